Context: an optimization exercise on an open-source flow, tuned for small area. The choices shown serve that exercise and are no tape-out recipe.
Function was checked by simulation only, so behaviour that the tests miss may differ from the original.
Runs are listed by start time; runs that overlapped did not see each other's results, and the first one shown may already differ from the original design.
Not every run is shown, and edits may drop behaviour that the tests do not exercise.
The flow treats the clock pin as an ideal source. Dropping or thinning the clock tree relies on that and would not hold on a real chip.

## constraint.sdc

```tcl
create_clock -name core_clock -period 10.0 [get_ports {i_clk}]
set_input_delay 2.0000 -clock core_clock [delete_from_list [all_inputs] [get_ports {i_clk}]]
set_output_delay 2.0000 -clock core_clock [all_outputs]
set_load 0.01 [all_outputs]
```

## config.mk

```make
export PLATFORM = sky130hd
export DESIGN_NAME = top_TimeClock
export DESIGN_NICKNAME = top_TimeClock
export VERILOG_FILES = /design/flow/design.v
export SDC_FILE = /design/flow/constraint.sdc
export NUM_CORES = 4
export LEC_CHECK = 0
export CAP_MARGIN = 20
export CORE_MARGIN = 2
export CORE_UTILIZATION = 40
export SLEW_MARGIN = 20
```

## design.v

```verilog
`timescale 1ns / 1ps
module Clock_Divider(
    input i_clk,
    input i_reset,
    output o_clk,
    output o_tick
    );
    reg r_clk;
    reg [31:0] r_counter;
    assign o_clk = r_clk;
    assign o_tick = (r_counter == 50 - 1) && (r_clk == 1'b0);
    always @(posedge i_clk or posedge i_reset) begin
        if(i_reset) begin
            r_clk <= 0;
            r_counter <= 0;
        end
        else begin        
            if(r_counter == 50 -1) begin          
                r_counter <= 0;
                r_clk <= ~r_clk;
            end
            else begin
                r_counter <= r_counter + 1;
            end
        end
    end
endmodule
`timescale 1ns / 1ps
module CounterFND(
    input i_clk,
    input i_reset,
    input i_tick,
    output [2:0] o_counter
    );
    reg [2:0] r_counter;
    assign o_counter = r_counter;
    always @(posedge i_clk or posedge i_reset) begin
        if(i_reset)begin
            r_counter <= 0;
        end
        else if(i_tick) begin
            r_counter <= r_counter + 1;
        end
    end
endmodule
`timescale 1ns / 1ps
module DecoderFNDDigit(
    input [2:0] i_select,
    input i_en,
    output [3:0] o_digitPosition
    );
    reg [3:0] r_digitPosition;
    assign o_digitPosition = r_digitPosition;
    always @(i_select or i_en) begin
        if(i_en) begin
            r_digitPosition <= 4'b1111;
        end
        else begin
        case (i_select)
            3'h0 : r_digitPosition <= 4'b1110;
            3'h1 : r_digitPosition <= 4'b1101;
            3'h2 : r_digitPosition <= 4'b1011;
            3'h3 : r_digitPosition <= 4'b0111;
            3'h4 : r_digitPosition <= 4'b1110;
            3'h5 : r_digitPosition <= 4'b1101;
            3'h6 : r_digitPosition <= 4'b1011;
            3'h7 : r_digitPosition <= 4'b0111;
        endcase
        end
    end
endmodule
`timescale 1ns / 1ps
module TriBuff(
    input [3:0] i_x,
    input i_en,
    output [3:0] o_y
    );
    assign o_y = (i_en == 1'b0) ? i_x : 4'b1111;
endmodule
`timescale 1ns / 1ps
module TimeClockCounter(
    input i_clk,
    input i_reset,
    input i_tick,
    input i_set,
    input [35:0] i_set_time,
    output [6:0] o_hour, o_min, o_sec,
    output [6:0] o_msec
    );
    reg [6:0] r_hour, r_min, r_sec;
    reg [9:0] r_msec;
    assign o_hour = r_hour;
    assign o_min  = r_min;
    assign o_sec  = r_sec;
    assign o_msec = r_msec/10;
    wire [6:0] w_set_hour = i_set_time[35:32]*10 + i_set_time[31:28];
    wire [6:0] w_set_min  = i_set_time[27:24]*10 + i_set_time[23:20];
    wire [6:0] w_set_sec  = i_set_time[19:16]*10 + i_set_time[15:12];
    wire [9:0] w_set_msec = i_set_time[11:8]*100 + i_set_time[7:4]*10 + i_set_time[3:0];
    always @(posedge i_clk or posedge i_reset) begin
        if(i_reset) begin
            r_hour <= 0;
            r_min  <= 0;
            r_sec  <= 0;
            r_msec <= 0;
        end
        else if(i_set) begin
            r_hour <= w_set_hour;
            r_min  <= w_set_min;
            r_sec  <= w_set_sec;
            r_msec <= w_set_msec;
        end
        else if(i_tick) begin
            if(r_msec == 999) begin
                r_msec <= 0;
                if(r_sec == 59) begin
                    r_sec <= 0;
                    if(r_min == 59) begin
                        r_min <= 0;
                        if(r_hour == 23) begin
                            r_hour <= 0;
                        end
                        else begin
                            r_hour <= r_hour + 1;
                        end
                    end
                    else begin
                        r_min <= r_min + 1;
                    end
                end
                else begin
                    r_sec <= r_sec + 1;
                end
            end
            else begin
                r_msec <= r_msec + 1;
            end
        end
    end
endmodule
`timescale 1ns / 1ps
module DigitDivider(
    input [6:0] i_a, i_b,
    output [3:0] o_1a, o_10a, o_1b, o_10b
    );
    assign o_1a  = i_a % 10;
    assign o_10a = i_a / 10 % 10;
    assign o_1b  = i_b % 10;
    assign o_10b = i_b / 10 % 10;
endmodule
`timescale 1ns / 1ps
module Comparator(
    input [6:0] i_msec,
    output [3:0] o_fndDP
    );
    assign o_fndDP = (i_msec <50) ? 11 : 10;
endmodule
`timescale 1ns / 1ps
module Mux_8x1(
    input [3:0] i_a, i_b, i_c, i_d, i_a1, i_b1, i_c1, i_d1,
    input [2:0] i_select,
    output [3:0] o_y
    );
    reg [3:0] r_y;
    assign o_y = r_y;
    always @(*) begin
        case (i_select)
            3'b000 : r_y <= i_a;
            3'b001 : r_y <= i_b;
            3'b010 : r_y <= i_c;
            3'b011 : r_y <= i_d;
            3'b100 : r_y <= i_a1;
            3'b101 : r_y <= i_b1;
            3'b110 : r_y <= i_c1;
            3'b111 : r_y <= i_d1;
        endcase
    end
endmodule
`timescale 1ns / 1ps
module Mux_2x1(
    input [3:0] i_a, i_b,
    input i_select,
    output [3:0] o_clockvalue
    );
    reg [3:0] r_clockvalue;
    assign o_clockvalue = r_clockvalue;
    always @(*) begin
        case (i_select)
            1'b0 : r_clockvalue <= i_a;
            1'b1 : r_clockvalue <= i_b;
        endcase
    end
endmodule
`timescale 1ns / 1ps
module BCDtoFND_Decoder(
    input [3:0] i_clockvalue,
    input i_en,
    output [7:0] o_fndfont
    );
    reg [7:0] r_fndfont;
    assign o_fndfont = r_fndfont;
    always @(i_en or i_clockvalue) begin
        if(i_en) begin
            r_fndfont <= 8'hff;
        end
        else begin
        case (i_clockvalue)
            default : r_fndfont <= 8'hff; 
            4'h0 : r_fndfont <= 8'hc0;
            4'h1 : r_fndfont <= 8'hf9;
            4'h2 : r_fndfont <= 8'ha4;
            4'h3 : r_fndfont <= 8'hb0;
            4'h4 : r_fndfont <= 8'h99;
            4'h5 : r_fndfont <= 8'h92;
            4'h6 : r_fndfont <= 8'h82;
            4'h7 : r_fndfont <= 8'hf8;
            4'h8 : r_fndfont <= 8'h80;
            4'h9 : r_fndfont <= 8'h90;
            4'ha : r_fndfont <= 8'h7f;        
        endcase
        end
    end
endmodule
`timescale 1ns / 1ps
module top_TimeClock(
    input i_clk,
    input i_reset,
    input i_mode_SW,
    input i_en,
    input i_enTriBuff,
    input i_set,
    input [35:0] i_set_time,
    output [3:0] o_digitPosition,
    output [7:0] o_fndfont
    );
    wire w_clk_1hz;
    wire w_tick;
    wire [3:0] w_digitPosition;
    wire [2:0] w_counter;
    wire [6:0] w_hour, w_min, w_sec, w_msec;
    wire [3:0] w_hour10, w_hour1, w_min10, w_min1;
    wire [3:0] w_sec10, w_sec1, w_msec10, w_msec1;
    wire [3:0] w_y0, w_y1;
    wire [3:0] w_clockvalue;
    Clock_Divider clk_div(
        .i_clk(i_clk),
        .i_reset(i_reset),
        .o_clk(w_clk_1hz),
        .o_tick(w_tick)
    );
    CounterFND cntFND(
        .i_clk(i_clk),
        .i_reset(i_reset),
        .i_tick(w_tick),
        .o_counter(w_counter)
    );
    DecoderFNDDigit Decoder2x4(
        .i_select(w_counter),
        .i_en(i_en),
        .o_digitPosition(w_digitPosition)
    );
    TriBuff TriBuff(
        .i_x(w_digitPosition),
        .i_en(i_enTriBuff),
        .o_y(o_digitPosition)
    );
    TimeClockCounter timeclkcnt(
        .i_clk(i_clk),
        .i_reset(i_reset),
        .i_tick(w_tick),
        .i_set(i_set),
        .i_set_time(i_set_time),
        .o_hour(w_hour),
        .o_min(w_min),
        .o_sec(w_sec),
        .o_msec(w_msec)
    );
    DigitDivider digit_div_hourmin(
        .i_a(w_min),
        .i_b(w_hour),
        .o_1a(w_min1),
        .o_10a(w_min10),
        .o_1b(w_hour1),
        .o_10b(w_hour10)
    );
    wire [3:0] w_fndDP;
    Comparator cmp(
        .i_msec(w_msec),
        .o_fndDP(w_fndDP)
    );
    Mux_8x1 mux_8x1_dut0(
        .i_a(w_min1),
        .i_b(w_min10),
        .i_c(w_hour1),
        .i_d(w_hour10),
        .i_select(w_counter),
        .i_a1(4'd11),
        .i_b1(4'd11),
        .i_c1(w_fndDP),
        .i_d1(4'd11),
        .o_y(w_y0)
    );
    DigitDivider digit_div_secmsec(
        .i_a(w_msec),
        .i_b(w_sec),
        .o_1a(w_msec1),
        .o_10a(w_msec10),
        .o_1b(w_sec1),
        .o_10b(w_sec10)
    );
    Mux_8x1 mux_8x1_dut1(
        .i_a(w_msec1),
        .i_b(w_msec10),
        .i_c(w_sec1),
        .i_d(w_sec10),
        .i_select(w_counter),
        .i_a1(4'd11),
        .i_b1(4'd11),
        .i_c1(w_fndDP),
        .i_d1(4'd11),
        .o_y(w_y1)
    );
    Mux_2x1 mux_2x1_0(
        .i_a(w_y1),
        .i_b(w_y0),
        .i_select(i_mode_SW),
        .o_clockvalue(w_clockvalue)
    );
    BCDtoFND_Decoder BCDtoFND(
        .i_clockvalue(w_clockvalue),
        .i_en(i_en),
        .o_fndfont(o_fndfont)
    );
endmodule
```

## run.sh

```bash
#!/bin/bash
# synth_recipe.tcl (not shown) runs the flow's synth.tcl, then flattens the netlist and writes it again
# the make line also repeats each setting of config.mk as NAME=value (left out here)
make -C /OpenROAD-flow-scripts/flow DESIGN_CONFIG=/design/flow/config.mk WORK_HOME=/design/flow/orfs CLKGATE_MAP_FILE= SYNTH_SCRIPT=/design/flow/synth_recipe.tcl finish
```

==> notes.md, run 1 <==
status=no timing/DRC/antenna violations; Initial Util=40.8%; htree depth=3; post-detailed-routing wire length=21900 um; Post-synth EDFFs=0; Post-CTS Hold Fix Bufs=0; WP data arrival=7.32 ns; Max FO, Critical Path=23; die area=22600 um^2; r2r setup slk=6.94 ns; met1 GRT Util=29.2%; largest cells by area after synthesis=dfrtp_1 (20%), ha_1 (10%), xnor2_1 (6.3%); synthesized flop and latch total=67; Hold Fails Final Rpt=0; worst-margin pin slew=0.858 ns; share of cells above drive strength 1=6.06%; wire per inst=15.6 um; post-CTS repair timing setup buffer count=0; DRC=0; number of global-route vias before repair=7456; library cells used by synthesis=107; Starting DRT DRC Count=784; Row Count=53; min Tclk post-route=9.32 ns; Slew Limit Fails=0; fillers=2058; final critical-path share of the clock period=93.2%; GRT Total Usage=19.7%; Setup TNS Final=0 ns; Slew headroom=42.8%; RSZ-0062 raised after global routing=no; clock sink total=67; most common cell after layout, fill and taps aside=nand2_1; first-pass GRT wire length=36900 um; Synth Instances=1097; met2 usage=30.4%; nets=1241; CORE AREA=21000 um^2; Root Driver=clkbuf_16; register area=1680 um^2; CTS clock-pin slew for the worst setup and hold paths=0.06 ns; post-DR vias/cell=5.83; register area share after synthesis=19.5%; Synth async-reset ratio=100%; RePlAce Congestion=0.917; die width=150 um; YS warnings=7; Layout area overhead=11.1%; Buffers on Ports=53; Worst Setup Start Kind=register; FMAX=107 MHz; post-route antenna net violation count=0; I/O pin cnt=54; CTS-repair resized insts=0; skew final=0.00621 ns; number of diodes=0; CP endpoint kind=primary output; area of the multi-input gates=6440 um^2; routing usage on met3=2.33%; final setup violating endpoints=0; initial antenna violation count=0; total CTS buffers=9; post-DP HPWL=16700 um; Hold Crit Class=reg2reg; max cap viols=0; Syn Area/Cell=7.82 um^2; Most Crowded Layer GR=met2; worst skew pair latency=0.33 ns; TritonCTS clock tree=built; Cell Area, Synth=8580 um^2; share of the synthesized area in the top cell type=19.5%; Initial DRT Pass Iterations=7; grt ovf=0; Synth area leader=dfrtp_1; DIE HEIGHT=150 um; Post-synth top flop=dfrtp_1; Net Count, Synth=1219; via count=8157; CP required=8.00 ns; crit path kind=reg2out; largest net degree at the start of global routing=68; Max clock buf depth=2; most frequent cells in the layout=nand2_1 (98), nor2_1 (91), o21ai_0 (84)
-- metrics by stage --
step	utilization [%]	std cells	hold slack (ns)	setup WS [ns]	cell area, um^2
floorplan	-	1097	0.443	2.29	8580
global placement	44.1	1383	0.456	1.28	9270
detailed placement	44.1	1383	0.460	1.15	9270
CTS	45.4	1398	0.471	0.773	9530
global route	45.4	1398	0.477	0.127	9530
finish	45.4	1398	0.469	0.682	9530
-- synthesized netlist by cell type (all sizes together) (7+ instances only) --
master	number
nor4	13
fa	11
a211oi	11
a21oi	70
o311ai	7
nand4	11
o221ai	7
o211ai	14
xnor2	62
nand2	98
nand3	43
and3	19
o22ai	7
nand2b	13
o21ai	91
dfrtp	67
nor2b	23
xor2	8
nor3b	9
inv	58
buf	17
clkbuf	32
ha	69
mux2i	16
a31oi	17
a221o	9
a22oi	10
or3	7
nor2	93
nor3	37
a21o	19
and4	7
-- per-layer routing --
layer / vias to the layer above / routed length (um)
met5: - / 0
met1: 3810 / 10800
met3: 23 / 949
met2: 199 / 9740
met4: 0 / 324
li1: 4125 / -
-- worst paths after layout --
| path | depth (start not counted) | to | start |
|---|---|---|---|
| max in group asynchronous | 3 | cntFND.r_counter[1]$_DFFE_PP0P_ | i_reset |
| setup / recovery | 25 | o_fndfont[2] | timeclkcnt.r_msec[7]$_DFFE_PP0P_ |
| setup reg to reg | 7 | timeclkcnt.r_hour[5]$_DFFE_PP0P_ | timeclkcnt.r_msec[4]$_DFFE_PP0P_ |
| hold reg to reg | 1 | clk_div.r_clk$_DFFE_PP0N_ | clk_div.r_clk$_DFFE_PP0N_ |
| min in group asynchronous | 3 | clk_div.r_counter[26]$_DFF_PP0_ | i_reset |
| hold / removal | 1 | clk_div.r_clk$_DFFE_PP0N_ | clk_div.r_clk$_DFFE_PP0N_ |
-- state kept, by name (all words and copies together), names as in the netlist --
register           flops
timeclkcnt.r_min       7
timeclkcnt.r_msec     10
timeclkcnt.r_sec       7
clk_div.r_clk          1
cntFND.r_counter       3
timeclkcnt.r_hour      7
clk_div.r_counter     32
-- cells by family (layout without fill, tap and decap cells) --
family          after synthesis  after routing  share of synthesized area, %
mux                          21             21                          2.67
simple gates                401            401                          24.1
xor+xnor                     70             70                          7.15
fa+ha+maj                    82             82                          12.9
compound gates              347            347                          28.3
flops                        67             67                          19.5
buf+inv                     109            135                          5.37
-- critical path, stage by stage (launching register included) --
cell,delay [ns]
dfrtp_1,0.59
nor2_2,0.23
inv_2,0.09
ha_1,0.33
nand2b_1,0.24
a21o_1,0.24
a22oi_1,0.29
nand3_1,0.28
o31a_1,0.38
ha_1,0.31
nor2b_1,0.18
nand3_1,0.11
a31oi_1,0.26
nor2_1,0.12
nor3b_1,0.53
nor2_1,0.17
ha_1,0.26
nand4_1,0.09
o311a_1,0.20
o21a_1,0.13
a31oi_2,0.06
or4b_1,0.52
and3_1,0.32
or3_1,0.40
a21o_1,0.18
clkdlybuf4s50_1,0.47
-- area by class of cell --
type / count / area share [%]
multi-input cells: 921 / 67.6
flip-flops and latches: 67 / 17.6
repair buffers: 60 / 6.06
well taps: 275 / 3.61
clock buffers: 10 / 2.51
inverters: 60 / 2.36
clock inverters: 5 / 0.315
Power of run 1 is not shown: the default activity estimate is doubtful for this run.
==> run 2: changes to the inputs <==
==> design.v (replaced) <==
`timescale 1ns / 1ps
module Clock_Divider(
    input i_clk,
    input i_reset,
    output o_tick
    );
    reg [6:0] r_sr;
    assign o_tick = r_sr[6] & r_sr[5] & ~r_sr[4] & ~r_sr[2] & r_sr[1] & r_sr[0];
    always @(posedge i_clk or posedge i_reset) begin
        if(i_reset) begin
            r_sr <= 7'b0001100;
        end
        else begin
            r_sr <= {r_sr[5:0], r_sr[6] ^ r_sr[0] ^ o_tick};
        end
    end
endmodule
`timescale 1ns / 1ps
module TimeClockCounter(
    input i_clk,
    input i_reset,
    input i_tick,
    input i_set,
    input [35:0] i_set_time,
    output [3:0] o_ms100, o_ms10,
    output [3:0] o_sec1, o_min1, o_hour1,
    output [2:0] o_sec10, o_min10,
    output [1:0] o_hour10
    );
    reg [3:0] r_ms1, r_ms10, r_ms100, r_sec1, r_min1, r_hour1;
    reg [2:0] r_sec10, r_min10;
    reg [1:0] r_hour10;
    assign o_ms100  = r_ms100;
    assign o_ms10   = r_ms10;
    assign o_sec1   = r_sec1;
    assign o_sec10  = r_sec10;
    assign o_min1   = r_min1;
    assign o_min10  = r_min10;
    assign o_hour1  = r_hour1;
    assign o_hour10 = r_hour10;
    wire t_ms1   = i_tick & r_ms1[0];
    wire c_ms1   = t_ms1 & r_ms1[3];
    wire t_ms10  = c_ms1 & r_ms10[0];
    wire c_ms10  = t_ms10 & r_ms10[3];
    wire t_ms100 = c_ms10 & r_ms100[0];
    wire c_ms100 = t_ms100 & r_ms100[3];
    wire t_sec1  = c_ms100 & r_sec1[0];
    wire c_sec1  = t_sec1 & r_sec1[3];
    wire t_sec10 = c_sec1 & r_sec10[0];
    wire c_sec10 = t_sec10 & r_sec10[2];
    wire t_min1  = c_sec10 & r_min1[0];
    wire c_min1  = t_min1 & r_min1[3];
    wire t_min10 = c_min1 & r_min10[0];
    wire c_min10 = t_min10 & r_min10[2];
    wire t_hour1 = c_min10 & r_hour1[0];
    wire c_hour1 = t_hour1 & r_hour1[3];
    wire w_wrap  = t_hour1 & r_hour10[1] & r_hour1[1];    
    function [3:0] tog10(input c, input t, input [3:0] q);
        tog10 = {t & (q[3] | (q[2] & q[1])), t & q[1], t & ~q[3], c};
    endfunction
    function [2:0] tog6(input c, input t, input [2:0] q);
        tog6 = {t & (q[2] | q[1]), t & ~q[2], c};
    endfunction
    wire [3:0] w_ms1   = r_ms1   ^ tog10(i_tick,  t_ms1,   r_ms1);
    wire [3:0] w_ms10  = r_ms10  ^ tog10(c_ms1,   t_ms10,  r_ms10);
    wire [3:0] w_ms100 = r_ms100 ^ tog10(c_ms10,  t_ms100, r_ms100);
    wire [3:0] w_sec1  = r_sec1  ^ tog10(c_ms100, t_sec1,  r_sec1);
    wire [2:0] w_sec10 = r_sec10 ^ tog6 (c_sec1,  t_sec10, r_sec10);
    wire [3:0] w_min1  = r_min1  ^ tog10(c_sec10, t_min1,  r_min1);
    wire [2:0] w_min10 = r_min10 ^ tog6 (c_min1,  t_min10, r_min10);
    wire [3:0] w_hour1 = r_hour1 ^ {t_hour1 & (r_hour1[3] | (r_hour1[2] & r_hour1[1])),
                                    t_hour1 & r_hour1[1] & ~r_hour10[1],
                                    t_hour1 & ~r_hour1[3],
                                    c_min10};
    wire [1:0] w_hour10 = r_hour10 ^ {(c_hour1 & r_hour10[0]) | w_wrap, c_hour1};
    always @(posedge i_clk or posedge i_reset) begin
        if(i_reset) begin
            r_ms1    <= 0;
            r_ms10   <= 0;
            r_ms100  <= 0;
            r_sec1   <= 0;
            r_sec10  <= 0;
            r_min1   <= 0;
            r_min10  <= 0;
            r_hour1  <= 0;
            r_hour10 <= 0;
        end
        else if(i_set) begin
            r_ms1    <= i_set_time[3:0];
            r_ms10   <= i_set_time[7:4];
            r_ms100  <= i_set_time[11:8];
            r_sec1   <= i_set_time[15:12];
            r_sec10  <= i_set_time[18:16];
            r_min1   <= i_set_time[23:20];
            r_min10  <= i_set_time[26:24];
            r_hour1  <= i_set_time[31:28];
            r_hour10 <= i_set_time[33:32];
        end
        else begin
            r_ms1    <= w_ms1;
            r_ms10   <= w_ms10;
            r_ms100  <= w_ms100;
            r_sec1   <= w_sec1;
            r_sec10  <= w_sec10;
            r_min1   <= w_min1;
            r_min10  <= w_min10;
            r_hour1  <= w_hour1;
            r_hour10 <= w_hour10;
        end
    end
endmodule
`timescale 1ns / 1ps
module top_TimeClock(
    input i_clk,
    input i_reset,
    input i_mode_SW,
    input i_en,
    input i_enTriBuff,
    input i_set,
    input [35:0] i_set_time,
    output [3:0] o_digitPosition,
    output [7:0] o_fndfont
    );
    wire w_tick;
    wire [3:0] w_ms100, w_ms10, w_sec1, w_min1, w_hour1;
    wire [2:0] w_sec10, w_min10;
    wire [1:0] w_hour10;
    Clock_Divider clk_div(
        .i_clk(i_clk),
        .i_reset(i_reset),
        .o_tick(w_tick)
    );
    TimeClockCounter timeclkcnt(
        .i_clk(i_clk),
        .i_reset(i_reset),
        .i_tick(w_tick),
        .i_set(i_set),
        .i_set_time(i_set_time),
        .o_ms100(w_ms100),
        .o_ms10(w_ms10),
        .o_sec1(w_sec1),
        .o_sec10(w_sec10),
        .o_min1(w_min1),
        .o_min10(w_min10),
        .o_hour1(w_hour1),
        .o_hour10(w_hour10)
    );
    reg [2:0] r_scan;
    always @(posedge i_clk or posedge i_reset) begin
        if(i_reset) begin
            r_scan <= 0;
        end
        else if(w_tick) begin
            r_scan <= r_scan + 1;
        end
    end
    assign o_digitPosition = (i_en | i_enTriBuff) ? 4'b1111 :
                             ~(4'b0001 << r_scan[1:0]);
    reg [3:0] r_value;
    always @(*) begin
        case ({i_mode_SW, r_scan[1:0]})
            3'b000 : r_value = w_ms10;
            3'b001 : r_value = w_ms100;
            3'b010 : r_value = w_sec1;
            3'b011 : r_value = {1'b0, w_sec10};
            3'b100 : r_value = w_min1;
            3'b101 : r_value = {1'b0, w_min10};
            3'b110 : r_value = w_hour1;
            3'b111 : r_value = {2'b00, w_hour10};
        endcase
    end
    reg [6:0] r_seg;
    always @(*) begin
        case (r_value)
            4'h0 : r_seg = 7'h40;
            4'h1 : r_seg = 7'h79;
            4'h2 : r_seg = 7'h24;
            4'h3 : r_seg = 7'h30;
            4'h4 : r_seg = 7'h19;
            4'h5 : r_seg = 7'h12;
            4'h6 : r_seg = 7'h02;
            4'h7 : r_seg = 7'h78;
            4'h8 : r_seg = 7'h00;
            default : r_seg = 7'h10;
        endcase
    end
    wire w_dp = (r_scan == 3'd6) & (w_ms100[3] | (w_ms100[2] & (w_ms100[1] | w_ms100[0])));
    assign o_fndfont = {~w_dp | i_en, (r_scan[2] | i_en) ? 7'h7f : r_seg};
endmodule
==> run 2 against run 1 <==
Against the previous run: routed wire length is 77% lower; setup slack better by 2.4 ns; cell count decreased by 73%; highest routed layer unchanged; synthesized cell count is 77% lower; critical path depth down 16; still clean on timing, DRC and antenna; largest cell class unchanged; fmax increased by 35%.
==> notes.md, run 2 <==
grt ovf=0; Post-synth EDFFs=0; via count=1850; Initial Util=42.0%; Top reg by flops=clk_div.r_sr; Synth async-reset ratio=100%; I/O pin cnt=54; share of the synthesized area in the top cell type=39.8%; Syn Area/Cell=10.1 um^2; FMAX=145 MHz; top cells by count, synth=dfrtp_1 (40), nand2_1 (37), o21ai_0 (27); total CTS buffers=5; YS warnings=3; count leader, synth=dfrtp_1; largest net degree at the start of global routing=56; max cap viols=0; Setup TNS Final=0 ns; DIE HEIGHT=83.3 um; Cell Area, Synth=2510 um^2; Synth Instances=249; Initial DRT Pass Iterations=4; status=no timing/DRC/antenna violations; fillers=540; Post-synth top flop=dfrtp_1; TritonCTS clock tree=built; Slew Limit Fails=0; worst-margin pin slew=0.964 ns; Net Count, Synth=310; Slew headroom=35.6%; RSZ-0062 raised after global routing=no; min Tclk post-route=6.91 ns; RePlAce Congestion=0.769; crit path kind=in2out; final critical-path share of the clock period=69.1%; first-pass GRT wire length=8510 um; Row Count=28; post-route antenna net violation count=0; Buffers on Ports=49; Max clock buf depth=2; die width=83.3 um; largest cells by area after synthesis=dfrtp_1 (40%), ha_1 (9.5%), mux2_2 (7.6%); max reg flops=7; most frequent cells in the layout=clkdlybuf4s50_1 (48), dfrtp_1 (40), nand2_1 (37); Post-CTS Hold Fix Bufs=0; Hold Crit Class=reg2reg; post-DP HPWL=3810 um; DRC=0; post-CTS repair timing setup buffer count=0; Root Driver=clkbuf_8; CP endpoint kind=primary output; die area=6940 um^2; Max FO, Critical Path=14; Worst Setup Start Kind=primary input; CTS clock-pin slew for the worst setup and hold paths=0.08 ns; number of global-route vias before repair=1781; CORE AREA=5990 um^2; Hold Fails Final Rpt=0; Starting DRT DRC Count=57; share of cells above drive strength 1=11.4%; most common cell after layout, fill and taps aside=clkdlybuf4s50_1; post-DR vias/cell=4.96; htree depth=2; nets=358; CP required=8.00 ns; Synth area leader=dfrtp_1; wire per inst=13.7 um; clock sink total=42; CTS-repair resized insts=0; synthesized flop and latch total=42; Layout area overhead=26.0%; initial antenna violation count=0; final setup violating endpoints=0; worst skew pair latency=0.29 ns; GRT Total Usage=15.2%; library cells used by synthesis=44; number of diodes=0; WP data arrival=4.91 ns; skew final=0.00546 ns; register area share after synthesis=41.9%; post-detailed-routing wire length=5100 um
==> run 2: final cells by class <==
class	count	area, um^2	area share (%)
multi-input combinational	191	1390	43.9
sequential	42	1050	33.2
timing repair buffer	50	493	15.6
tap	75	93.8	2.96
clock buffer	6	72.6	2.29
clock inverter	2	37.5	1.18
inverter	7	26.3	0.829
==> run 2: worst paths after layout <==
check,from,end,slack (ns),depth (start not counted)
worst max-delay path,i_mode_SW,o_fndfont[4],3.09,9
worst min-delay path,clk_div.r_sr[2]$_DFF_PP1_,clk_div.r_sr[3]$_DFF_PP1_,0.36,0
worst max register to register,clk_div.r_sr[2]$_DFF_PP1_,timeclkcnt.r_hour10[1]$_DFF_PP0_,4.99,22
worst min register to register,clk_div.r_sr[2]$_DFF_PP1_,clk_div.r_sr[3]$_DFF_PP1_,0.36,0
max in group asynchronous,i_reset,clk_div.r_sr[3]$_DFF_PP1_,7.49,3
min in group asynchronous,i_reset,timeclkcnt.r_hour1[3]$_DFF_PP0_,2.14,3
==> run 2: cell families (layout without fill, tap and decap cells) <==
family	after synthesis	in the layout	synth area share, %
AND/OR/NAND/NOR	76	76	14.9
AO/OA/AOI/OAI	53	53	13.6
flip-flops	42	42	41.9
multiplexers	26	26	11.5
adder cells (fa/ha/maj)	19	19	9.45
XOR/XNOR	17	17	5.92
buffers and inverters	16	65	2.74
==> run 2: routing by layer <==
metal	share of wire (%)	track usage [%]	vias up
met4	1.1	4.02	0
met5	0	0	-
met1	50	21.2	855
li1	-	-	953
met2	45	24.1	37
met3	4.2	2.98	5
==> run 2: per-stage QoR <==
stage | setup slack [ns] | area (um^2) | hold slack (ns) | instances | util, %
after floorplan | 4.45 | 2510 | 0.346 | 249 | -
after global placement | 3.08 | 3060 | 0.358 | 365 | 51.1
after detailed placement | 3.08 | 3060 | 0.354 | 365 | 51.1
after CTS | 3.08 | 3170 | 0.366 | 373 | 52.9
after global routing | 2.92 | 3170 | 0.372 | 373 | 52.9
final | 3.09 | 3170 | 0.365 | 373 | 52.9
==> run 2: worst max-delay path: stages <==
cell,delay (ns)
clkdlybuf4s50_1,0.84
mux2_1,0.38
a22o_1,0.23
o22ai_1,0.31
inv_1,0.14
ha_1,0.21
nor3b_1,0.13
o21ai_1,0.13
clkdlybuf4s50_1,0.54
Power of run 2 is not shown: the default activity estimate is doubtful for this run.
==> run 3: changes to the inputs <==
==> design.v (replaced) <==
`timescale 1ns / 1ps
module g_inv(input a, output y); assign y = ~a; endmodule
module g_nand2(input a, b, output y); assign y = ~(a & b); endmodule
module g_nand3(input a, b, c, output y); assign y = ~(a & b & c); endmodule
module g_nor2(input a, b, output y); assign y = ~(a | b); endmodule
module g_nor3(input a, b, c, output y); assign y = ~(a | b | c); endmodule
module g_or2(input a, b, output y); assign y = a | b; endmodule
module g_and2(input a, b, output y); assign y = a & b; endmodule
module g_and3(input a, b, c, output y); assign y = a & b & c; endmodule
module g_a21o(input a1, a2, b, output y); assign y = (a1 & a2) | b; endmodule
module g_a21oi(input a1, a2, b, output y); assign y = ~((a1 & a2) | b); endmodule
module g_o21ai(input a1, a2, b, output y); assign y = ~((a1 | a2) & b); endmodule
module g_o2111ai(input a1, a2, b, c, d, output y); assign y = ~((a1 | a2) & b & c & d); endmodule
module g_a22oi(input a1, a2, b1, b2, output y); assign y = ~((a1 & a2) | (b1 & b2)); endmodule
module g_a222oi(input a1, a2, b1, b2, c1, c2, output y); assign y = ~((a1 & a2) | (b1 & b2) | (c1 & c2)); endmodule
module g_nand3b(input an, b, c, output y); assign y = ~(~an & b & c); endmodule
`timescale 1ns / 1ps
module BCDtoFND_Decoder(
    input i_mode_SW, input i_en, input i_enTriBuff, input [2:0] r_scan,
    input [3:0] w_ms100, w_ms10, w_sec1, w_min1, w_hour1,
    input [2:0] w_sec10, w_min10,
    input [1:0] w_hour10,
    output [3:0] o_digitPosition,
    output [7:0] o_fndfont);
    wire S2 = r_scan[2], S1 = r_scan[1], S0 = r_scan[0], m = i_mode_SW;
    wire nS1, nS0, nm, noff;
    g_inv u_i1(S1, nS1);
    g_inv u_i0(S0, nS0);
    g_inv u_im(m, nm);
    g_nor2  u_noff(i_en, i_enTriBuff, noff);
    g_nand3 u_p0(noff, nS1, nS0, o_digitPosition[0]);
    g_nand3 u_p1(noff, nS1, S0,  o_digitPosition[1]);
    g_nand3 u_p2(noff, S1,  nS0, o_digitPosition[2]);
    g_nand3 u_p3(noff, S1,  S0,  o_digitPosition[3]);
    wire [7:0] s;
    g_nor3 u_s0(S1,  S0,  m,  s[0]);
    g_nor3 u_s1(S1,  nS0, m,  s[1]);
    g_nor3 u_s2(nS1, S0,  m,  s[2]);
    g_nor3 u_s3(nS1, nS0, m,  s[3]);
    g_nor3 u_s4(S1,  S0,  nm, s[4]);
    g_nor3 u_s5(S1,  nS0, nm, s[5]);
    g_nor3 u_s6(nS1, S0,  nm, s[6]);
    g_nor3 u_s7(nS1, nS0, nm, s[7]);
    wire [3:0] v;
    wire k0a, k0b, k0c, k1a, k1b, k1c, k2a, k2b, k2c, k3a, k3b;
    g_a222oi u_k0a(s[0], w_ms10[0], s[1], w_ms100[0], s[2], w_sec1[0], k0a);
    g_a222oi u_k0b(s[3], w_sec10[0], s[4], w_min1[0], s[5], w_min10[0], k0b);
    g_a22oi  u_k0c(s[6], w_hour1[0], s[7], w_hour10[0], k0c);
    g_nand3  u_v0(k0a, k0b, k0c, v[0]);
    g_a222oi u_k1a(s[0], w_ms10[1], s[1], w_ms100[1], s[2], w_sec1[1], k1a);
    g_a222oi u_k1b(s[3], w_sec10[1], s[4], w_min1[1], s[5], w_min10[1], k1b);
    g_a22oi  u_k1c(s[6], w_hour1[1], s[7], w_hour10[1], k1c);
    g_nand3  u_v1(k1a, k1b, k1c, v[1]);
    g_a222oi u_k2a(s[0], w_ms10[2], s[1], w_ms100[2], s[2], w_sec1[2], k2a);
    g_a222oi u_k2b(s[3], w_sec10[2], s[4], w_min1[2], s[5], w_min10[2], k2b);
    g_nand2  u_k2c(s[6], w_hour1[2], k2c);
    g_nand3  u_v2(k2a, k2b, k2c, v[2]);
    g_a222oi u_k3a(s[0], w_ms10[3], s[1], w_ms100[3], s[2], w_sec1[3], k3a);
    g_a22oi  u_k3b(s[4], w_min1[3], s[6], w_hour1[3], k3b);
    g_nand2  u_v3(k3a, k3b, v[3]);
    wire nx, x;
    g_nor2 u_nx(i_en, S2, nx);
    g_inv  u_x(nx, x);
    wire n14, n15, n16, n17, n18, n20, n23, n25, n27, n28;
    g_inv     u_n14(v[3], n14);
    g_o21ai   u_n15(v[1], v[0], v[2], n15);
    g_inv     u_n16(v[2], n16);
    g_nand2   u_n17(n16, v[1], n17);
    g_o2111ai u_n18(v[2], v[0], n14, n15, n17, n18);
    g_nand2   u_o0(n18, nx, o_fndfont[0]);
    g_and2    u_n20(v[1], v[0], n20);
    g_o21ai   u_o1(n15, n20, nx, o_fndfont[1]);
    g_o21ai   u_o2(v[0], n17, nx, o_fndfont[2]);
    g_a21oi   u_n23(n20, v[2], x, n23);
    g_nand2   u_o3(n23, n18, o_fndfont[3]);
    g_nor2    u_n25(x, v[0], n25);
    g_o21ai   u_o4(v[1], n16, n25, o_fndfont[4]);
    g_nor2    u_n27(v[1], v[0], n27);
    g_nand2   u_n28(n14, n16, n28);
    g_o21ai   u_o5(n27, n28, n23, o_fndfont[5]);
    g_o21ai   u_o6(v[1], n28, n23, o_fndfont[6]);
    wire q6, b10, ge;
    g_and3  u_q6(S2, S1, nS0, q6);
    g_or2   u_b10(w_ms100[1], w_ms100[0], b10);
    g_a21o  u_ge(w_ms100[2], b10, w_ms100[3], ge);
    g_nand3b u_dp(i_en, q6, ge, o_fndfont[7]);
endmodule
`timescale 1ns / 1ps
module top_TimeClock(
    input i_clk,
    input i_reset,
    input i_mode_SW,
    input i_en,
    input i_enTriBuff,
    input i_set,
    input [35:0] i_set_time,
    output [3:0] o_digitPosition,
    output [7:0] o_fndfont
    );
    reg [6:0] r_presc;
    wire w_tick = r_presc[6] & r_presc[5] & ~r_presc[4] & ~r_presc[2] & r_presc[1] & r_presc[0];
    always @(posedge i_clk or posedge i_reset) begin
        if(i_reset) begin
            r_presc <= 7'b0001100;
        end
        else begin
            r_presc <= {r_presc[5:0], r_presc[6] ^ r_presc[0] ^ w_tick};
        end
    end
    reg [2:0] r_scan;
    always @(posedge i_clk or posedge i_reset) begin
        if(i_reset) begin
            r_scan <= 0;
        end
        else if(w_tick) begin
            r_scan <= r_scan + 1;
        end
    end
    reg [3:0] r_ms1, r_ms10, r_ms100, r_sec1, r_min1, r_hour1;
    reg [2:0] r_sec10, r_min10;
    reg [1:0] r_hour10;
    wire t_ms1   = w_tick & r_ms1[0];
    wire c_ms1   = t_ms1 & r_ms1[3];
    wire t_ms10  = c_ms1 & r_ms10[0];
    wire c_ms10  = t_ms10 & r_ms10[3];
    wire t_ms100 = c_ms10 & r_ms100[0];
    wire c_ms100 = t_ms100 & r_ms100[3];
    wire t_sec1  = c_ms100 & r_sec1[0];
    wire c_sec1  = t_sec1 & r_sec1[3];
    wire t_sec10 = c_sec1 & r_sec10[0];
    wire c_sec10 = t_sec10 & r_sec10[2];
    wire t_min1  = c_sec10 & r_min1[0];
    wire c_min1  = t_min1 & r_min1[3];
    wire t_min10 = c_min1 & r_min10[0];
    wire c_min10 = t_min10 & r_min10[2];
    wire t_hour1 = c_min10 & r_hour1[0];
    wire c_hour1 = t_hour1 & r_hour1[3];
    wire w_wrap  = t_hour1 & r_hour10[1] & r_hour1[1];    
    function [3:0] tog10(input c, input t, input [3:0] q);
        tog10 = {t & (q[3] | (q[2] & q[1])), t & q[1], t & ~q[3], c};
    endfunction
    function [2:0] tog6(input c, input t, input [2:0] q);
        tog6 = {t & (q[2] | q[1]), t & ~q[2], c};
    endfunction
    wire [3:0] w_ms1   = r_ms1   ^ tog10(w_tick,  t_ms1,   r_ms1);
    wire [3:0] w_ms10  = r_ms10  ^ tog10(c_ms1,   t_ms10,  r_ms10);
    wire [3:0] w_ms100 = r_ms100 ^ tog10(c_ms10,  t_ms100, r_ms100);
    wire [3:0] w_sec1  = r_sec1  ^ tog10(c_ms100, t_sec1,  r_sec1);
    wire [2:0] w_sec10 = r_sec10 ^ tog6 (c_sec1,  t_sec10, r_sec10);
    wire [3:0] w_min1  = r_min1  ^ tog10(c_sec10, t_min1,  r_min1);
    wire [2:0] w_min10 = r_min10 ^ tog6 (c_min1,  t_min10, r_min10);
    wire [3:0] w_hour1 = r_hour1 ^ {t_hour1 & (r_hour1[3] | (r_hour1[2] & r_hour1[1])),
                                    t_hour1 & r_hour1[1] & ~r_hour10[1],
                                    t_hour1 & ~r_hour1[3],
                                    c_min10};
    wire [1:0] w_hour10 = r_hour10 ^ {(c_hour1 & r_hour10[0]) | w_wrap, c_hour1};
    always @(posedge i_clk or posedge i_reset) begin
        if(i_reset) begin
            r_ms1    <= 0;
            r_ms10   <= 0;
            r_ms100  <= 0;
            r_sec1   <= 0;
            r_sec10  <= 0;
            r_min1   <= 0;
            r_min10  <= 0;
            r_hour1  <= 0;
            r_hour10 <= 0;
        end
        else if(i_set) begin
            r_ms1    <= i_set_time[3:0];
            r_ms10   <= i_set_time[7:4];
            r_ms100  <= i_set_time[11:8];
            r_sec1   <= i_set_time[15:12];
            r_sec10  <= i_set_time[18:16];
            r_min1   <= i_set_time[23:20];
            r_min10  <= i_set_time[26:24];
            r_hour1  <= i_set_time[31:28];
            r_hour10 <= i_set_time[33:32];
        end
        else begin
            r_ms1    <= w_ms1;
            r_ms10   <= w_ms10;
            r_ms100  <= w_ms100;
            r_sec1   <= w_sec1;
            r_sec10  <= w_sec10;
            r_min1   <= w_min1;
            r_min10  <= w_min10;
            r_hour1  <= w_hour1;
            r_hour10 <= w_hour10;
        end
    end
    BCDtoFND_Decoder display(
        .i_mode_SW(i_mode_SW),
        .i_en(i_en),
        .i_enTriBuff(i_enTriBuff),
        .r_scan(r_scan),
        .w_ms100(r_ms100),
        .w_ms10(r_ms10),
        .w_sec1(r_sec1),
        .w_min1(r_min1),
        .w_hour1(r_hour1),
        .w_sec10(r_sec10),
        .w_min10(r_min10),
        .w_hour10(r_hour10),
        .o_digitPosition(o_digitPosition),
        .o_fndfont(o_fndfont)
    );
endmodule
==> flow/run.sh (new file) <==
#!/bin/bash
# The standard layout with: cells downsized to their smallest drive
# strength after synthesis, single-size port buffers (buf_1), clkbuf_4 clock
# buffers and no CTS dummy loads. make's output goes to standard.log, each
# ORFS step's own log to orfs/logs/.
F=$(pwd)/flow
bash standard.sh \
  POST_SYNTH_TCL=$F/downsize.tcl \
  BUFFER_PORTS_ARGS="-buffer_cell sky130_fd_sc_hd__buf_1" \
  CTS_ARGS="-sink_clustering_enable -repair_clock_nets -dont_use_dummy_load -buf_list {sky130_fd_sc_hd__clkbuf_4 sky130_fd_sc_hd__clkbuf_8}" \
  finish > standard.log 2>&1
==> flow/downsize.tcl (new file) <==
set block [ord::get_db_block]
set db [ord::get_db]
set dont_use [split $::env(DONT_USE_CELLS)]
set n 0
foreach inst [$block getInsts] {
  set m [$inst getMaster]
  set name [$m getName]
  if {![regexp {^(sky130_fd_sc_hd__[a-z0-9]+)_([0-9]+)$} $name -> base strength]} { continue }
  set best $m
  set best_area [expr {[$m getWidth] * [$m getHeight]}]
  foreach lib [$db getLibs] {
    foreach c [$lib getMasters] {
      set cn [$c getName]
      if {![regexp "^${base}_(\[0-9\]+)\$" $cn]} { continue }
      if {[lsearch -exact $dont_use $cn] >= 0} { continue }
      set a [expr {[$c getWidth] * [$c getHeight]}]
      if {$a < $best_area} {
        set best $c
        set best_area $a
      }
    }
  }
  if {$best ne $m} {
    $inst swapMaster $best
    incr n
  }
}
puts "downsize: swapped $n instances"
==> standard.sh (new file) <==
#!/bin/bash
# synth_recipe.tcl (not shown) runs the flow's synth.tcl, then flattens the netlist and writes it again
# the make line also repeats each setting of config.mk as NAME=value (left out here)
make -C /OpenROAD-flow-scripts/flow DESIGN_CONFIG=/design/flow/config.mk WORK_HOME=/design/flow/orfs CLKGATE_MAP_FILE= SYNTH_SCRIPT=/design/flow/synth_recipe.tcl "${@:-finish}"
--- a/config.mk
+++ b/config.mk
@@ -8,4 +8,5 @@
 export CAP_MARGIN = 20
-export CORE_MARGIN = 2
-export CORE_UTILIZATION = 40
+export CORE_AREA = 2.3 2.72 57.5 59.84
+export DIE_AREA = 0 0 59.8 62.56
 export SLEW_MARGIN = 20
+export SYNTH_HIERARCHICAL = 1
removed: run.sh
==> run 3 against run 2 <==
Against the previous run: critical path depth shrank 1; global-route usage grew 11 points; count of clock-buffer cells in the layout shrank 1; routed wire length shrank 15%; first-iteration DRC count grew to 3.1 times the previous value; fmax grew 23%; cell count shrank 15%; area after synthesis shrank 9.5%; via count shrank 0.11%; utilization grew 27 points; synthesized cell count shrank 6.0%; largest cell class unchanged.
==> notes.md, run 3 <==
CTS-repair resized insts=0; Worst Setup Start Kind=primary input; RePlAce Congestion=0.812; htree depth=2; initial antenna violation count=0; Starting DRT DRC Count=174; worst-margin pin slew=0.945 ns; grt ovf=0; Buffers on Ports=49; Layout area overhead=11.0%; Post-CTS Hold Fix Bufs=0; fillers=209; CP required=8.00 ns; Syn Area/Cell=9.73 um^2; worst skew pair latency=0.33 ns; skew final=0.0107 ns; Setup TNS Final=0 ns; max cap viols=0; most frequent cells in the layout=buf_1 (48), dfrtp_1 (40), nand2_1 (34); wire per inst=13.6 um; most common cell after layout, fill and taps aside=buf_1; Slew Limit Fails=0; post-detailed-routing wire length=4320 um; RSZ-0062 raised after global routing=no; first-pass GRT wire length=7420 um; DIE HEIGHT=62.6 um; I/O pin cnt=54; TritonCTS clock tree=built; CP endpoint kind=primary output; post-DR vias/cell=5.83; die width=59.8 um; final critical-path share of the clock period=56.3%; crit path kind=in2out; share of cells above drive strength 1=6.71%; Max FO, Critical Path=6; Synth Instances=234; post-DP HPWL=3260 um; WP data arrival=3.63 ns; Net Count, Synth=287; YS warnings=7; Cell Area, Synth=2280 um^2; min Tclk post-route=5.63 ns; nets=338; Row Count=21; Hold Fails Final Rpt=0; register area=1050 um^2; number of global-route vias before repair=1792; area of the multi-input gates=1170 um^2; post-route antenna net violation count=0; number of diodes=0; Initial DRT Pass Iterations=5; Root Driver=clkbuf_4; CORE AREA=3150 um^2; final setup violating endpoints=0; largest net degree at the start of global routing=56; FMAX=178 MHz; status=no timing/DRC/antenna violations; Hold Crit Class=reg2reg; Top reg by flops=r_presc; Initial Util=72.2%; max reg flops=7; post-CTS repair timing setup buffer count=0; GRT Total Usage=25.8%; Max clock buf depth=2; CTS clock-pin slew for the worst setup and hold paths=0.11 ns; clock sink total=42; total CTS buffers=5; via count=1848; Slew headroom=37.0%; die area=3740 um^2; DRC=0
==> run 3: worst paths after layout <==
kind | startpoint | end | slack [ns] | cells after the start
worst max-delay path | i_mode_SW | o_fndfont[5] | 4.37 | 8
worst min-delay path | r_presc[2]$_DFF_PP1_ | r_presc[3]$_DFF_PP1_ | 0.38 | 0
worst max register to register | r_presc[2]$_DFF_PP1_ | r_hour10[0]$_DFF_PP0_ | 5.49 | 20
worst min register to register | r_presc[2]$_DFF_PP1_ | r_presc[3]$_DFF_PP1_ | 0.38 | 0
max in group asynchronous | i_reset | r_ms10[0]$_DFF_PP0_ | 7.88 | 3
min in group asynchronous | i_reset | r_presc[5]$_DFF_PP0_ | 1.75 | 3
==> run 3: stage by stage <==
stage          util (%)  cell area [um^2]  cells  hold WS, ns  setup slack [ns]
2_1_floorplan         -              2280    234        0.347              4.84
3_3_place_gp       79.0              2490    312        0.356              4.42
3_5_place_dp       79.0              2490    312        0.360              4.40
4_1_cts            80.2              2530    317        0.378              4.39
5_1_grt            80.2              2530    317        0.384              4.16
6_report           80.2              2530    317        0.377              4.37
==> run 3: final cells by class <==
| type | count | area share, % |
|---|---|---|
| sequential | 42 | 41.7 |
| tap | 34 | 1.68 |
| inverter | 9 | 1.34 |
| multi-input combinational | 177 | 46.2 |
| timing repair buffer | 50 | 7.62 |
| clock buffer | 5 | 1.49 |
==> run 3: worst max-delay path, cell delays in order <==
cell      delay, ns
buf_1          0.17
nor3_1         0.12
a222oi_1       0.43
nand3_1        0.25
and2_1         0.22
a21oi_1        0.21
o21ai_1        0.10
buf_1          0.13
==> run 3: metal layers <==
metal / routed length [um] / GRT usage (%) / vias to the layer above
met3: 202 / 4.76 / 6
met2: 2160 / 42.9 / 51
met5: 0 / 0 / -
met4: 39 / 8.06 / 0
li1: - / - / 921
met1: 1920 / 33.4 / 870
Power of run 3 is not shown: the default activity estimate is doubtful for this run.
==> run 4: changes to the inputs <==
--- a/flow/run.sh
+++ b/flow/run.sh
@@ -9,3 +9,3 @@
   BUFFER_PORTS_ARGS="-buffer_cell sky130_fd_sc_hd__buf_1" \
-  CTS_ARGS="-sink_clustering_enable -repair_clock_nets -dont_use_dummy_load -buf_list {sky130_fd_sc_hd__clkbuf_4 sky130_fd_sc_hd__clkbuf_8}" \
+  CTS_ARGS="-sink_clustering_enable -repair_clock_nets -dont_use_dummy_load -buf_list sky130_fd_sc_hd__clkbuf_4 -sink_clustering_max_diameter 20" \
   finish > standard.log 2>&1
==> run 4 against run 3 <==
Against the previous run: cell count stayed put; area after synthesis stayed put; global-route usage stayed put; non-clock buffer count stayed put; sequential share of layout area stayed put; fmax stayed put; critical path depth stayed put; first-iteration DRC count stayed put; cell area stayed put; synthesized cell count stayed put; critical endpoint unchanged.
==> notes.md, run 4 <==
Layout area overhead=11.0%; DRC=0; final critical-path share of the clock period=56.3%; CTS-repair resized insts=0; wire per inst=13.6 um; post-DR vias/cell=5.83; min Tclk post-route=5.63 ns; GRT Total Usage=25.8%; area of the multi-input gates=1170 um^2; Setup TNS Final=0 ns; most frequent cells in the layout=buf_1 (48), dfrtp_1 (40), nand2_1 (34); clock sink total=42; via count=1848; skew final=0.0107 ns; RePlAce Congestion=0.812; post-detailed-routing wire length=4320 um; YS warnings=7; die area=3740 um^2; total CTS buffers=5; CORE AREA=3150 um^2; Starting DRT DRC Count=174; status=no timing/DRC/antenna violations; Root Driver=clkbuf_4; Worst Hold Launch=r_presc[2]$_DFF_PP1_; CP endpoint kind=primary output; Syn Area/Cell=9.73 um^2; TritonCTS clock tree=built; final setup violating endpoints=0; CP required=8.00 ns; first-pass GRT wire length=7420 um; Hold Crit Class=reg2reg; worst skew pair latency=0.33 ns; CP startpoint=i_mode_SW; max reg flops=7; number of diodes=0; most common cell after layout, fill and taps aside=buf_1; Final Cell Area=2530 um^2; initial antenna violation count=0; Initial DRT Pass Iterations=5; Synth Instances=234; max cap viols=0; crit path kind=in2out; CTS clock-pin slew for the worst setup and hold paths=0.11 ns; RSZ-0062 raised after global routing=no; DIE HEIGHT=62.6 um; worst-margin pin slew=0.945 ns; Hold Fails Final Rpt=0; largest net degree at the start of global routing=56; Max FO, Critical Path=6; Worst Setup Start Kind=primary input; die width=59.8 um; I/O pin cnt=54; WP data arrival=3.63 ns; fillers=209; Buffers on Ports=49; Top reg by flops=r_presc; DP Area=2490 um^2; post-CTS repair timing setup buffer count=0; reg-to-reg startpoint=r_presc[2]$_DFF_PP1_; Row Count=21; FMAX=178 MHz; number of global-route vias before repair=1792; r2r setup slk=5.49 ns; grt ovf=0; Max clock buf depth=2; Cell Area, Synth=2280 um^2; Post-CTS Hold Fix Bufs=0; nets=338; post-route antenna net violation count=0; Net Count, Synth=287; htree depth=2; Slew headroom=37.0%; Initial Util=72.2%; share of cells above drive strength 1=6.71%; register area=1050 um^2; post-DP HPWL=3260 um; Slew Limit Fails=0
run 4: metal layers:
| layer | vias up | GRT usage (%) | wire [um] |
|---|---|---|---|
| li1 | 921 | - | - |
| met1 | 870 | 33.4 | 1920 |
| met2 | 51 | 42.9 | 2160 |
| met3 | 6 | 4.76 | 202 |
| met4 | 0 | 8.06 | 39 |
| met5 | - | 0 | 0 |
run 4: area by class of cell:
type | instances | area share (%)
inverters | 9 | 1.34
well taps | 34 | 1.68
flip-flops and latches | 42 | 41.7
multi-input cells | 177 | 46.2
clock buffers | 5 | 1.49
repair buffers | 50 | 7.62
run 4: per-stage QoR:
step	hold slack [ns]	utilization (%)	worst slack, ns	std cells
2_1_floorplan	0.347	-	4.84	234
3_3_place_gp	0.356	79.0	4.42	312
3_5_place_dp	0.360	79.0	4.40	312
4_1_cts	0.378	80.2	4.39	317
5_1_grt	0.384	80.2	4.16	317
6_report	0.377	80.2	4.37	317
run 4: path summary, 6_finish.rpt:
path / end / depth (start not counted)
max reg2reg: r_hour10[0]$_DFF_PP0_ / 20
max in group asynchronous: r_ms10[0]$_DFF_PP0_ / 3
max: o_fndfont[5] / 8
min in group asynchronous: r_presc[5]$_DFF_PP0_ / 3
min reg2reg: r_presc[3]$_DFF_PP1_ / 0
min: r_presc[3]$_DFF_PP1_ / 0
run 4: critical path, cell delays in order:
cell and delay (ns):
buf_1 0.17, nor3_1 0.12, a222oi_1 0.43, nand3_1 0.25
and2_1 0.22, a21oi_1 0.21, o21ai_1 0.10, buf_1 0.13
Power of run 4 is not shown: the default activity estimate is doubtful for this run.
==> run 5: changes to the inputs <==
--- a/design.v
+++ b/design.v
@@ -1 +1,197 @@
+`timescale 1ns / 1ps
+module gc_a21oi_1(input A1, input A2, input B1, output Y); assign Y = (~A1&~B1) | (~A2&~B1); endmodule
+module gc_a31oi_1(input A1, input A2, input A3, input B1, output Y); assign Y = (~A1&~B1) | (~A2&~B1) | (~A3&~B1); endmodule
+module gc_a32o_1(input A1, input A2, input A3, input B1, input B2, output X); assign X = (A1&A2&A3) | (B1&B2); endmodule
+module gc_and2_1(input A, input B, output X); assign X = (A&B); endmodule
+module gc_and3_1(input A, input B, input C, output X); assign X = (A&B&C); endmodule
+module gc_inv_1(input A, output Y); assign Y = (~A); endmodule
+module gc_nand2_1(input A, input B, output Y); assign Y = (~A) | (~B); endmodule
+module gc_nand3_1(input A, input B, input C, output Y); assign Y = (~A) | (~B) | (~C); endmodule
+module gc_nor2_1(input A, input B, output Y); assign Y = (~A&~B); endmodule
+module gc_nor2b_1(input A, input B_N, output Y); assign Y = (~A&B_N); endmodule
+module gc_nor3_1(input A, input B, input C, output Y); assign Y = (~A&~B&~C); endmodule
+module gc_o21a_1(input A1, input A2, input B1, output X); assign X = (A1&B1) | (A2&B1); endmodule
+module gc_o21ai_1(input A1, input A2, input B1, output Y); assign Y = (~A1&~A2) | (~B1); endmodule
+module gc_o22a_1(input A1, input A2, input B1, input B2, output X); assign X = (A1&B1) | (A2&B1) | (A1&B2) | (A2&B2); endmodule
+module gc_o31ai_1(input A1, input A2, input A3, input B1, output Y); assign Y = (~A1&~A2&~A3) | (~B1); endmodule
+module gc_o32a_1(input A1, input A2, input A3, input B1, input B2, output X); assign X = (A1&B1) | (A1&B2) | (A2&B1) | (A3&B1) | (A2&B2) | (A3&B2); endmodule
+module gc_o32ai_1(input A1, input A2, input A3, input B1, input B2, output Y); assign Y = (~A1&~A2&~A3) | (~B1&~B2); endmodule
+module gc_or2_1(input A, input B, output X); assign X = (A) | (B); endmodule
+`timescale 1ns / 1ps
+module TimeClockCounter(
+    input [6:0] r_presc,
+    input [2:0] r_scan,
+    input [3:0] r_ms1, r_ms10, r_ms100, r_sec1, r_min1, r_hour1,
+    input [2:0] r_sec10, r_min10,
+    input [1:0] r_hour10,
+    input i_set,
+    input [35:0] i_set_time,
+    output [6:0] n_presc,
+    output [2:0] n_scan,
+    output [3:0] n_ms1, n_ms10, n_ms100, n_sec1, n_min1, n_hour1,
+    output [2:0] n_sec10, n_min10,
+    output [1:0] n_hour10
+    );
+    wire new_n122, new_n123, new_n124, new_n125, new_n126, new_n127, new_n128, new_n129, new_n130, new_n131, new_n132, new_n133, new_n134, new_n135, new_n136, new_n138, new_n139, new_n141, new_n142, new_n144, new_n146, new_n147, new_n149, new_n150, new_n151, new_n152, new_n154, new_n155, new_n156, new_n158, new_n159, new_n160, new_n162, new_n163, new_n165, new_n166, new_n167, new_n168, new_n170, new_n171, new_n172, new_n174, new_n175, new_n176, new_n178, new_n179, new_n181, new_n182, new_n183, new_n184, new_n186, new_n187, new_n188, new_n190, new_n191, new_n192, new_n194, new_n195, new_n197, new_n198, new_n199, new_n200, new_n202, new_n203, new_n204, new_n206, new_n207, new_n208, new_n210, new_n211, new_n212, new_n213, new_n214, new_n216, new_n217, new_n218, new_n219, new_n221, new_n222, new_n223, new_n225, new_n226, new_n227, new_n229, new_n230, new_n231, new_n232, new_n233, new_n235, new_n236, new_n237, new_n238, new_n240, new_n241, new_n242, new_n243, new_n244, new_n245, new_n247, new_n248, new_n250, new_n251, new_n253, new_n254, new_n255, new_n256, new_n258, new_n260, new_n261, new_n263, new_n264, new_n265, new_n266, new_n268, new_n270, new_n271, new_n273, new_n274;
+    gc_inv_1 u0(.A(r_ms1[1]), .Y(new_n122));
+    gc_inv_1 u1(.A(r_ms10[1]), .Y(new_n123));
+    gc_inv_1 u2(.A(r_ms100[1]), .Y(new_n124));
+    gc_inv_1 u3(.A(r_sec1[1]), .Y(new_n125));
+    gc_inv_1 u4(.A(r_min1[1]), .Y(new_n126));
+    gc_inv_1 u5(.A(r_hour1[1]), .Y(new_n127));
+    gc_inv_1 u6(.A(r_sec10[2]), .Y(new_n128));
+    gc_inv_1 u7(.A(r_min10[2]), .Y(new_n129));
+    gc_inv_1 u8(.A(i_set), .Y(new_n130));
+    gc_inv_1 u9(.A(i_set_time[31]), .Y(new_n131));
+    gc_and2_1 u10(.A(r_presc[0]), .B(r_presc[6]), .X(new_n132));
+    gc_nand3_1 u11(.A(r_presc[1]), .B(r_presc[5]), .C(new_n132), .Y(new_n133));
+    gc_nor3_1 u12(.A(r_presc[2]), .B(r_presc[4]), .C(new_n133), .Y(new_n134));
+    gc_inv_1 u13(.A(new_n134), .Y(new_n135));
+    gc_nor2_1 u14(.A(r_presc[0]), .B(r_presc[6]), .Y(new_n136));
+    gc_o21ai_1 u15(.A1(new_n132), .A2(new_n136), .B1(new_n135), .Y(n_presc[0]));
+    gc_nor2b_1 u16(.A(new_n135), .B_N(r_scan[0]), .Y(new_n138));
+    gc_nor2_1 u17(.A(r_scan[0]), .B(new_n134), .Y(new_n139));
+    gc_nor2_1 u18(.A(new_n138), .B(new_n139), .Y(n_scan[0]));
+    gc_and3_1 u19(.A(r_scan[0]), .B(new_n134), .C(r_scan[1]), .X(new_n141));
+    gc_nor2_1 u20(.A(r_scan[1]), .B(new_n138), .Y(new_n142));
+    gc_nor2_1 u21(.A(new_n141), .B(new_n142), .Y(n_scan[1]));
+    gc_nor2_1 u22(.A(r_scan[2]), .B(new_n141), .Y(new_n144));
+    gc_a21oi_1 u23(.A1(r_scan[2]), .A2(new_n141), .B1(new_n144), .Y(n_scan[2]));
+    gc_nand2_1 u24(.A(r_ms1[0]), .B(new_n134), .Y(new_n146));
+    gc_o21a_1 u25(.A1(r_ms1[0]), .A2(new_n134), .B1(new_n146), .X(new_n147));
+    gc_o22a_1 u26(.A1(i_set), .A2(new_n147), .B1(new_n130), .B2(i_set_time[0]), .X(n_ms1[0]));
+    gc_nand2_1 u27(.A(i_set), .B(i_set_time[1]), .Y(new_n149));
+    gc_nor2_1 u28(.A(r_ms1[3]), .B(new_n146), .Y(new_n150));
+    gc_nor2_1 u29(.A(new_n122), .B(new_n150), .Y(new_n151));
+    gc_a21oi_1 u30(.A1(new_n122), .A2(new_n150), .B1(new_n151), .Y(new_n152));
+    gc_o21ai_1 u31(.A1(i_set), .A2(new_n152), .B1(new_n149), .Y(n_ms1[1]));
+    gc_nor2_1 u32(.A(new_n122), .B(new_n146), .Y(new_n154));
+    gc_nor2_1 u33(.A(r_ms1[2]), .B(new_n154), .Y(new_n155));
+    gc_a21oi_1 u34(.A1(r_ms1[2]), .A2(new_n154), .B1(new_n155), .Y(new_n156));
+    gc_o22a_1 u35(.A1(i_set), .A2(new_n156), .B1(new_n130), .B2(i_set_time[2]), .X(n_ms1[2]));
+    gc_a21oi_1 u36(.A1(r_ms1[2]), .A2(new_n154), .B1(r_ms1[3]), .Y(new_n158));
+    gc_and3_1 u37(.A(r_ms1[0]), .B(new_n134), .C(r_ms1[3]), .X(new_n159));
+    gc_nand2_1 u38(.A(i_set), .B(i_set_time[3]), .Y(new_n160));
+    gc_o31ai_1 u39(.A1(i_set), .A2(new_n159), .A3(new_n158), .B1(new_n160), .Y(n_ms1[3]));
+    gc_nand2_1 u40(.A(r_ms10[0]), .B(new_n159), .Y(new_n162));
+    gc_o21a_1 u41(.A1(r_ms10[0]), .A2(new_n159), .B1(new_n162), .X(new_n163));
+    gc_o22a_1 u42(.A1(i_set), .A2(new_n163), .B1(new_n130), .B2(i_set_time[4]), .X(n_ms10[0]));
+    gc_nand2_1 u43(.A(i_set), .B(i_set_time[5]), .Y(new_n165));
+    gc_nor2_1 u44(.A(r_ms10[3]), .B(new_n162), .Y(new_n166));
+    gc_nor2_1 u45(.A(new_n123), .B(new_n166), .Y(new_n167));
+    gc_a21oi_1 u46(.A1(new_n123), .A2(new_n166), .B1(new_n167), .Y(new_n168));
+    gc_o21ai_1 u47(.A1(i_set), .A2(new_n168), .B1(new_n165), .Y(n_ms10[1]));
+    gc_nor2_1 u48(.A(new_n123), .B(new_n162), .Y(new_n170));
+    gc_nor2_1 u49(.A(r_ms10[2]), .B(new_n170), .Y(new_n171));
+    gc_a21oi_1 u50(.A1(r_ms10[2]), .A2(new_n170), .B1(new_n171), .Y(new_n172));
+    gc_o22a_1 u51(.A1(i_set), .A2(new_n172), .B1(new_n130), .B2(i_set_time[6]), .X(n_ms10[2]));
+    gc_nand2_1 u52(.A(i_set), .B(i_set_time[7]), .Y(new_n174));
+    gc_a21oi_1 u53(.A1(r_ms10[2]), .A2(new_n170), .B1(r_ms10[3]), .Y(new_n175));
+    gc_nor2b_1 u54(.A(new_n162), .B_N(r_ms10[3]), .Y(new_n176));
+    gc_o31ai_1 u55(.A1(i_set), .A2(new_n176), .A3(new_n175), .B1(new_n174), .Y(n_ms10[3]));
+    gc_nand2_1 u56(.A(r_ms100[0]), .B(new_n176), .Y(new_n178));
+    gc_o21a_1 u57(.A1(r_ms100[0]), .A2(new_n176), .B1(new_n178), .X(new_n179));
+    gc_o22a_1 u58(.A1(i_set), .A2(new_n179), .B1(new_n130), .B2(i_set_time[8]), .X(n_ms100[0]));
+    gc_nand2_1 u59(.A(i_set), .B(i_set_time[9]), .Y(new_n181));
+    gc_nor2_1 u60(.A(r_ms100[3]), .B(new_n178), .Y(new_n182));
+    gc_nor2_1 u61(.A(new_n124), .B(new_n182), .Y(new_n183));
+    gc_a21oi_1 u62(.A1(new_n124), .A2(new_n182), .B1(new_n183), .Y(new_n184));
+    gc_o21ai_1 u63(.A1(i_set), .A2(new_n184), .B1(new_n181), .Y(n_ms100[1]));
+    gc_nor2_1 u64(.A(new_n124), .B(new_n178), .Y(new_n186));
+    gc_nor2_1 u65(.A(r_ms100[2]), .B(new_n186), .Y(new_n187));
+    gc_a21oi_1 u66(.A1(r_ms100[2]), .A2(new_n186), .B1(new_n187), .Y(new_n188));
+    gc_o22a_1 u67(.A1(i_set), .A2(new_n188), .B1(new_n130), .B2(i_set_time[10]), .X(n_ms100[2]));
+    gc_nand2_1 u68(.A(i_set), .B(i_set_time[11]), .Y(new_n190));
+    gc_a21oi_1 u69(.A1(r_ms100[2]), .A2(new_n186), .B1(r_ms100[3]), .Y(new_n191));
+    gc_nor2b_1 u70(.A(new_n178), .B_N(r_ms100[3]), .Y(new_n192));
+    gc_o31ai_1 u71(.A1(i_set), .A2(new_n192), .A3(new_n191), .B1(new_n190), .Y(n_ms100[3]));
+    gc_nand2_1 u72(.A(r_sec1[0]), .B(new_n192), .Y(new_n194));
+    gc_o21a_1 u73(.A1(r_sec1[0]), .A2(new_n192), .B1(new_n194), .X(new_n195));
+    gc_o22a_1 u74(.A1(i_set), .A2(new_n195), .B1(new_n130), .B2(i_set_time[12]), .X(n_sec1[0]));
+    gc_nand2_1 u75(.A(i_set), .B(i_set_time[13]), .Y(new_n197));
+    gc_nor2_1 u76(.A(r_sec1[3]), .B(new_n194), .Y(new_n198));
+    gc_nor2_1 u77(.A(new_n125), .B(new_n198), .Y(new_n199));
+    gc_a21oi_1 u78(.A1(new_n125), .A2(new_n198), .B1(new_n199), .Y(new_n200));
+    gc_o21ai_1 u79(.A1(i_set), .A2(new_n200), .B1(new_n197), .Y(n_sec1[1]));
+    gc_nor2_1 u80(.A(new_n125), .B(new_n194), .Y(new_n202));
+    gc_nor2_1 u81(.A(r_sec1[2]), .B(new_n202), .Y(new_n203));
+    gc_a21oi_1 u82(.A1(r_sec1[2]), .A2(new_n202), .B1(new_n203), .Y(new_n204));
+    gc_o22a_1 u83(.A1(i_set), .A2(new_n204), .B1(new_n130), .B2(i_set_time[14]), .X(n_sec1[2]));
+    gc_nand2_1 u84(.A(i_set), .B(i_set_time[15]), .Y(new_n206));
+    gc_a21oi_1 u85(.A1(r_sec1[2]), .A2(new_n202), .B1(r_sec1[3]), .Y(new_n207));
+    gc_nor2b_1 u86(.A(new_n194), .B_N(r_sec1[3]), .Y(new_n208));
+    gc_o31ai_1 u87(.A1(i_set), .A2(new_n208), .A3(new_n207), .B1(new_n206), .Y(n_sec1[3]));
+    gc_nand2_1 u88(.A(r_sec10[0]), .B(new_n208), .Y(new_n210));
+    gc_inv_1 u89(.A(new_n210), .Y(new_n211));
+    gc_nor2_1 u90(.A(new_n128), .B(new_n210), .Y(new_n212));
+    gc_nand2_1 u91(.A(r_min1[0]), .B(new_n212), .Y(new_n213));
+    gc_o21a_1 u92(.A1(r_min1[0]), .A2(new_n212), .B1(new_n213), .X(new_n214));
+    gc_o22a_1 u93(.A1(i_set), .A2(new_n214), .B1(new_n130), .B2(i_set_time[20]), .X(n_min1[0]));
+    gc_nand2_1 u94(.A(i_set), .B(i_set_time[21]), .Y(new_n216));
+    gc_nor2_1 u95(.A(r_min1[3]), .B(new_n213), .Y(new_n217));
+    gc_nor2_1 u96(.A(new_n126), .B(new_n217), .Y(new_n218));
+    gc_a21oi_1 u97(.A1(new_n126), .A2(new_n217), .B1(new_n218), .Y(new_n219));
+    gc_o21ai_1 u98(.A1(i_set), .A2(new_n219), .B1(new_n216), .Y(n_min1[1]));
+    gc_nor2_1 u99(.A(new_n126), .B(new_n213), .Y(new_n221));
+    gc_nor2_1 u100(.A(r_min1[2]), .B(new_n221), .Y(new_n222));
+    gc_a21oi_1 u101(.A1(r_min1[2]), .A2(new_n221), .B1(new_n222), .Y(new_n223));
+    gc_o22a_1 u102(.A1(i_set), .A2(new_n223), .B1(new_n130), .B2(i_set_time[22]), .X(n_min1[2]));
+    gc_nand2_1 u103(.A(i_set), .B(i_set_time[23]), .Y(new_n225));
+    gc_a21oi_1 u104(.A1(r_min1[2]), .A2(new_n221), .B1(r_min1[3]), .Y(new_n226));
+    gc_nor2b_1 u105(.A(new_n213), .B_N(r_min1[3]), .Y(new_n227));
+    gc_o31ai_1 u106(.A1(i_set), .A2(new_n227), .A3(new_n226), .B1(new_n225), .Y(n_min1[3]));
+    gc_nand2_1 u107(.A(r_min10[0]), .B(new_n227), .Y(new_n229));
+    gc_inv_1 u108(.A(new_n229), .Y(new_n230));
+    gc_nor2_1 u109(.A(new_n129), .B(new_n229), .Y(new_n231));
+    gc_nand2_1 u110(.A(r_hour1[0]), .B(new_n231), .Y(new_n232));
+    gc_o21a_1 u111(.A1(r_hour1[0]), .A2(new_n231), .B1(new_n232), .X(new_n233));
+    gc_o22a_1 u112(.A1(i_set), .A2(new_n233), .B1(new_n130), .B2(i_set_time[28]), .X(n_hour1[0]));
+    gc_nand2_1 u113(.A(i_set), .B(i_set_time[29]), .Y(new_n235));
+    gc_nor2_1 u114(.A(r_hour1[3]), .B(new_n232), .Y(new_n236));
+    gc_nor2_1 u115(.A(new_n127), .B(new_n236), .Y(new_n237));
+    gc_a21oi_1 u116(.A1(new_n127), .A2(new_n236), .B1(new_n237), .Y(new_n238));
+    gc_o21ai_1 u117(.A1(i_set), .A2(new_n238), .B1(new_n235), .Y(n_hour1[1]));
+    gc_nand2_1 u118(.A(i_set), .B(i_set_time[30]), .Y(new_n240));
+    gc_nor2_1 u119(.A(new_n127), .B(new_n232), .Y(new_n241));
+    gc_inv_1 u120(.A(new_n241), .Y(new_n242));
+    gc_nor2_1 u121(.A(r_hour10[1]), .B(new_n242), .Y(new_n243));
+    gc_nand2_1 u122(.A(r_hour1[2]), .B(new_n243), .Y(new_n244));
+    gc_o21ai_1 u123(.A1(r_hour1[2]), .A2(new_n243), .B1(new_n244), .Y(new_n245));
+    gc_o21ai_1 u124(.A1(i_set), .A2(new_n245), .B1(new_n240), .Y(n_hour1[2]));
+    gc_a21oi_1 u125(.A1(r_hour1[2]), .A2(new_n241), .B1(r_hour1[3]), .Y(new_n247));
+    gc_nor2b_1 u126(.A(new_n232), .B_N(r_hour1[3]), .Y(new_n248));
+    gc_o32ai_1 u127(.A1(i_set), .A2(new_n248), .A3(new_n247), .B1(new_n130), .B2(new_n131), .Y(n_hour1[3]));
+    gc_nor2_1 u128(.A(r_sec10[0]), .B(new_n208), .Y(new_n250));
+    gc_nand2_1 u129(.A(i_set), .B(i_set_time[16]), .Y(new_n251));
+    gc_o31ai_1 u130(.A1(new_n211), .A2(new_n250), .A3(i_set), .B1(new_n251), .Y(n_sec10[0]));
+    gc_nand2_1 u131(.A(i_set), .B(i_set_time[17]), .Y(new_n253));
+    gc_a21oi_1 u132(.A1(new_n128), .A2(new_n211), .B1(r_sec10[1]), .Y(new_n254));
+    gc_a31oi_1 u133(.A1(new_n128), .A2(new_n211), .A3(r_sec10[1]), .B1(i_set), .Y(new_n255));
+    gc_inv_1 u134(.A(new_n255), .Y(new_n256));
+    gc_o21ai_1 u135(.A1(new_n254), .A2(new_n256), .B1(new_n253), .Y(n_sec10[1]));
+    gc_o21ai_1 u136(.A1(new_n128), .A2(new_n211), .B1(new_n255), .Y(new_n258));
+    gc_o21a_1 u137(.A1(new_n130), .A2(i_set_time[18]), .B1(new_n258), .X(n_sec10[2]));
+    gc_nor2_1 u138(.A(r_min10[0]), .B(new_n227), .Y(new_n260));
+    gc_nand2_1 u139(.A(i_set), .B(i_set_time[24]), .Y(new_n261));
+    gc_o31ai_1 u140(.A1(new_n230), .A2(new_n260), .A3(i_set), .B1(new_n261), .Y(n_min10[0]));
+    gc_nand2_1 u141(.A(i_set), .B(i_set_time[25]), .Y(new_n263));
+    gc_a21oi_1 u142(.A1(new_n129), .A2(new_n230), .B1(r_min10[1]), .Y(new_n264));
+    gc_a31oi_1 u143(.A1(new_n129), .A2(new_n230), .A3(r_min10[1]), .B1(i_set), .Y(new_n265));
+    gc_inv_1 u144(.A(new_n265), .Y(new_n266));
+    gc_o21ai_1 u145(.A1(new_n264), .A2(new_n266), .B1(new_n263), .Y(n_min10[1]));
+    gc_o21ai_1 u146(.A1(new_n129), .A2(new_n230), .B1(new_n265), .Y(new_n268));
+    gc_o21a_1 u147(.A1(new_n130), .A2(i_set_time[26]), .B1(new_n268), .X(n_min10[2]));
+    gc_or2_1 u148(.A(r_hour10[0]), .B(new_n248), .X(new_n270));
+    gc_nand2_1 u149(.A(r_hour10[0]), .B(new_n248), .Y(new_n271));
+    gc_a32o_1 u150(.A1(new_n270), .A2(new_n271), .A3(new_n130), .B1(i_set), .B2(i_set_time[32]), .X(n_hour10[0]));
+    gc_nor2_1 u151(.A(r_hour10[1]), .B(new_n271), .Y(new_n273));
+    gc_and3_1 u152(.A(r_hour10[1]), .B(new_n242), .C(new_n271), .X(new_n274));
+    gc_o32a_1 u153(.A1(i_set), .A2(new_n274), .A3(new_n273), .B1(new_n130), .B2(i_set_time[33]), .X(n_hour10[1]));
+    assign n_presc[1] = r_presc[0];
+    assign n_presc[2] = r_presc[1];
+    assign n_presc[3] = r_presc[2];
+    assign n_presc[4] = r_presc[3];
+    assign n_presc[5] = r_presc[4];
+    assign n_presc[6] = r_presc[5];
+endmodule
 `timescale 1ns / 1ps
@@ -100,20 +296,3 @@
     reg [6:0] r_presc;
-    wire w_tick = r_presc[6] & r_presc[5] & ~r_presc[4] & ~r_presc[2] & r_presc[1] & r_presc[0];
-    always @(posedge i_clk or posedge i_reset) begin
-        if(i_reset) begin
-            r_presc <= 7'b0001100;
-        end
-        else begin
-            r_presc <= {r_presc[5:0], r_presc[6] ^ r_presc[0] ^ w_tick};
-        end
-    end
     reg [2:0] r_scan;
-    always @(posedge i_clk or posedge i_reset) begin
-        if(i_reset) begin
-            r_scan <= 0;
-        end
-        else if(w_tick) begin
-            r_scan <= r_scan + 1;
-        end
-    end
     reg [3:0] r_ms1, r_ms10, r_ms100, r_sec1, r_min1, r_hour1;
@@ -121,39 +300,22 @@
     reg [1:0] r_hour10;
-    wire t_ms1   = w_tick & r_ms1[0];
-    wire c_ms1   = t_ms1 & r_ms1[3];
-    wire t_ms10  = c_ms1 & r_ms10[0];
-    wire c_ms10  = t_ms10 & r_ms10[3];
-    wire t_ms100 = c_ms10 & r_ms100[0];
-    wire c_ms100 = t_ms100 & r_ms100[3];
-    wire t_sec1  = c_ms100 & r_sec1[0];
-    wire c_sec1  = t_sec1 & r_sec1[3];
-    wire t_sec10 = c_sec1 & r_sec10[0];
-    wire c_sec10 = t_sec10 & r_sec10[2];
-    wire t_min1  = c_sec10 & r_min1[0];
-    wire c_min1  = t_min1 & r_min1[3];
-    wire t_min10 = c_min1 & r_min10[0];
-    wire c_min10 = t_min10 & r_min10[2];
-    wire t_hour1 = c_min10 & r_hour1[0];
-    wire c_hour1 = t_hour1 & r_hour1[3];
-    wire w_wrap  = t_hour1 & r_hour10[1] & r_hour1[1];    
-    function [3:0] tog10(input c, input t, input [3:0] q);
-        tog10 = {t & (q[3] | (q[2] & q[1])), t & q[1], t & ~q[3], c};
-    endfunction
-    function [2:0] tog6(input c, input t, input [2:0] q);
-        tog6 = {t & (q[2] | q[1]), t & ~q[2], c};
-    endfunction
-    wire [3:0] w_ms1   = r_ms1   ^ tog10(w_tick,  t_ms1,   r_ms1);
-    wire [3:0] w_ms10  = r_ms10  ^ tog10(c_ms1,   t_ms10,  r_ms10);
-    wire [3:0] w_ms100 = r_ms100 ^ tog10(c_ms10,  t_ms100, r_ms100);
-    wire [3:0] w_sec1  = r_sec1  ^ tog10(c_ms100, t_sec1,  r_sec1);
-    wire [2:0] w_sec10 = r_sec10 ^ tog6 (c_sec1,  t_sec10, r_sec10);
-    wire [3:0] w_min1  = r_min1  ^ tog10(c_sec10, t_min1,  r_min1);
-    wire [2:0] w_min10 = r_min10 ^ tog6 (c_min1,  t_min10, r_min10);
-    wire [3:0] w_hour1 = r_hour1 ^ {t_hour1 & (r_hour1[3] | (r_hour1[2] & r_hour1[1])),
-                                    t_hour1 & r_hour1[1] & ~r_hour10[1],
-                                    t_hour1 & ~r_hour1[3],
-                                    c_min10};
-    wire [1:0] w_hour10 = r_hour10 ^ {(c_hour1 & r_hour10[0]) | w_wrap, c_hour1};
+    wire [6:0] n_presc;
+    wire [2:0] n_scan;
+    wire [3:0] n_ms1, n_ms10, n_ms100, n_sec1, n_min1, n_hour1;
+    wire [2:0] n_sec10, n_min10;
+    wire [1:0] n_hour10;
+    TimeClockCounter next_state(
+        .r_presc(r_presc), .r_scan(r_scan),
+        .r_ms1(r_ms1), .r_ms10(r_ms10), .r_ms100(r_ms100), .r_sec1(r_sec1),
+        .r_min1(r_min1), .r_hour1(r_hour1), .r_sec10(r_sec10), .r_min10(r_min10),
+        .r_hour10(r_hour10),
+        .i_set(i_set), .i_set_time(i_set_time),
+        .n_presc(n_presc), .n_scan(n_scan),
+        .n_ms1(n_ms1), .n_ms10(n_ms10), .n_ms100(n_ms100), .n_sec1(n_sec1),
+        .n_min1(n_min1), .n_hour1(n_hour1), .n_sec10(n_sec10), .n_min10(n_min10),
+        .n_hour10(n_hour10)
+    );
     always @(posedge i_clk or posedge i_reset) begin
         if(i_reset) begin
+            r_presc  <= 7'b0001100;
+            r_scan   <= 0;
             r_ms1    <= 0;
@@ -168,23 +330,14 @@
         end
-        else if(i_set) begin
-            r_ms1    <= i_set_time[3:0];
-            r_ms10   <= i_set_time[7:4];
-            r_ms100  <= i_set_time[11:8];
-            r_sec1   <= i_set_time[15:12];
-            r_sec10  <= i_set_time[18:16];
-            r_min1   <= i_set_time[23:20];
-            r_min10  <= i_set_time[26:24];
-            r_hour1  <= i_set_time[31:28];
-            r_hour10 <= i_set_time[33:32];
-        end
         else begin
-            r_ms1    <= w_ms1;
-            r_ms10   <= w_ms10;
-            r_ms100  <= w_ms100;
-            r_sec1   <= w_sec1;
-            r_sec10  <= w_sec10;
-            r_min1   <= w_min1;
-            r_min10  <= w_min10;
-            r_hour1  <= w_hour1;
-            r_hour10 <= w_hour10;
+            r_presc  <= n_presc;
+            r_scan   <= n_scan;
+            r_ms1    <= n_ms1;
+            r_ms10   <= n_ms10;
+            r_ms100  <= n_ms100;
+            r_sec1   <= n_sec1;
+            r_sec10  <= n_sec10;
+            r_min1   <= n_min1;
+            r_min10  <= n_min10;
+            r_hour1  <= n_hour1;
+            r_hour10 <= n_hour10;
         end
==> run 5 against run 4 <==
Against the previous run: still clean; count of clock-buffer cells in the layout is the same; cell area down 4.3%; cell count rose by 7.3%; sequential share of layout area up 1.9 points; register-to-register slack better by 0.03 ns; critical path type unchanged; largest cell class is now flip-flops and latches.
==> notes.md, run 5 <==
status=no timing/DRC/antenna violations; CP bufs+invs=2; most frequent CP cell=buf_1; WP data arrival=3.63 ns; Cell Area, Synth=2170 um^2; first-pass GRT wire length=7860 um; Post-CTS Hold Fix Bufs=0; worst-margin pin slew=0.918 ns; total CTS buffers=5; crit path kind=in2out; Worst Setup Start Kind=primary input; min Tclk post-route=5.63 ns; FMAX=178 MHz; critical path's slowest cell=a222oi_1; largest net degree at the start of global routing=48; Slew headroom=38.8%; DP Area=2380 um^2; Finished Core Util=76.7%; CORE AREA=3150 um^2; Setup TNS Final=0 ns; cell count of the worst reg-to-reg path=21; RePlAce Congestion=0.842; die area=3740 um^2; CP cell instances=buf_1 -> nor3_1 -> a222oi_1 -> nand3_1 -> and2_1 -> a21oi_1 -> o21ai_1 -> buf_1; Starting DRT DRC Count=275; Max clock buf depth=2; Max FO, Critical Path=6; Initial Util=68.8%; nets=350; Row Count=21; RSZ-0062 raised after global routing=no; CP startpoint=i_mode_SW; most common cell after layout, fill and taps aside=buf_1; max incr delay on CP=0.39 ns; YS warnings=7; CTS-repair resized insts=0; r2r setup slk=5.52 ns; Hold Crit Class=reg2reg; Buffers on Ports=49; final critical-path share of the clock period=56.3%; Hold Fails Final Rpt=0; GRT Total Usage=27.9%; wire per inst=13.4 um; max cap viols=0; grt ovf=0; number of diodes=0; skew final=0.0205 ns; post-route antenna net violation count=0; Worst R2R End=r_hour10[1]$_DFF_PP0_; post-DR vias/cell=5.83; cell family with most CP delay=compound AO/OA/AOI/OAI gates; share of cells above drive strength 1=2.94%; post-CTS repair timing setup buffer count=0; final setup violating endpoints=0; Root Driver=clkbuf_4; Final Cell Area=2420 um^2; number of global-route vias before repair=1856; post-detailed-routing wire length=4570 um; dpl cells=335; CTS clock-pin slew for the worst setup and hold paths=0.10 ns; clock sink total=42; post-DP HPWL=3290 um; DIE HEIGHT=62.6 um; Synth Instances=257; final instance count without filler cells=340; via count=1981; CP endpoint kind=primary output; CP endpoint=o_fndfont[6]; most frequent cells in the layout=buf_1 (48), dfrtp_1 (40), nor2_1 (39); TritonCTS clock tree=built; DRC=0; Top reg by flops=r_presc; reg-to-reg startpoint=r_presc[0]$_DFF_PP0_; htree depth=2; worst skew pair latency=0.36 ns; Slew Limit Fails=0; die width=59.8 um; Initial DRT Pass Iterations=6; I/O pin cnt=54; initial antenna violation count=0; Net Count, Synth=299; WP depth=8; Layout area overhead=11.5%; max reg flops=7; CP required=8.00 ns; Syn Area/Cell=8.44 um^2
## run 5: worst min path at each step
stage               cells after the start            startpoint                    to  slack [ns]
floorplan                               1  r_presc[2]$_DFF_PP1_  r_presc[3]$_DFF_PP1_        0.43
global placement                        0  r_presc[2]$_DFF_PP1_  r_presc[3]$_DFF_PP1_        0.36
CTS                                     0  r_presc[2]$_DFF_PP1_  r_presc[3]$_DFF_PP1_        0.38
global route                            0  r_presc[2]$_DFF_PP1_  r_presc[3]$_DFF_PP1_        0.39
finish                                  0  r_presc[2]$_DFF_PP1_  r_presc[3]$_DFF_PP1_        0.38
detailed placement                      0  r_presc[2]$_DFF_PP1_  r_presc[3]$_DFF_PP1_        0.36
## run 5: routing by layer
metal  routed length (um)  vias up  global-route usage [%]
met5                    0        -                       0
met4                   58        0                    9.44
met3                  316        6                    7.45
met2                 2020       75                    42.0
met1                 2170      886                    38.9
li1                     -     1014                       -
## run 5: layout make-up
type                            instances  area (um^2)
Fill cell                             252          734
Sequential cell                        42         1050
Inverter                               23         86.3
Clock buffer                            5         37.5
Tap cell                               34         42.5
Multi-Input combinational cell        186         1010
Timing Repair Buffer                   50          193
## run 5: through the flow
step / setup WS [ns] / hold WS [ns]
2_1_floorplan: 4.84 / 0.429
4_1_cts: 4.38 / 0.380
3_3_place_gp: 4.42 / 0.355
3_5_place_dp: 4.38 / 0.365
6_report: 4.37 / 0.381
5_1_grt: 4.17 / 0.390
Power of run 5 is not shown: the default activity estimate is doubtful for this run.
==> run 6: changes to the inputs <==
==> design.v (replaced) <==
`timescale 1ns / 1ps
module gc_a21oi_1(input A1, input A2, input B1, output Y); assign Y = (~A1&~B1) | (~A2&~B1); endmodule
module gc_a31oi_1(input A1, input A2, input A3, input B1, output Y); assign Y = (~A1&~B1) | (~A2&~B1) | (~A3&~B1); endmodule
module gc_and2_1(input A, input B, output X); assign X = (A&B); endmodule
module gc_and3_1(input A, input B, input C, output X); assign X = (A&B&C); endmodule
module gc_inv_1(input A, output Y); assign Y = (~A); endmodule
module gc_nand2_1(input A, input B, output Y); assign Y = (~A) | (~B); endmodule
module gc_nand4_1(input A, input B, input C, input D, output Y); assign Y = (~A) | (~B) | (~C) | (~D); endmodule
module gc_nor2_1(input A, input B, output Y); assign Y = (~A&~B); endmodule
module gc_nor3_1(input A, input B, input C, output Y); assign Y = (~A&~B&~C); endmodule
module gc_o21a_1(input A1, input A2, input B1, output X); assign X = (A1&B1) | (A2&B1); endmodule
module gc_o21ai_1(input A1, input A2, input B1, output Y); assign Y = (~A1&~A2) | (~B1); endmodule
module gc_o22a_1(input A1, input A2, input B1, input B2, output X); assign X = (A1&B1) | (A2&B1) | (A1&B2) | (A2&B2); endmodule
module gc_o31ai_1(input A1, input A2, input A3, input B1, output Y); assign Y = (~A1&~A2&~A3) | (~B1); endmodule
module gc_o32a_1(input A1, input A2, input A3, input B1, input B2, output X); assign X = (A1&B1) | (A1&B2) | (A2&B1) | (A3&B1) | (A2&B2) | (A3&B2); endmodule
module gc_o32ai_1(input A1, input A2, input A3, input B1, input B2, output Y); assign Y = (~A1&~A2&~A3) | (~B1&~B2); endmodule
module gc_or2_1(input A, input B, output X); assign X = (A) | (B); endmodule
`timescale 1ns / 1ps
module TimeClockCounter(
    input [6:0] r_presc,
    input [2:0] r_scan,
    input [3:0] r_ms1, r_ms10, r_ms100, r_sec1, r_min1, r_hour1,
    input [2:0] r_sec10, r_min10,
    input [1:0] r_hour10,
    input i_set,
    input [35:0] i_set_time,
    output [6:0] n_presc,
    output [2:0] n_scan,
    output [3:0] n_ms1, n_ms10, n_ms100, n_sec1, n_min1, n_hour1,
    output [2:0] n_sec10, n_min10,
    output [1:0] n_hour10
    );
    wire new_n122, new_n123, new_n124, new_n125, new_n126, new_n127, new_n128, new_n129, new_n130, new_n131, new_n132, new_n133, new_n134, new_n136, new_n137, new_n139, new_n140, new_n142, new_n144, new_n145, new_n146, new_n148, new_n149, new_n150, new_n151, new_n153, new_n154, new_n155, new_n156, new_n158, new_n159, new_n160, new_n162, new_n163, new_n164, new_n166, new_n167, new_n168, new_n169, new_n171, new_n172, new_n173, new_n175, new_n176, new_n178, new_n179, new_n181, new_n182, new_n183, new_n184, new_n186, new_n187, new_n188, new_n190, new_n191, new_n193, new_n194, new_n196, new_n197, new_n198, new_n199, new_n201, new_n202, new_n203, new_n205, new_n206, new_n208, new_n209, new_n210, new_n211, new_n212, new_n214, new_n215, new_n216, new_n217, new_n219, new_n220, new_n221, new_n223, new_n224, new_n226, new_n227, new_n228, new_n229, new_n230, new_n232, new_n233, new_n234, new_n235, new_n237, new_n238, new_n239, new_n241, new_n242, new_n244, new_n245, new_n247, new_n248, new_n249, new_n250, new_n252, new_n254, new_n255, new_n257, new_n258, new_n259, new_n260, new_n262, new_n264, new_n265, new_n266, new_n267, new_n269, new_n270;
    gc_inv_1 u0(.A(r_sec10[2]), .Y(new_n122));
    gc_inv_1 u1(.A(r_min10[2]), .Y(new_n123));
    gc_inv_1 u2(.A(r_hour10[1]), .Y(new_n124));
    gc_inv_1 u3(.A(i_set), .Y(new_n125));
    gc_inv_1 u4(.A(i_set_time[7]), .Y(new_n126));
    gc_inv_1 u5(.A(i_set_time[11]), .Y(new_n127));
    gc_inv_1 u6(.A(i_set_time[15]), .Y(new_n128));
    gc_inv_1 u7(.A(i_set_time[23]), .Y(new_n129));
    gc_inv_1 u8(.A(i_set_time[31]), .Y(new_n130));
    gc_nand4_1 u9(.A(r_presc[0]), .B(r_presc[6]), .C(r_presc[1]), .D(r_presc[5]), .Y(new_n131));
    gc_nor3_1 u10(.A(r_presc[2]), .B(r_presc[4]), .C(new_n131), .Y(new_n132));
    gc_nor2_1 u11(.A(r_presc[0]), .B(r_presc[6]), .Y(new_n133));
    gc_a21oi_1 u12(.A1(r_presc[0]), .A2(r_presc[6]), .B1(new_n133), .Y(new_n134));
    gc_or2_1 u13(.A(new_n132), .B(new_n134), .X(n_presc[0]));
    gc_and2_1 u14(.A(r_scan[0]), .B(new_n132), .X(new_n136));
    gc_nor2_1 u15(.A(r_scan[0]), .B(new_n132), .Y(new_n137));
    gc_nor2_1 u16(.A(new_n136), .B(new_n137), .Y(n_scan[0]));
    gc_and3_1 u17(.A(r_scan[0]), .B(new_n132), .C(r_scan[1]), .X(new_n139));
    gc_nor2_1 u18(.A(r_scan[1]), .B(new_n136), .Y(new_n140));
    gc_nor2_1 u19(.A(new_n139), .B(new_n140), .Y(n_scan[1]));
    gc_nor2_1 u20(.A(r_scan[2]), .B(new_n139), .Y(new_n142));
    gc_a21oi_1 u21(.A1(r_scan[2]), .A2(new_n139), .B1(new_n142), .Y(n_scan[2]));
    gc_nand2_1 u22(.A(r_ms1[0]), .B(new_n132), .Y(new_n144));
    gc_o21ai_1 u23(.A1(r_ms1[0]), .A2(new_n132), .B1(new_n144), .Y(new_n145));
    gc_nand2_1 u24(.A(i_set), .B(i_set_time[0]), .Y(new_n146));
    gc_o21ai_1 u25(.A1(i_set), .A2(new_n145), .B1(new_n146), .Y(n_ms1[0]));
    gc_nor2_1 u26(.A(new_n125), .B(i_set_time[1]), .Y(new_n148));
    gc_nor2_1 u27(.A(r_ms1[3]), .B(new_n144), .Y(new_n149));
    gc_nand2_1 u28(.A(r_ms1[1]), .B(new_n149), .Y(new_n150));
    gc_o21ai_1 u29(.A1(r_ms1[1]), .A2(new_n149), .B1(new_n150), .Y(new_n151));
    gc_a21oi_1 u30(.A1(new_n125), .A2(new_n151), .B1(new_n148), .Y(n_ms1[1]));
    gc_and3_1 u31(.A(r_ms1[0]), .B(new_n132), .C(r_ms1[1]), .X(new_n153));
    gc_nand2_1 u32(.A(r_ms1[2]), .B(new_n153), .Y(new_n154));
    gc_o21ai_1 u33(.A1(r_ms1[2]), .A2(new_n153), .B1(new_n154), .Y(new_n155));
    gc_nand2_1 u34(.A(i_set), .B(i_set_time[2]), .Y(new_n156));
    gc_o21ai_1 u35(.A1(i_set), .A2(new_n155), .B1(new_n156), .Y(n_ms1[2]));
    gc_a21oi_1 u36(.A1(r_ms1[2]), .A2(new_n153), .B1(r_ms1[3]), .Y(new_n158));
    gc_and3_1 u37(.A(r_ms1[0]), .B(new_n132), .C(r_ms1[3]), .X(new_n159));
    gc_nand2_1 u38(.A(i_set), .B(i_set_time[3]), .Y(new_n160));
    gc_o31ai_1 u39(.A1(i_set), .A2(new_n159), .A3(new_n158), .B1(new_n160), .Y(n_ms1[3]));
    gc_nand2_1 u40(.A(r_ms10[0]), .B(new_n159), .Y(new_n162));
    gc_o21ai_1 u41(.A1(r_ms10[0]), .A2(new_n159), .B1(new_n162), .Y(new_n163));
    gc_nand2_1 u42(.A(i_set), .B(i_set_time[4]), .Y(new_n164));
    gc_o21ai_1 u43(.A1(i_set), .A2(new_n163), .B1(new_n164), .Y(n_ms10[0]));
    gc_nor2_1 u44(.A(new_n125), .B(i_set_time[5]), .Y(new_n166));
    gc_nor2_1 u45(.A(r_ms10[3]), .B(new_n162), .Y(new_n167));
    gc_nand2_1 u46(.A(r_ms10[1]), .B(new_n167), .Y(new_n168));
    gc_o21ai_1 u47(.A1(r_ms10[1]), .A2(new_n167), .B1(new_n168), .Y(new_n169));
    gc_a21oi_1 u48(.A1(new_n125), .A2(new_n169), .B1(new_n166), .Y(n_ms10[1]));
    gc_and3_1 u49(.A(r_ms10[0]), .B(new_n159), .C(r_ms10[1]), .X(new_n171));
    gc_nor2_1 u50(.A(r_ms10[2]), .B(new_n171), .Y(new_n172));
    gc_a21oi_1 u51(.A1(r_ms10[2]), .A2(new_n171), .B1(new_n172), .Y(new_n173));
    gc_o22a_1 u52(.A1(i_set), .A2(new_n173), .B1(new_n125), .B2(i_set_time[6]), .X(n_ms10[2]));
    gc_a21oi_1 u53(.A1(r_ms10[2]), .A2(new_n171), .B1(r_ms10[3]), .Y(new_n175));
    gc_and3_1 u54(.A(r_ms10[0]), .B(new_n159), .C(r_ms10[3]), .X(new_n176));
    gc_o32ai_1 u55(.A1(i_set), .A2(new_n176), .A3(new_n175), .B1(new_n125), .B2(new_n126), .Y(n_ms10[3]));
    gc_nand2_1 u56(.A(r_ms100[0]), .B(new_n176), .Y(new_n178));
    gc_o21a_1 u57(.A1(r_ms100[0]), .A2(new_n176), .B1(new_n178), .X(new_n179));
    gc_o22a_1 u58(.A1(i_set), .A2(new_n179), .B1(new_n125), .B2(i_set_time[8]), .X(n_ms100[0]));
    gc_nor2_1 u59(.A(new_n125), .B(i_set_time[9]), .Y(new_n181));
    gc_nor2_1 u60(.A(r_ms100[3]), .B(new_n178), .Y(new_n182));
    gc_nand2_1 u61(.A(r_ms100[1]), .B(new_n182), .Y(new_n183));
    gc_o21ai_1 u62(.A1(r_ms100[1]), .A2(new_n182), .B1(new_n183), .Y(new_n184));
    gc_a21oi_1 u63(.A1(new_n125), .A2(new_n184), .B1(new_n181), .Y(n_ms100[1]));
    gc_and3_1 u64(.A(r_ms100[0]), .B(new_n176), .C(r_ms100[1]), .X(new_n186));
    gc_nor2_1 u65(.A(r_ms100[2]), .B(new_n186), .Y(new_n187));
    gc_a21oi_1 u66(.A1(r_ms100[2]), .A2(new_n186), .B1(new_n187), .Y(new_n188));
    gc_o22a_1 u67(.A1(i_set), .A2(new_n188), .B1(new_n125), .B2(i_set_time[10]), .X(n_ms100[2]));
    gc_a21oi_1 u68(.A1(r_ms100[2]), .A2(new_n186), .B1(r_ms100[3]), .Y(new_n190));
    gc_and3_1 u69(.A(r_ms100[0]), .B(new_n176), .C(r_ms100[3]), .X(new_n191));
    gc_o32ai_1 u70(.A1(i_set), .A2(new_n191), .A3(new_n190), .B1(new_n125), .B2(new_n127), .Y(n_ms100[3]));
    gc_nand2_1 u71(.A(r_sec1[0]), .B(new_n191), .Y(new_n193));
    gc_o21a_1 u72(.A1(r_sec1[0]), .A2(new_n191), .B1(new_n193), .X(new_n194));
    gc_o22a_1 u73(.A1(i_set), .A2(new_n194), .B1(new_n125), .B2(i_set_time[12]), .X(n_sec1[0]));
    gc_nor2_1 u74(.A(new_n125), .B(i_set_time[13]), .Y(new_n196));
    gc_nor2_1 u75(.A(r_sec1[3]), .B(new_n193), .Y(new_n197));
    gc_nand2_1 u76(.A(r_sec1[1]), .B(new_n197), .Y(new_n198));
    gc_o21ai_1 u77(.A1(r_sec1[1]), .A2(new_n197), .B1(new_n198), .Y(new_n199));
    gc_a21oi_1 u78(.A1(new_n125), .A2(new_n199), .B1(new_n196), .Y(n_sec1[1]));
    gc_and3_1 u79(.A(r_sec1[0]), .B(new_n191), .C(r_sec1[1]), .X(new_n201));
    gc_nor2_1 u80(.A(r_sec1[2]), .B(new_n201), .Y(new_n202));
    gc_a21oi_1 u81(.A1(r_sec1[2]), .A2(new_n201), .B1(new_n202), .Y(new_n203));
    gc_o22a_1 u82(.A1(i_set), .A2(new_n203), .B1(new_n125), .B2(i_set_time[14]), .X(n_sec1[2]));
    gc_a21oi_1 u83(.A1(r_sec1[2]), .A2(new_n201), .B1(r_sec1[3]), .Y(new_n205));
    gc_and3_1 u84(.A(r_sec1[0]), .B(new_n191), .C(r_sec1[3]), .X(new_n206));
    gc_o32ai_1 u85(.A1(i_set), .A2(new_n206), .A3(new_n205), .B1(new_n125), .B2(new_n128), .Y(n_sec1[3]));
    gc_nand2_1 u86(.A(r_sec10[0]), .B(new_n206), .Y(new_n208));
    gc_inv_1 u87(.A(new_n208), .Y(new_n209));
    gc_nor2_1 u88(.A(new_n122), .B(new_n208), .Y(new_n210));
    gc_nand2_1 u89(.A(r_min1[0]), .B(new_n210), .Y(new_n211));
    gc_o21a_1 u90(.A1(r_min1[0]), .A2(new_n210), .B1(new_n211), .X(new_n212));
    gc_o22a_1 u91(.A1(i_set), .A2(new_n212), .B1(new_n125), .B2(i_set_time[20]), .X(n_min1[0]));
    gc_nor2_1 u92(.A(new_n125), .B(i_set_time[21]), .Y(new_n214));
    gc_nor2_1 u93(.A(r_min1[3]), .B(new_n211), .Y(new_n215));
    gc_nand2_1 u94(.A(r_min1[1]), .B(new_n215), .Y(new_n216));
    gc_o21ai_1 u95(.A1(r_min1[1]), .A2(new_n215), .B1(new_n216), .Y(new_n217));
    gc_a21oi_1 u96(.A1(new_n125), .A2(new_n217), .B1(new_n214), .Y(n_min1[1]));
    gc_and3_1 u97(.A(r_min1[0]), .B(new_n210), .C(r_min1[1]), .X(new_n219));
    gc_nor2_1 u98(.A(r_min1[2]), .B(new_n219), .Y(new_n220));
    gc_a21oi_1 u99(.A1(r_min1[2]), .A2(new_n219), .B1(new_n220), .Y(new_n221));
    gc_o22a_1 u100(.A1(i_set), .A2(new_n221), .B1(new_n125), .B2(i_set_time[22]), .X(n_min1[2]));
    gc_a21oi_1 u101(.A1(r_min1[2]), .A2(new_n219), .B1(r_min1[3]), .Y(new_n223));
    gc_and3_1 u102(.A(r_min1[0]), .B(new_n210), .C(r_min1[3]), .X(new_n224));
    gc_o32ai_1 u103(.A1(i_set), .A2(new_n224), .A3(new_n223), .B1(new_n125), .B2(new_n129), .Y(n_min1[3]));
    gc_nand2_1 u104(.A(r_min10[0]), .B(new_n224), .Y(new_n226));
    gc_inv_1 u105(.A(new_n226), .Y(new_n227));
    gc_nor2_1 u106(.A(new_n123), .B(new_n226), .Y(new_n228));
    gc_nand2_1 u107(.A(r_hour1[0]), .B(new_n228), .Y(new_n229));
    gc_o21a_1 u108(.A1(r_hour1[0]), .A2(new_n228), .B1(new_n229), .X(new_n230));
    gc_o22a_1 u109(.A1(i_set), .A2(new_n230), .B1(new_n125), .B2(i_set_time[28]), .X(n_hour1[0]));
    gc_nor2_1 u110(.A(new_n125), .B(i_set_time[29]), .Y(new_n232));
    gc_nor2_1 u111(.A(r_hour1[3]), .B(new_n229), .Y(new_n233));
    gc_nand2_1 u112(.A(r_hour1[1]), .B(new_n233), .Y(new_n234));
    gc_o21ai_1 u113(.A1(r_hour1[1]), .A2(new_n233), .B1(new_n234), .Y(new_n235));
    gc_a21oi_1 u114(.A1(new_n125), .A2(new_n235), .B1(new_n232), .Y(n_hour1[1]));
    gc_and3_1 u115(.A(r_hour1[0]), .B(new_n228), .C(r_hour1[1]), .X(new_n237));
    gc_a21oi_1 u116(.A1(new_n124), .A2(new_n237), .B1(r_hour1[2]), .Y(new_n238));
    gc_a31oi_1 u117(.A1(new_n124), .A2(new_n237), .A3(r_hour1[2]), .B1(new_n238), .Y(new_n239));
    gc_o22a_1 u118(.A1(new_n125), .A2(i_set_time[30]), .B1(i_set), .B2(new_n239), .X(n_hour1[2]));
    gc_a21oi_1 u119(.A1(r_hour1[2]), .A2(new_n237), .B1(r_hour1[3]), .Y(new_n241));
    gc_and3_1 u120(.A(r_hour1[0]), .B(new_n228), .C(r_hour1[3]), .X(new_n242));
    gc_o32ai_1 u121(.A1(i_set), .A2(new_n242), .A3(new_n241), .B1(new_n125), .B2(new_n130), .Y(n_hour1[3]));
    gc_nor2_1 u122(.A(r_sec10[0]), .B(new_n206), .Y(new_n244));
    gc_nand2_1 u123(.A(i_set), .B(i_set_time[16]), .Y(new_n245));
    gc_o31ai_1 u124(.A1(new_n209), .A2(new_n244), .A3(i_set), .B1(new_n245), .Y(n_sec10[0]));
    gc_nand2_1 u125(.A(i_set), .B(i_set_time[17]), .Y(new_n247));
    gc_a21oi_1 u126(.A1(new_n122), .A2(new_n209), .B1(r_sec10[1]), .Y(new_n248));
    gc_a31oi_1 u127(.A1(new_n122), .A2(new_n209), .A3(r_sec10[1]), .B1(i_set), .Y(new_n249));
    gc_inv_1 u128(.A(new_n249), .Y(new_n250));
    gc_o21ai_1 u129(.A1(new_n248), .A2(new_n250), .B1(new_n247), .Y(n_sec10[1]));
    gc_o21ai_1 u130(.A1(new_n122), .A2(new_n209), .B1(new_n249), .Y(new_n252));
    gc_o21a_1 u131(.A1(new_n125), .A2(i_set_time[18]), .B1(new_n252), .X(n_sec10[2]));
    gc_nor2_1 u132(.A(r_min10[0]), .B(new_n224), .Y(new_n254));
    gc_nand2_1 u133(.A(i_set), .B(i_set_time[24]), .Y(new_n255));
    gc_o31ai_1 u134(.A1(new_n227), .A2(new_n254), .A3(i_set), .B1(new_n255), .Y(n_min10[0]));
    gc_nand2_1 u135(.A(i_set), .B(i_set_time[25]), .Y(new_n257));
    gc_a21oi_1 u136(.A1(new_n123), .A2(new_n227), .B1(r_min10[1]), .Y(new_n258));
    gc_a31oi_1 u137(.A1(new_n123), .A2(new_n227), .A3(r_min10[1]), .B1(i_set), .Y(new_n259));
    gc_inv_1 u138(.A(new_n259), .Y(new_n260));
    gc_o21ai_1 u139(.A1(new_n258), .A2(new_n260), .B1(new_n257), .Y(n_min10[1]));
    gc_o21ai_1 u140(.A1(new_n123), .A2(new_n227), .B1(new_n259), .Y(new_n262));
    gc_o21a_1 u141(.A1(new_n125), .A2(i_set_time[26]), .B1(new_n262), .X(n_min10[2]));
    gc_nor2_1 u142(.A(r_hour10[0]), .B(new_n242), .Y(new_n264));
    gc_nand2_1 u143(.A(r_hour10[0]), .B(new_n242), .Y(new_n265));
    gc_inv_1 u144(.A(new_n265), .Y(new_n266));
    gc_nand2_1 u145(.A(i_set), .B(i_set_time[32]), .Y(new_n267));
    gc_o31ai_1 u146(.A1(new_n264), .A2(new_n266), .A3(i_set), .B1(new_n267), .Y(n_hour10[0]));
    gc_nor2_1 u147(.A(r_hour10[1]), .B(new_n265), .Y(new_n269));
    gc_nor3_1 u148(.A(new_n124), .B(new_n237), .C(new_n266), .Y(new_n270));
    gc_o32a_1 u149(.A1(i_set), .A2(new_n270), .A3(new_n269), .B1(new_n125), .B2(i_set_time[33]), .X(n_hour10[1]));
    assign n_presc[1] = r_presc[0];
    assign n_presc[2] = r_presc[1];
    assign n_presc[3] = r_presc[2];
    assign n_presc[4] = r_presc[3];
    assign n_presc[5] = r_presc[4];
    assign n_presc[6] = r_presc[5];
endmodule
`timescale 1ns / 1ps
module g_inv(input a, output y); assign y = ~a; endmodule
module g_nand2(input a, b, output y); assign y = ~(a & b); endmodule
module g_nand3(input a, b, c, output y); assign y = ~(a & b & c); endmodule
module g_nor2(input a, b, output y); assign y = ~(a | b); endmodule
module g_nor3(input a, b, c, output y); assign y = ~(a | b | c); endmodule
module g_or2(input a, b, output y); assign y = a | b; endmodule
module g_and2(input a, b, output y); assign y = a & b; endmodule
module g_and3(input a, b, c, output y); assign y = a & b & c; endmodule
module g_a21o(input a1, a2, b, output y); assign y = (a1 & a2) | b; endmodule
module g_a21oi(input a1, a2, b, output y); assign y = ~((a1 & a2) | b); endmodule
module g_o21ai(input a1, a2, b, output y); assign y = ~((a1 | a2) & b); endmodule
module g_o2111ai(input a1, a2, b, c, d, output y); assign y = ~((a1 | a2) & b & c & d); endmodule
module g_a22oi(input a1, a2, b1, b2, output y); assign y = ~((a1 & a2) | (b1 & b2)); endmodule
module g_a222oi(input a1, a2, b1, b2, c1, c2, output y); assign y = ~((a1 & a2) | (b1 & b2) | (c1 & c2)); endmodule
module g_nand3b(input an, b, c, output y); assign y = ~(~an & b & c); endmodule
`timescale 1ns / 1ps
module BCDtoFND_Decoder(
    input i_mode_SW, input i_en, input i_enTriBuff, input [2:0] r_scan,
    input [3:0] w_ms100, w_ms10, w_sec1, w_min1, w_hour1,
    input [2:0] w_sec10, w_min10,
    input [1:0] w_hour10,
    output [3:0] o_digitPosition,
    output [7:0] o_fndfont);
    wire S2 = r_scan[2], S1 = r_scan[1], S0 = r_scan[0], m = i_mode_SW;
    wire nS1, nS0, nm, noff;
    g_inv u_i1(S1, nS1);
    g_inv u_i0(S0, nS0);
    g_inv u_im(m, nm);
    g_nor2  u_noff(i_en, i_enTriBuff, noff);
    g_nand3 u_p0(noff, nS1, nS0, o_digitPosition[0]);
    g_nand3 u_p1(noff, nS1, S0,  o_digitPosition[1]);
    g_nand3 u_p2(noff, S1,  nS0, o_digitPosition[2]);
    g_nand3 u_p3(noff, S1,  S0,  o_digitPosition[3]);
    wire [7:0] s;
    g_nor3 u_s0(S1,  S0,  m,  s[0]);
    g_nor3 u_s1(S1,  nS0, m,  s[1]);
    g_nor3 u_s2(nS1, S0,  m,  s[2]);
    g_nor3 u_s3(nS1, nS0, m,  s[3]);
    g_nor3 u_s4(S1,  S0,  nm, s[4]);
    g_nor3 u_s5(S1,  nS0, nm, s[5]);
    g_nor3 u_s6(nS1, S0,  nm, s[6]);
    g_nor3 u_s7(nS1, nS0, nm, s[7]);
    wire [3:0] v;
    wire k0a, k0b, k0c, k1a, k1b, k1c, k2a, k2b, k2c, k3a, k3b;
    g_a222oi u_k0a(s[0], w_ms10[0], s[1], w_ms100[0], s[2], w_sec1[0], k0a);
    g_a222oi u_k0b(s[3], w_sec10[0], s[4], w_min1[0], s[5], w_min10[0], k0b);
    g_a22oi  u_k0c(s[6], w_hour1[0], s[7], w_hour10[0], k0c);
    g_nand3  u_v0(k0a, k0b, k0c, v[0]);
    g_a222oi u_k1a(s[0], w_ms10[1], s[1], w_ms100[1], s[2], w_sec1[1], k1a);
    g_a222oi u_k1b(s[3], w_sec10[1], s[4], w_min1[1], s[5], w_min10[1], k1b);
    g_a22oi  u_k1c(s[6], w_hour1[1], s[7], w_hour10[1], k1c);
    g_nand3  u_v1(k1a, k1b, k1c, v[1]);
    g_a222oi u_k2a(s[0], w_ms10[2], s[1], w_ms100[2], s[2], w_sec1[2], k2a);
    g_a222oi u_k2b(s[3], w_sec10[2], s[4], w_min1[2], s[5], w_min10[2], k2b);
    g_nand2  u_k2c(s[6], w_hour1[2], k2c);
    g_nand3  u_v2(k2a, k2b, k2c, v[2]);
    g_a222oi u_k3a(s[0], w_ms10[3], s[1], w_ms100[3], s[2], w_sec1[3], k3a);
    g_a22oi  u_k3b(s[4], w_min1[3], s[6], w_hour1[3], k3b);
    g_nand2  u_v3(k3a, k3b, v[3]);
    wire nx, x;
    g_nor2 u_nx(i_en, S2, nx);
    g_inv  u_x(nx, x);
    wire n14, n15, n16, n17, n18, n20, n23, n25, n27, n28;
    g_inv     u_n14(v[3], n14);
    g_o21ai   u_n15(v[1], v[0], v[2], n15);
    g_inv     u_n16(v[2], n16);
    g_nand2   u_n17(n16, v[1], n17);
    g_o2111ai u_n18(v[2], v[0], n14, n15, n17, n18);
    g_nand2   u_o0(n18, nx, o_fndfont[0]);
    g_and2    u_n20(v[1], v[0], n20);
    g_o21ai   u_o1(n15, n20, nx, o_fndfont[1]);
    g_o21ai   u_o2(v[0], n17, nx, o_fndfont[2]);
    g_a21oi   u_n23(n20, v[2], x, n23);
    g_nand2   u_o3(n23, n18, o_fndfont[3]);
    g_nor2    u_n25(x, v[0], n25);
    g_o21ai   u_o4(v[1], n16, n25, o_fndfont[4]);
    g_nor2    u_n27(v[1], v[0], n27);
    g_nand2   u_n28(n14, n16, n28);
    g_o21ai   u_o5(n27, n28, n23, o_fndfont[5]);
    g_o21ai   u_o6(v[1], n28, n23, o_fndfont[6]);
    wire q6, b10, ge;
    g_and3  u_q6(S2, S1, nS0, q6);
    g_or2   u_b10(w_ms100[1], w_ms100[0], b10);
    g_a21o  u_ge(w_ms100[2], b10, w_ms100[3], ge);
    g_nand3b u_dp(i_en, q6, ge, o_fndfont[7]);
endmodule
`timescale 1ns / 1ps
module top_TimeClock(
    input i_clk,
    input i_reset,
    input i_mode_SW,
    input i_en,
    input i_enTriBuff,
    input i_set,
    input [35:0] i_set_time,
    output [3:0] o_digitPosition,
    output [7:0] o_fndfont
    );
    reg [6:0] r_presc;
    reg [2:0] r_scan;
    reg [3:0] r_ms1, r_ms10, r_ms100, r_sec1, r_min1, r_hour1;
    reg [2:0] r_sec10, r_min10;
    reg [1:0] r_hour10;
    wire [6:0] n_presc;
    wire [2:0] n_scan;
    wire [3:0] n_ms1, n_ms10, n_ms100, n_sec1, n_min1, n_hour1;
    wire [2:0] n_sec10, n_min10;
    wire [1:0] n_hour10;
    TimeClockCounter next_state(
        .r_presc(r_presc), .r_scan(r_scan),
        .r_ms1(r_ms1), .r_ms10(r_ms10), .r_ms100(r_ms100), .r_sec1(r_sec1),
        .r_min1(r_min1), .r_hour1(r_hour1), .r_sec10(r_sec10), .r_min10(r_min10),
        .r_hour10(r_hour10),
        .i_set(i_set), .i_set_time(i_set_time),
        .n_presc(n_presc), .n_scan(n_scan),
        .n_ms1(n_ms1), .n_ms10(n_ms10), .n_ms100(n_ms100), .n_sec1(n_sec1),
        .n_min1(n_min1), .n_hour1(n_hour1), .n_sec10(n_sec10), .n_min10(n_min10),
        .n_hour10(n_hour10)
    );
    always @(posedge i_clk or posedge i_reset) begin
        if(i_reset) begin
            r_presc  <= 7'b0001100;
            r_scan   <= 0;
            r_ms1    <= 0;
            r_ms10   <= 0;
            r_ms100  <= 0;
            r_sec1   <= 0;
            r_sec10  <= 0;
            r_min1   <= 0;
            r_min10  <= 0;
            r_hour1  <= 0;
            r_hour10 <= 0;
        end
        else begin
            r_presc  <= n_presc;
            r_scan   <= n_scan;
            r_ms1    <= n_ms1;
            r_ms10   <= n_ms10;
            r_ms100  <= n_ms100;
            r_sec1   <= n_sec1;
            r_sec10  <= n_sec10;
            r_min1   <= n_min1;
            r_min10  <= n_min10;
            r_hour1  <= n_hour1;
            r_hour10 <= n_hour10;
        end
    end
    BCDtoFND_Decoder display(
        .i_mode_SW(i_mode_SW),
        .i_en(i_en),
        .i_enTriBuff(i_enTriBuff),
        .r_scan(r_scan),
        .w_ms100(r_ms100),
        .w_ms10(r_ms10),
        .w_sec1(r_sec1),
        .w_min1(r_min1),
        .w_hour1(r_hour1),
        .w_sec10(r_sec10),
        .w_min10(r_min10),
        .w_hour10(r_hour10),
        .o_digitPosition(o_digitPosition),
        .o_fndfont(o_fndfont)
    );
endmodule
==> flow/run.sh (replaced) <==
#!/bin/bash
# The standard layout (standard.sh) with: cells downsized to their
# smallest drive strength after synthesis, buf_1 port buffers, clkbuf_4 clock
# buffers, no CTS dummy loads, and the CTS root buffer removed when the port
# can drive the leaf buffers itself. make's output goes to standard.log, each
# ORFS step's own log to orfs/logs/.
F=$(pwd)/flow
bash standard.sh \
  POST_SYNTH_TCL=$F/downsize.tcl \
  POST_CTS_TCL=$F/clkroot.tcl \
  BUFFER_PORTS_ARGS="-buffer_cell sky130_fd_sc_hd__buf_1" \
  CTS_ARGS="-sink_clustering_enable -repair_clock_nets -dont_use_dummy_load -buf_list sky130_fd_sc_hd__clkbuf_4 -sink_clustering_max_diameter 20" \
  finish > standard.log 2>&1
==> flow/clkroot.tcl (new file) <==
set block [ord::get_db_block]
set clk [$block findNet i_clk]
set sinks [$clk getITerms]
if {[llength $sinks] == 1} {
  set root [[lindex $sinks 0] getInst]
  set rm [[$root getMaster] getName]
  if {[string match {sky130_fd_sc_hd__clkbuf_*} $rm]} {
    set out [[$root findITerm X] getNet]
    set loads {}
    foreach it [$out getITerms] {
      if {[$it getInst] ne $root} { lappend loads $it }
    }
    set ok [expr {[llength $loads] <= 4 && [llength [$out getBTerms]] == 0}]
    foreach it $loads {
      if {![string match {sky130_fd_sc_hd__clkbuf_*} [[[$it getInst] getMaster] getName]]} { set ok 0 }
    }
    if {$ok} {
      foreach it $loads {
        $it disconnect
        $it connect $clk
      }
      odb::dbInst_destroy $root
      odb::dbNet_destroy $out
      puts "clkroot: removed $rm, port drives [llength $loads] leaf buffers"
    }
  }
}
--- a/flow/downsize.tcl
+++ b/flow/downsize.tcl
@@ -10,2 +10,3 @@
   set best_area [expr {[$m getWidth] * [$m getHeight]}]
+  set best_strength $strength
   foreach lib [$db getLibs] {
@@ -13,8 +14,9 @@
       set cn [$c getName]
-      if {![regexp "^${base}_(\[0-9\]+)\$" $cn]} { continue }
+      if {![regexp "^${base}_(\[0-9\]+)\$" $cn -> s]} { continue }
       if {[lsearch -exact $dont_use $cn] >= 0} { continue }
       set a [expr {[$c getWidth] * [$c getHeight]}]
-      if {$a < $best_area} {
+      if {$a < $best_area || ($a == $best_area && $s > $best_strength)} {
         set best $c
         set best_area $a
+        set best_strength $s
       }
==> run 6 against run 5 <==
Against the previous run: still clean on timing, DRC and antenna; sequential cell count unchanged; setup slack got worse by 0.10 ns; global-route usage decreased by 0.65 points; hold slack got worse by 0.0071 ns; critical path type unchanged; critical endpoint unchanged; largest cell class unchanged.
==> notes.md, run 6 <==
status=no timing/DRC/antenna violations; met2 usage=43.2%; Cell Area, Synth=2160 um^2; Worst Hold Launch=r_presc[2]$_DFF_PP1_; cell family with most CP delay=compound AO/OA/AOI/OAI gates; most frequent cells in the layout=buf_1 (49), dfrtp_1 (40), nor2_1 (32); Synth Instances=253; Setup TNS Final=0 ns; CP cell instances=buf_1 -> nor3_1 -> a222oi_1 -> nand3_1 -> and2_1 -> a21oi_1 -> o21ai_1 -> buf_1; routing usage on met3=5.18%; CORE AREA=3150 um^2; initial antenna violation count=0; max cap viols=0; register area=1050 um^2; critical path's slowest cell=a222oi_1; number of diodes=0; DRC=0; Worst Setup Start Kind=primary input; worst setup margin=4.27 ns; via count=2030; Hold Fails Final Rpt=0; clock sink total=42; grt ovf=0; post-DP HPWL=3510 um; Buffers on Ports=49; post-DR vias/cell=6.06; Slew headroom=41.6%; RSZ-0062 raised after global routing=no; largest net degree at the start of global routing=43; worst skew pair latency=0.17 ns; Layout area overhead=11.2%; wire per inst=14.6 um; final critical-path share of the clock period=57.3%; final setup violating endpoints=0; most frequent CP cell=buf_1; Worst R2R End=r_hour10[1]$_DFF_PP0_; CP bufs+invs=2; Syn Area/Cell=8.53 um^2; post-route antenna net violation count=0; WP data arrival=3.73 ns; Max FO, Critical Path=6; fillers=246; YS warnings=7; I/O pin cnt=54; met1 GRT Util=37.8%; CP required=8.00 ns; first-pass GRT wire length=7870 um; worst-margin pin slew=0.874 ns; Row Count=21; FMAX=174 MHz; max incr delay on CP=0.45 ns; area of the multi-input gates=1000 um^2; cell count of the worst reg-to-reg path=16; number of global-route vias before repair=1848; die width=59.8 um; WHS Endpoint=r_presc[3]$_DFF_PP1_; Finished Core Util=76.1%; skew final=0.0172 ns; GRT Total Usage=27.3%; Final Cell Area=2400 um^2; DP Area=2370 um^2; Slew Limit Fails=0; share of cells above drive strength 1=9.97%; Min-Delay Path Depth=0; most common cell after layout, fill and taps aside=buf_1; die area=3740 um^2; Top reg by flops=r_presc; CP endpoint kind=primary output; crit path kind=in2out; Net Count, Synth=295; Hold Crit Class=reg2reg; DIE HEIGHT=62.6 um; RePlAce Congestion=0.793; reg-to-reg startpoint=r_presc[0]$_DFF_PP0_; r2r setup slk=5.94 ns; Most Crowded Layer GR=met2; CTS clock-pin slew for the worst setup and hold paths=0.12 ns; Initial Util=68.5%; post-detailed-routing wire length=4880 um; Initial DRT Pass Iterations=5; nets=345; min Tclk post-route=5.73 ns; Starting DRT DRC Count=171; worst slack, placed=4.29 ns; max reg flops=7
run 6: worst max path at each step:
stage                    from  cells after the start           end  slack [ns]
global placement    i_mode_SW                      8  o_fndfont[5]        4.32
floorplan           i_mode_SW                      7  o_fndfont[5]        4.87
detailed placement  i_mode_SW                      8  o_fndfont[6]        4.29
finish              i_mode_SW                      8  o_fndfont[6]        4.27
global route        i_mode_SW                      8  o_fndfont[6]        4.09
run 6: final cells by class:
| cell class | count | area share (%) |
|---|---|---|
| clock buffer | 4 | 1.25 |
| inverter | 21 | 3.28 |
| timing repair buffer | 50 | 7.98 |
| tap | 34 | 1.77 |
| sequential | 42 | 43.9 |
| multi-input combinational | 184 | 41.8 |
run 6: layer usage:
layer / part of all wire (%) / routed length [um]
met2: 46 / 2250
met4: 1.9 / 94
met5: 0 / 0
met3: 6.5 / 318
met1: 45 / 2220
run 6: through the flow:
step,hold slack (ns),instances
finish,0.374,335
global placement,0.355,331
global route,0.377,335
floorplan,0.429,253
detailed placement,0.357,331
Power of run 6 is not shown: the default activity estimate is doubtful for this run.

-- separate check: timing with driven ports --
How much do the figures lean on ideal ports? The routed layouts below were timed once more, with nothing changed but the port constraints.
Step 1 (the two cells are an assumption about what drives the block):
set clk [get_ports {i_clk}]
set_driving_cell -lib_cell sky130_fd_sc_hd__clkbuf_16 $clk
set_driving_cell -lib_cell sky130_fd_sc_hd__buf_2 [delete_from_list [all_inputs] $clk]
Step 2 adds t to the input delays and takes it off the output delays; t is the mean of the earliest and latest rising clock arrival at the registers after step 1. Input paths then give back, and output paths get back, about the clock's delay inside the block.
Slacks: ideal / step 1 / step 2; pairs: ideal / step 1.
| run | t (ns) | setup slack, ns | worst setup path after step 2 | worst register clock-pin slew, ns |
|---|---|---|---|---|
| run 1 | 0.366 | 0.682 / 0.643 / 1.009 | register to output | 0.06 / 0.06 |
| run 2 | 0.318 | 3.086 / 3.043 / 3.043 | input to output | 0.08 / 0.08 |
| run 3 | 0.350 | 4.367 / 4.324 / 4.324 | input to output | 0.11 / 0.11 |
| run 4 | 0.350 | 4.367 / 4.324 / 4.324 | input to output | 0.11 / 0.11 |
| run 5 | 0.372 | 4.367 / 4.332 / 4.332 | input to output | 0.12 / 0.12 |
| run 6 | 0.209 | 4.266 / 4.236 / 4.236 | input to output | 0.12 / 0.12 |
After both steps every run listed still meets setup and hold.
